Source: an optimization exercise on an open RTL-to-GDS flow (aim: small area). Production flows keep margins and buffers that such runs may drop.
RTL that was checked went through simulation tests only; none was proved equivalent to the original.
Order is by start time. A run may have started before the one above it ended, and the first run may already hold edits.
Some runs may be left out. An edit can pass the tests and still lose a function that they never use.
No functional check of the RTL was part of run 1.
Power figures rest on the tool's default switching activity, not on a simulated workload.

File: flow/constraint.sdc
create_clock -name core_clock -period 12.0 [get_ports {clk}]
set_input_delay 2.4000 -clock core_clock [delete_from_list [all_inputs] [get_ports {clk}]]
set_output_delay 2.4000 -clock core_clock [all_outputs]
set_load 0.01 [all_outputs]
File: flow/design.v
module qpu_exec(
  input  clk,
  input  rst_n,
  input  i_valid,
  input  [31:0] i_ir,
  input  [31:0] i_pc,
  input  i_prdt_taken,
  input  [31:0] i_rs1,
  input  [31:0] i_rs2,
  input  [15:0] i_time,
  input  [11:0] i_qmr,
  input  [131:0] i_edata,
  input  [13:0] i_oprand,
  input  [47:0] i_tqgl_pre,
  input  [47:0] i_tqgl_cur,
  input  cmt_ready,
  input  cwbck_ready,
  input  qcwbck_ready,
  input  twbck_ready,
  input  ewbck_ready,
  output [5:0] o_rs1idx,
  output [5:0] o_rs2idx,
  output o_rs1en,
  output o_rs2en,
  output o_rs1x0,
  output o_rs2x0,
  output o_tqg,
  output o_bxx,
  output [31:0] o_bjp_imm,
  output o_ready,
  output cmt_valid,
  output [31:0] cmt_pc,
  output [31:0] cmt_imm,
  output cmt_bjp,
  output cmt_bjp_prdt,
  output cmt_bjp_rslv,
  output cwbck_valid,
  output [31:0] cwbck_data,
  output [5:0] cwbck_rdidx,
  output qcwbck_valid,
  output [31:0] qcwbck_data,
  output [5:0] qcwbck_rdidx,
  output twbck_valid,
  output [15:0] twbck_data,
  output ewbck_valid,
  output [131:0] ewbck_data,
  output [13:0] ewbck_oprand,
  output [47:0] ewbck_tqgl
  );
  wire [31:0] ir = i_ir;
  wire [4:0]  n_opc    = ir[4:0];
  wire [2:0]  n_f3     = ir[31:29];
  wire        n_q      = ir[0];
  wire        n_branch = (n_opc == 5'b11000);
  wire        n_opimm  = (n_opc == 5'b00010);
  wire        n_op     = (n_opc == 5'b01010);
  wire        n_qwait  = (n_opc == 5'b10010);
  wire        n_fmr    = (n_opc == 5'b11010);
  wire        n_smis   = (n_opc == 5'b00110);
  wire        n_meas   = &ir[9:1];            
  wire        n_pinz   = |n_f3;               
  wire n_arith = n_op | n_opimm;
  wire n_xor   = n_arith & (n_f3 == 3'd1);
  wire n_or    = n_arith & (n_f3 == 3'd2);
  wire n_and   = n_arith & (n_f3 == 3'd3);
  wire n_sub   = (n_op & (n_f3 == 3'd4)) | n_branch;
  wire [31:0] n_i_imm = {{18{ir[28]}}, ir[28:15]};
  wire [31:0] n_m_imm = {{10{ir[31]}}, ir[31:24], ir[14:10], ir[23:15]};
  wire [31:0] n_w_imm = {{5{ir[31]}}, ir[31:29], ir[9:5], ir[28:24], ir[14:10], ir[23:15]};
  wire [31:0] op1 = n_smis            ? 32'd0 :
                    (n_qwait | n_q)   ? {16'd0, i_time} :
                    n_fmr             ? {20'd0, i_qmr} :
                                        i_rs1;
  wire [31:0] op2 = n_opimm ? n_i_imm :
                    n_smis  ? n_m_imm :
                    n_qwait ? n_w_imm :
                    n_q     ? {29'd0, n_f3} :
                              i_rs2;
  wire [32:0] sum = {op1[31], op1} + ({33{n_sub}} ^ {op2[31], op2}) + {32'd0, n_sub};
  wire [31:0] res = n_xor ? (op1 ^ op2) :
                    n_or  ? (op1 | op2) :
                    n_and ? (op1 & op2) :
                            sum[31:0];
  wire n_eq  = (sum[31:0] == 32'd0);
  wire n_lt  = sum[32];
  wire n_cmp = n_f3[1] ? (n_lt ^ n_f3[0]) : (n_eq ^ n_f3[0]);
  wire [11:0]  n_oprand;
  wire [107:0] n_edata;
  genvar gi;
  generate
    for (gi = 0; gi < 12; gi = gi + 1) begin : g_qubit
      assign n_edata[gi*9 +: 9] = ({9{i_rs1[gi]}} & ir[9:1])
                                | ({9{i_rs2[gi]}} & ir[23:15])
                                | (i_edata[gi*9 +: 9] & {9{~n_pinz}});
      assign n_oprand[gi] = i_rs1[gi] | (~n_meas & (i_rs2[gi] | (i_oprand[gi] & ~n_pinz)));
    end
  endgenerate
  wire [47:0] n_tqgl = i_tqgl_cur | (i_tqgl_pre & {48{~n_pinz}});
  reg         r_valid;
  reg  [31:0] r_ir;
  reg  [31:0] r_pc;
  reg         r_prdt_taken;
  reg         r_cmt_ready;
  reg         r_cwbck_ready;
  reg         r_qcwbck_ready;
  reg         r_twbck_ready;
  reg         r_ewbck_ready;
  always @(posedge clk or negedge rst_n) begin
    if (rst_n == 1'b0) begin
      r_valid        <= 1'b0;
      r_ir           <= 32'd0;
      r_pc           <= 32'd0;
      r_prdt_taken   <= 1'b0;
      r_cmt_ready    <= 1'b0;
      r_cwbck_ready  <= 1'b0;
      r_qcwbck_ready <= 1'b0;
      r_twbck_ready  <= 1'b0;
      r_ewbck_ready  <= 1'b0;
    end
    else begin
      r_valid        <= i_valid;
      r_ir           <= i_ir;
      r_pc           <= i_pc;
      r_prdt_taken   <= i_prdt_taken;
      r_cmt_ready    <= cmt_ready;
      r_cwbck_ready  <= cwbck_ready;
      r_qcwbck_ready <= qcwbck_ready;
      r_twbck_ready  <= twbck_ready;
      r_ewbck_ready  <= ewbck_ready;
    end
  end
  reg  [31:0]  r_res_n;
  reg  [107:0] r_edata_n;
  reg  [11:0]  r_oprand_n;
  reg  [31:0]  r_tqgl_n;
  always @(posedge clk) begin
    r_res_n[31:16] <= ~(n_q ? n_tqgl[15:0] : res[31:16]);
    r_res_n[15:1]  <= ~res[15:1];
    r_res_n[0]     <= ~(n_branch ? n_cmp : res[0]);
    r_edata_n      <= ~n_edata;
    r_oprand_n     <= ~n_oprand;
    r_tqgl_n       <= ~n_tqgl[47:16];
  end
  wire [4:0] opc     = r_ir[4:0];
  wire [2:0] f3      = r_ir[31:29];
  wire q             = r_ir[0];
  wire load          = (opc == 5'b00000);
  wire store         = (opc == 5'b01000);
  wire branch        = (opc == 5'b11000);
  wire opimm         = (opc == 5'b00010);
  wire op            = (opc == 5'b01010);
  wire qwait         = (opc == 5'b10010);
  wire fmr           = (opc == 5'b11010);
  wire smis          = (opc == 5'b00110);
  wire rs1_x0 = (r_ir[14:10] == 5'd0);
  wire rs2_x0 = (r_ir[28:24] == 5'd0);
  wire rd_x0  = (r_ir[9:5]   == 5'd0);
  wire meas   = q & (&r_ir[9:1]);
  wire q_single = (r_ir[23:15] == 9'd0);
  wire ntp    = qwait | (q & (|f3));
  wire sel_bjp = branch;
  wire sel_qiu = q;
  wire sel_any = ~(load | store);
  assign o_rs1idx = {fmr | q, r_ir[14:10]};
  assign o_rs2idx = {q, r_ir[28:24]};
  assign o_rs1en  = ~rs1_x0 & ~qwait & ~smis;
  assign o_rs2en  = ~rs2_x0 & (branch | store | op | fmr | (q & ~q_single));
  assign o_rs1x0  = rs1_x0 & ~q;
  assign o_rs2x0  = rs2_x0;
  assign o_tqg    = q & (&r_ir[9:5]) & ~(&r_ir[4:1]);
  assign o_bxx    = branch;
  assign o_bjp_imm = {1'b0, {17{r_ir[9]}}, r_ir[9:5], r_ir[23:15]};
  wire [31:0] i_imm = {{18{r_ir[28]}}, r_ir[28:15]};
  wire [31:0] s_imm = {{15{r_ir[31]}}, r_ir[31:29], r_ir[9:5], r_ir[23:15]};
  wire [31:0] b_imm = {1'b0, {17{r_ir[9]}}, r_ir[9:5], r_ir[23:15]};
  wire [31:0] m_imm = {{10{r_ir[31]}}, r_ir[31:24], r_ir[14:10], r_ir[23:15]};
  wire [31:0] w_imm = {{5{r_ir[31]}}, r_ir[31:29], r_ir[9:5], r_ir[28:24], r_ir[14:10], r_ir[23:15]};
  wire [31:0] q_imm = {29'd0, f3};
  assign cmt_imm = ({32{opimm}} & i_imm)
                 | ({32{store}} & s_imm)
                 | ({32{branch}} & b_imm)
                 | ({32{smis}}  & m_imm)
                 | ({32{qwait}} & w_imm)
                 | ({32{q}}     & q_imm);
  assign cmt_pc = r_pc;
  wire alu_def = fmr | (op & (f3 <= 3'd4)) | (opimm & (f3 <= 3'd3));
  assign cwbck_data  = ~(r_res_n | {32{~alu_def}});
  assign qcwbck_data = {{10{r_ir[31] & smis}}, ~(r_res_n[21:0] | {22{~smis}})};
  assign twbck_data  = ~(r_res_n[15:0] | {16{~ntp}});
  wire qi_n = ~(q & ~meas);
  assign ewbck_data   = {{2{~(r_oprand_n | {12{~meas}})}}, ~(r_edata_n | {108{qi_n}})};
  assign ewbck_oprand = {meas, meas, ~(r_oprand_n | {12{qi_n}})};
  assign ewbck_tqgl   = ~({r_tqgl_n, r_res_n[31:16]} | {48{~q}});
  assign cwbck_rdidx  = {smis, r_ir[9:5]};
  assign qcwbck_rdidx = {smis, r_ir[9:5]};
  assign cmt_bjp      = branch;
  assign cmt_bjp_prdt = branch & r_prdt_taken;
  assign cmt_bjp_rslv = branch & ~f3[2] & ~r_res_n[0];
  wire rdwen = ~rd_x0 & ~branch & ~store & ~qwait & ~q;
  wire need_cwbck  = rdwen & ~smis;
  wire need_qcwbck = rdwen & smis;
  wire need_ewbck  = q | ntp;
  wire o_valid = r_valid & sel_any;
  assign o_ready = sel_any & r_cmt_ready
                 & (  need_cwbck  ? r_cwbck_ready
                    : need_qcwbck ? r_qcwbck_ready
                    : ntp         ? r_twbck_ready
                    : need_ewbck  ? r_ewbck_ready
                    : 1'b1);
  assign cwbck_valid  = need_cwbck  & o_valid & r_cmt_ready;
  assign qcwbck_valid = need_qcwbck & o_valid & r_cmt_ready;
  assign twbck_valid  = ntp         & o_valid & r_cmt_ready;
  assign ewbck_valid  = need_ewbck  & o_valid & r_cmt_ready;
  assign cmt_valid = o_valid
                   & (  need_cwbck ? r_cwbck_ready
                      : ntp        ? r_twbck_ready
                      : need_ewbck ? r_ewbck_ready
                      : 1'b1);
endmodule
File: flow/config.mk
export PLATFORM = sky130hd
export DESIGN_NAME = qpu_exec
export DESIGN_NICKNAME = qpu_exec
export VERILOG_FILES = /design/flow/design.v
export SDC_FILE = /design/flow/constraint.sdc
export NUM_CORES = 4
export LEC_CHECK = 0
export CAP_MARGIN = 20
export CORE_MARGIN = 2
export CORE_UTILIZATION = 30
export SLEW_MARGIN = 20
File: flow/run.sh
#!/bin/bash
# synth_recipe.tcl (not shown) runs the flow's synth.tcl, then flattens the netlist and writes it again
# the make line also repeats each setting of config.mk as NAME=value (left out here)
make -C /OpenROAD-flow-scripts/flow DESIGN_CONFIG=/design/flow/config.mk WORK_HOME=/design/flow/orfs CLKGATE_MAP_FILE= SYNTH_SCRIPT=/design/flow/synth_recipe.tcl finish
==> results of run 1 <==
## worst paths after layout
check,from,endpoint,slack [ps]
max,i_ir[2],r_res_n[0],3470
min,rst_n,r_ir[24],1620
max in group asynchronous,rst_n,r_ir[0],9220
min in group core_clock,i_pc[19],r_pc[19],2260
## power breakdown
group	internal [mW]	switching (mW)	total, mW
clock network	0.543	0.395	0.939
registers	0.934	0.0685	1.00
logic	0.410	0.438	0.848
## cell usage after synthesis (all sizes together), types with 7 or more instances
cell | count | share of area
nor2 | 319 | 0.079
dfxtp | 184 | 0.24
clkbuf | 134 | 0.033
a21oi | 130 | 0.043
nand2 | 116 | 0.029
a222oi | 114 | 0.075
ha | 93 | 0.077
inv | 82 | 0.020
buf | 76 | 0.035
dfrtp | 71 | 0.12
o21ai | 64 | 0.021
nor2b | 59 | 0.024
xnor2 | 44 | 0.025
and2 | 30 | 0.012
o211ai | 27 | 0.013
nor3 | 26 | 0.0089
a21o | 23 | 0.011
a211oi | 16 | 0.0086
nand3 | 14 | 0.0046
a22o | 13 | 0.0075
and3 | 13 | 0.0054
mux2i | 13 | 0.0086
nand2b | 13 | 0.0054
nor4 | 13 | 0.0068
xor2 | 13 | 0.0075
a31oi | 12 | 0.0060
o211a | 12 | 0.0079
o31ai | 9 | 0.0045
or4 | 7 | 0.0037
## layout make-up
cell class                      count  area, µm²
Fill cell                        4858      25800
Multi-Input combinational cell   1285       8390
Timing Repair Buffer              825       8140
Sequential cell                   255       5460
Clock buffer                       44        906
Tap cell                          672        841
Inverter                           82        308
Clock inverter                     12       97.6
Antenna cell                       15       37.5
## cells by family after synthesis
group | after synthesis | share of synthesized area
and+or+nand+nor | 648 | 0.199
other | 1 | 0.000248
muxes | 15 | 0.0101
DFF | 255 | 0.361
AOI/OAI and AO/OA | 469 | 0.229
adders and majority gates | 95 | 0.0788
buffers and inverters | 292 | 0.0889
xor gates and xnor gates | 57 | 0.0330
## routing by layer
| metal | routed length (µm) | part of all wire | global-route usage | up-vias |
|---|---|---|---|---|
| li1 | - | - | - | 7772 |
| met1 | 34000 | 0.37 | 0.384 | 8543 |
| met2 | 45500 | 0.49 | 0.585 | 1015 |
| met3 | 8310 | 0.090 | 0.0838 | 185 |
| met4 | 4650 | 0.050 | 0.167 | 8 |
| met5 | 51 | 0.00055 | 0 | - |
## through the flow
step,utilization,instances,hold slack [ps]
floorplan,-,1832,2100
global placement,0.463,3119,2210
detailed placement,0.463,3119,2210
CTS,0.483,3175,1580
global route,0.484,3187,1600
finish,0.484,3190,1620
## state kept, by name, indices dropped and copies added, names as in the netlist
name,cells
r_edata_n,108
r_ir,32
r_pc,32
r_res_n,32
r_tqgl_n,32
r_oprand_n,12
r_cmt_ready,1
r_cwbck_ready,1
r_ewbck_ready,1
r_prdt_taken,1
r_qcwbck_ready,1
r_twbck_ready,1
r_valid,1
==> tab_implementation.tex, run 1 <==
\begin{tabular}{lr}
\hline
Metric & Value \\
\hline
\multicolumn{2}{l}{\textbf{Status}} \\
Status & finished clean \\
\multicolumn{2}{l}{\textbf{Yosys}} \\
Warning count from the yosys run & 1 \\
Flops \& latches, synth & 255 \\
Mean instance size in the synthesized netlist & 8.26 µm² \\
Async S/R FF share, synth & 0.278 \\
Synth Instances & 1832 \\
Synth Net Count & between 2k and 2.5k \\
Sequential element share of the synthesized area & 0.361 \\
Post-synthesis cell area & 0.0151 mm² \\
Post-synth EDFFs & 0 \\
Dominant synthesized flop cell & dfxtp\_1 \\
Distinct cell type count of the synthesized netlist & 92 \\
\multicolumn{2}{l}{\textbf{Global route}} \\
Maximum number of pins on one net before global-route repair & 86 \\
Wire length of the first global-routing pass & approximately 130000 µm \\
Number of antenna violations at the first check in global routing & 20 \\
Number of global-route vias before repair & about 17k \\
Aggregate global-route resource usage & 0.337 \\
Total grt overflow & 0 \\
\multicolumn{2}{l}{\textbf{Power}} \\
Ratio of total power to cell area & 115 mW/mm² \\
Sum of internal, switching and leakage power & 2.79 mW \\
Peak supply drop & roughly 0.00011 V \\
Static Leakage & roughly 9.8 nW \\
\multicolumn{2}{l}{\textbf{Critical path}} \\
Required @ worst endpoint & about 13000 ps \\
Max stage delay cell, worst path & a31oi\_4 \\
Setup crit start kind & input port \\
Max FO, Critical Path & 24 \\
Crit path top cell by count & xnor2\_1 \\
Biggest cell delay along the critical path & $\sim$660 ps \\
Levels on crit path & 20 \\
Critical path class & in2reg \\
Critical path's top delay family & compound AO/OA/AOI/OAI gates \\
Chain of cells forming the critical path & clkdlybuf4s50\_1 > buf\_4 > xor2\_1 > a31oi\_4 > a22oi\_1 > o21ai\_0 > xnor2\_1 > ha\_1 > a21o\_1 > a31o\_2 > a221oi\_1 > a21bo\_2 > a21oi\_1 > o31ai\_1 > xnor2\_1 > o211ai\_1 > nor4\_1 > nand4\_1 > o311a\_1 > nor3\_1 \\
CP Data Arrival Time & 9030 ps \\
CP Buf/Inv Count & 2 \\
Type of destination of the critical path & flip-flop \\
\multicolumn{2}{l}{\textbf{Finish}} \\
Commonest non-fill, non-tap cells in the layout & 783 x clkdlybuf4s50\_1, 319 x nor2\_1, 184 x dfxtp\_1 \\
Most common library cell in the layout ignoring fill and taps & clkdlybuf4s50\_1 \\
Final-stage net count & a little under 3k \\
Synth-to-layout area growth & 59.7\% \\
Fraction of final layout cells sized beyond drive strength 1 & 0.0503 \\
Fin area & 0.0242 mm² \\
\multicolumn{2}{l}{\textbf{STA}} \\
Total negative slack & 0 ps \\
Achievable clock frequency & roughly 120 MHz \\
Count of endpoints failing setup in the final report & 0 \\
Final hold vios & 0 \\
Total count of max-transition violations in the final report & 0 \\
Tcrit/Tclk final & 0.711 \\
Relative slew slack & 0.215 \\
Worst-case setup margin in the final layout & about 3500 ps \\
Fin crit period & 8530 ps \\
Tightest Pin Transition & roughly 1200 ps \\
Unrepaired setup endpoints after global routing & no \\
\multicolumn{2}{l}{\textbf{Die}} \\
I/O pin cnt & between 800 and 900 \\
DIE HEIGHT & 229 µm \\
Cell row count & 82 \\
Core Region & around 0.05 mm² \\
Starting Density & 0.303 \\
Die Area & $\sim$0.052 mm² \\
Die Wd & 229 µm \\
\multicolumn{2}{l}{\textbf{Clock tree}} \\
Clock tree sinks & between 200 and 300 \\
\# resized after CTS & 0 \\
CTS hold repair buffers & 0 \\
CTS Buf Count & 31 \\
Clock transition time at the flip-flop clock pins of the worst setup and hold paths & roughly 70 ps \\
Root cell of the clock tree & clkbuf\_16 \\
Clock Path Buffers & 3 \\
CTS H-tree lvls & 1 \\
Setup repair bufs after CTS & 0 \\
TritonCTS clock tree & yes \\
\multicolumn{2}{l}{\textbf{Route}} \\
Mean number of vias per cell & 5.49 \\
Via total after detailed routing & about 18k \\
Iteration-0 DRC count of the detailed router & 2162 \\
First-pass DRT Iterations & 8 \\
Routed wire length & approximately 90000 µm \\
Wirelength per Cell & 29.0 µm \\
Antenna Violating Nets Remaining & 0 \\
Drt drc & 0 \\
\multicolumn{2}{l}{\textbf{Placement}} \\
Cell Area, Placed & 0.0231 mm² \\
Detailed placer's ending HPWL & roughly 70000 µm \\
Routability-driven placement congestion ratio & 0.971 \\
Count of port buffers added during placement & around 790 \\
Pre-CTS setup slack & approximately 3000 ps \\
\multicolumn{2}{l}{\textbf{Run}} \\
Max-cap check violation count & 0 \\
\multicolumn{2}{l}{\textbf{Hold path}} \\
Worst hold path class & in2async \\
\hline
\end{tabular}
==> inputs of run 2 (changes only) <==
--- a/flow/design.v
+++ b/flow/design.v
@@ -77,11 +77,22 @@
                     n_q     ? {29'd0, n_f3} :
                               i_rs2;
-  wire [32:0] sum = {op1[31], op1} + ({33{n_sub}} ^ {op2[31], op2}) + {32'd0, n_sub};
-  wire [31:0] res = n_xor ? (op1 ^ op2) :
-                    n_or  ? (op1 | op2) :
-                    n_and ? (op1 & op2) :
-                            sum[31:0];
-  wire n_eq  = (sum[31:0] == 32'd0);
-  wire n_lt  = sum[32];
+  wire [31:0] add_b = op2 ^ {32{n_sub}};
+  wire [31:0] add_p = op1 ^ add_b;
+  wire [31:0] add_g = op1 & add_b;
+  wire [32:0] add_c;
+  assign add_c[0] = n_sub;
+  genvar gc;
+  generate
+    for (gc = 0; gc < 32; gc = gc + 1) begin : g_carry
+      assign add_c[gc+1] = add_g[gc] | (add_p[gc] & add_c[gc]);
+    end
+  endgenerate
+  wire [31:0] sum = add_p ^ add_c[31:0];
+  wire [31:0] res = n_xor ? add_p :
+                    n_or  ? (add_p | add_g) :
+                    n_and ? add_g :
+                            sum;
+  wire n_eq  = &add_p;
+  wire n_lt  = add_p[31] ^ add_c[32];
   wire n_cmp = n_f3[1] ? (n_lt ^ n_f3[0]) : (n_eq ^ n_f3[0]);
   wire [11:0]  n_oprand;
==> run 2 against run 1 <==
Net effect:
- the flow now stops in 3_2_place_iop
- area after synthesis shrank 6.3%
- synthesized cell count shrank 14%
==> tab_implementation.tex, run 2 <==
\begin{tabular}{lr}
\hline
Metric & Value \\
\hline
\multicolumn{2}{l}{\textbf{Status}} \\
Status & stopped before the end \\
Stage at which the run stopped & 3\_2\_place\_iop \\
Run-stopping error & [ERROR PPL-0024] Number of IO pins (816) exceeds maximum number of available positions (796). Increase the die perimeter from 885.94um to 1109.76um. \\
\multicolumn{2}{l}{\textbf{Die}} \\
Starting Density & 0.304 (+0.00117) \\
DIE HEIGHT & 221 µm (-3.1\%) \\
Die Wd & 221 µm (-3.1\%) \\
Cell row count & 79 (-3.7\%) \\
\multicolumn{2}{l}{\textbf{Yosys}} \\
Largest family of logic cells by synthesized area & compound AO/OA/AOI/OAI gates \\
Synthesized-area fraction occupied by adder cells & 0.100 (+0.0213) \\
Most common cell in the synthesized netlist & nor2\_1 \\
Async S/R FF share, synth & 0.278 (unchanged) \\
Dominant synthesized flop cell & dfxtp\_1 \\
Distinct cell type count of the synthesized netlist & 64 (-30\%) \\
Post-synth EDFFs & 0 (unchanged) \\
Compound-cell area share of the yosys netlist & 0.191 (-0.0387) \\
Post-synthesis cell area & 0.0142 mm² (-6.3\%) \\
Synth Instances & 1576 (-14\%) \\
Mean instance size in the synthesized netlist & 9.00 µm² (+9.0\%) \\
Simple-gate share of the synthesized area & 0.169 (-0.0301) \\
Sequential element share of the synthesized area & 0.385 (+0.0241) \\
Multiplexer area fraction after synthesis & 0.0282 (+0.0181) \\
Warning count from the yosys run & 1 (unchanged) \\
Largest cells by area after synthesis & dfxtp\_1 26\%, dfrtp\_1 13\%, a222oi\_1 8.0\% \\
Fraction of synthesized cell area in xor and xnor cells & 0.0401 (+0.00714) \\
Synth Net Count & 2078 (-11\%) \\
Flops \& latches, synth & 255 (unchanged) \\
Top post-synthesis cells by count & 288 x nor2\_1, 184 x dfxtp\_1, 121 x clkbuf\_1 \\
Dominant cell type by area after synthesis & dfxtp\_1 \\
Portion of synthesized cell area occupied by the leading cell type & 0.260 (+0.0163) \\
\hline
\end{tabular}
==> run 2: logic make-up after synthesis <==
logic type,after synthesis
fa+ha+maj,95
simple gates,510
other cells,1
flops,255
compound gates,347
buf+inv,263
xor+xnor,65
mux,40
==> inputs of run 3 (changes only) <==
--- a/flow/design.v
+++ b/flow/design.v
@@ -80,12 +80,23 @@
   wire [31:0] add_p = op1 ^ add_b;
   wire [31:0] add_g = op1 & add_b;
-  wire [32:0] add_c;
-  assign add_c[0] = n_sub;
-  genvar gc;
-  generate
-    for (gc = 0; gc < 32; gc = gc + 1) begin : g_carry
-      assign add_c[gc+1] = add_g[gc] | (add_p[gc] & add_c[gc]);
-    end
-  endgenerate
+  reg  [31:0] pf_g;
+  reg  [31:0] pf_p;
+  integer d, k;
+  always @(*) begin
+    pf_g = add_g;
+    pf_p = add_p;
+    pf_g[0] = add_g[0] | (add_p[0] & n_sub);
+    for (d = 1; d < 32; d = d * 2)
+      for (k = 2 * d - 1; k < 32; k = k + 2 * d) begin
+        pf_g[k] = pf_g[k] | (pf_p[k] & pf_g[k-d]);
+        pf_p[k] = pf_p[k] & pf_p[k-d];
+      end
+    for (d = 8; d >= 1; d = d / 2)
+      for (k = 3 * d - 1; k < 32; k = k + 2 * d) begin
+        pf_g[k] = pf_g[k] | (pf_p[k] & pf_g[k-d]);
+        pf_p[k] = pf_p[k] & pf_p[k-d];
+      end
+  end
+  wire [32:0] add_c = {pf_g, n_sub};
   wire [31:0] sum = add_p ^ add_c[31:0];
   wire [31:0] res = n_xor ? add_p :
--- a/flow/config.mk
+++ b/flow/config.mk
@@ -7,5 +7,5 @@
 export LEC_CHECK = 0
 export CAP_MARGIN = 20
-export CORE_MARGIN = 2
-export CORE_UTILIZATION = 30
+export CORE_AREA = 5 5 285 285
+export DIE_AREA = 0 0 290 290
 export SLEW_MARGIN = 20
==> run 3 against run 2 <==
Net effect:
- now clean on timing, DRC and antenna
- synthesized cell count up 4.8%
- area after synthesis up 0.44%
==> tab_implementation.tex, run 3 <==
\begin{tabular}{lr}
\hline
Metric & Value \\
\hline
\multicolumn{2}{l}{\textbf{Die}} \\
I/O pin cnt & between 800 and 900 \\
Die Area & 0.0841 mm² \\
Die Wd & 290 µm (+31\%) \\
DIE HEIGHT & 290 µm (+31\%) \\
Starting Density & 0.184 (-0.120) \\
Cell row count & 102 (+29\%) \\
Core Region & 0.0776 mm² \\
\multicolumn{2}{l}{\textbf{Yosys}} \\
Top post-synthesis cells by count & 293 x nor2\_1, 184 x dfxtp\_1, 118 x clkbuf\_1 \\
Most common cell in the synthesized netlist & nor2\_1 \\
Synth Instances & 1651 (+4.8\%) \\
Async S/R FF share, synth & 0.278 (unchanged) \\
Synth Net Count & 2138 (+2.9\%) \\
Largest cells by area after synthesis & dfxtp\_1 26\%, dfrtp\_1 12\%, a222oi\_1 7.9\% \\
Flops \& latches, synth & 255 (unchanged) \\
Sequential element share of the synthesized area & 0.383 (-0.00169) \\
Mean instance size in the synthesized netlist & 8.63 µm² (-4.1\%) \\
Distinct cell type count of the synthesized netlist & 68 (+6.3\%) \\
Portion of synthesized cell area occupied by the leading cell type & 0.258 (-0.00114) \\
Warning count from the yosys run & 1 (unchanged) \\
Post-synthesis cell area & 0.0143 mm² (+0.44\%) \\
Post-synth EDFFs & 0 (unchanged) \\
Dominant synthesized flop cell & dfxtp\_1 \\
Dominant cell type by area after synthesis & dfxtp\_1 \\
\multicolumn{2}{l}{\textbf{Finish}} \\
Synth-to-layout area growth & 67.1\% \\
Final-stage net count & 2797 \\
Commonest non-fill, non-tap cells in the layout & 784 x clkdlybuf4s50\_1, 293 x nor2\_1, 184 x dfxtp\_1 \\
Register ranked first by flip-flop count & r\_edata\_n \\
\# fillers & between 8k and 9k \\
Max reg flops & 108 \\
Fraction of final layout cells sized beyond drive strength 1 & 0.0488 \\
Most common library cell in the layout ignoring fill and taps & clkdlybuf4s50\_1 \\
\multicolumn{2}{l}{\textbf{STA}} \\
Final hold vios & 0 \\
Tightest Pin Transition & 1240 ps \\
Tcrit/Tclk final & 0.665 \\
Unrepaired setup endpoints after global routing & no \\
Final Hold Slack & 1780 ps \\
Total count of max-transition violations in the final report & 0 \\
Total negative slack & 0 ps \\
Achievable clock frequency & $\sim$130 MHz \\
Relative slew slack & 0.170 \\
Fin crit period & between 7000 and 8000 ps \\
Count of endpoints failing setup in the final report & 0 \\
\multicolumn{2}{l}{\textbf{Critical path}} \\
Type of destination of the critical path & flip-flop \\
Setup crit start kind & input port \\
CP Data Arrival Time & $\sim$8500 ps \\
Required @ worst endpoint & 12470 ps \\
Critical path class & in2reg \\
Max FO, Critical Path & 22 \\
\multicolumn{2}{l}{\textbf{Global route}} \\
Number of global-route vias before repair & about 16k \\
Maximum number of pins on one net before global-route repair & around 80 \\
Number of antenna violations at the first check in global routing & 21 \\
Aggregate global-route resource usage & 0.195 \\
Wire length of the first global-routing pass & 121000 µm \\
Total grt overflow & 0 \\
\multicolumn{2}{l}{\textbf{Route}} \\
Iteration-0 DRC count of the detailed router & between 1.5k and 2k \\
Wirelength per Cell & 26.0 µm \\
Routed wire length & between 80000 and 90000 µm \\
Drt drc & 0 \\
Via total after detailed routing & around 16k \\
First-pass DRT Iterations & 11 \\
Mean number of vias per cell & 4.71 \\
Antenna Violating Nets Remaining & 0 \\
\multicolumn{2}{l}{\textbf{Clock tree}} \\
Clock transition time at the flip-flop clock pins of the worst setup and hold paths & 60 ps \\
Clock tree sinks & 255 \\
TritonCTS clock tree & yes \\
CTS Buf Count & 31 \\
Root cell of the clock tree & clkbuf\_16 \\
CTS H-tree lvls & 1 \\
CTS hold repair buffers & 0 \\
\# resized after CTS & 0 \\
Setup repair bufs after CTS & 0 \\
Clock Path Buffers & 3 \\
\multicolumn{2}{l}{\textbf{Power}} \\
Peak supply drop & just over 0.0001 V \\
Ratio of total power to cell area & roughly 110 mW/mm² \\
Static Leakage & 9.51 nW \\
\multicolumn{2}{l}{\textbf{Hold path}} \\
Worst hold path class & in2async \\
\multicolumn{2}{l}{\textbf{Status}} \\
Status & finished clean \\
\multicolumn{2}{l}{\textbf{Run}} \\
Max-cap check violation count & 0 \\
\multicolumn{2}{l}{\textbf{Placement}} \\
Detailed placer's ending HPWL & 68500 µm \\
Count of port buffers added during placement & $\sim$790 \\
Routability-driven placement congestion ratio & between 0.8 and 0.9 \\
\hline
\end{tabular}
==> run 3: cell types whose count changed after synthesis, sizes merged, moves of 15 or more <==
cell and change:
a21oi +43, a2bb2oi -22, fa -15, nand2 +17, o21ai +24, xnor2 -40
xor2 +31
==> run 3: cell families (layout without fill, tap and decap cells) <==
group	after synthesis	after routing	share of synthesized area
xor gates and xnor gates	56	56	0.0344
muxes	37	37	0.0264
and+or+nand+nor	552	552	0.180
AOI/OAI and AO/OA	398	398	0.205
other	1	11	0.000263
DFF	255	255	0.383
buffers and inverters	272	955	0.0924
adders and majority gates	80	80	0.0787
==> run 3: final timing paths <==
kind / start / endpoint / slack [ps] / cells past startpoint
min in group core_clock: i_pc[8] / r_pc[8] / 2240 / 1
max in group asynchronous: rst_n / r_ir[0] / 9610 / 2
hold / removal: rst_n / r_pc[23] / 1780 / 1
setup / recovery: i_ir[1] / r_res_n[30] / 4020 / 20
==> run 3: area by class of cell <==
type / instances / area, µm² / area share
Inverter: 71 / 267 / 0.0112
Clock buffer: 45 / 878 / 0.0369
Clock inverter: 12 / 143 / 0.00599
Multi-Input combinational cell: 1124 / 7540 / 0.317
Timing Repair Buffer: 827 / 8200 / 0.344
Tap cell: 1040 / 1300 / 0.0547
Sequential cell: 255 / 5460 / 0.229
Antenna cell: 10 / 25.0 / 0.00105
==> run 3: power by group <==
part           leakage, nW  internal (mW)  total, mW  switching, mW
combinational         6.63          0.384      0.759          0.375
sequential            2.38          0.933      0.990         0.0564
clock                0.501          0.569      0.967          0.398
total                 9.51           1.89       2.72          0.829
==> run 3: metrics by stage <==
step                utilization  worst slack, ps  std cells  cell area [µm²]  power, mW
finish                    0.307             4020       3384            23800       2.72
CTS                       0.306             4110       3372            23700       2.76
detailed placement        0.293             3470       3315            22700       1.77
floorplan                     -             5160       1651            14300       1.32
global route              0.307             3530       3375            23800       2.85
global placement          0.293             3540       3315            22700       1.76
==> run 3: metal layers <==
layer	vias to the layer above	track usage	wire length (µm)
li1	7122	-	-
met1	7732	0.234	34200
met2	938	0.340	42800
met3	128	0.0609	8410
met4	16	0.0512	2360
met5	-	0	101
==> run 3: worst max-delay path, cell delays in order <==
cell,delay (ps)
clkdlybuf4s50_1,460
buf_4,360
nand2b_1,170
nor3_2,560
or2_2,510
nor2_1,90
a21oi_1,310
mux2i_1,300
fa_1,280
nand3b_1,150
a21oi_1,90
a2111oi_2,800
o21ai_0,220
nor2_1,360
inv_1,150
a21oi_1,230
fa_1,420
o211ai_1,170
o21ai_0,140
mux2_2,280
==> inputs of run 4 (changes only) <==
==> flow/flow/run.sh (new file) <==
#!/bin/bash
set -euo pipefail
export BUFFER_PORTS_ARGS="-buffer_cell sky130_fd_sc_hd__buf_1"
bash standard.sh > standard.log 2>&1
==> flow/standard.sh (new file) <==
#!/bin/bash
# synth_recipe.tcl (not shown) runs the flow's synth.tcl, then flattens the netlist and writes it again
# the make line also repeats each setting of config.mk as NAME=value (left out here)
make -C /OpenROAD-flow-scripts/flow DESIGN_CONFIG=/design/flow/config.mk WORK_HOME=/design/flow/orfs CLKGATE_MAP_FILE= SYNTH_SCRIPT=/design/flow/synth_recipe.tcl "${@:-finish}"
--- a/flow/config.mk
+++ b/flow/config.mk
@@ -8,4 +8,6 @@
 export CAP_MARGIN = 20
 export CORE_AREA = 5 5 285 285
+export CTS_BUF_LIST = sky130_fd_sc_hd__clkbuf_4
+export CTS_CLUSTER_SIZE = 20
 export DIE_AREA = 0 0 290 290
 export SLEW_MARGIN = 20
removed: flow/run.sh
==> run 4 against run 3 <==
Net effect:
- utilization down 6.2 points
- design area down 20%
- critical path depth down 1
- hold slack worse by 77 ps
- synthesized cell count unchanged
- power down 8.1%
- routed wire length down 2.9%
- sequential share of layout area up 5.8 points
- worst setup slack better by 190 ps
- final cell count up 2.7%
- maximum frequency up 2.4%
- combinational power down 23%
- critical path type unchanged
- critical endpoint unchanged
- highest routed layer unchanged
==> tab_implementation.tex, run 4 <==
\begin{tabular}{lr}
\hline
Metric & Value \\
\hline
\multicolumn{2}{l}{\textbf{Finish}} \\
Synth-to-layout area growth & 33.2\% \\
Final-stage net count & 2853 (+2.0\%) \\
Number of non-filler instances in the completed layout & 3476 (+2.7\%) \\
Area taken by flip-flops and latches & 0.00546 mm² (unchanged) \\
Register ranked first by flip-flop count & r\_edata\_n \\
\# fillers & 8765 (+5.2\%) \\
Most common library cell in the layout ignoring fill and taps & buf\_1 \\
Area used by multi-input combinational logic & 0.00754 mm² (unchanged) \\
Fraction of final layout cells sized beyond drive strength 1 & 0.0878 (+0.0389) \\
Max reg flops & 108 (unchanged) \\
Commonest non-fill, non-tap cells in the layout & 777 x buf\_1, 293 x nor2\_1, 184 x dfxtp\_1 \\
\multicolumn{2}{l}{\textbf{Route}} \\
First-pass DRT Iterations & 9 (-2) \\
Drt drc & 0 (unchanged) \\
Antenna Violating Nets Remaining & 0 (unchanged) \\
Via total after detailed routing & 16.5k (+3.5\%) \\
Wirelength per Cell & 24.5 µm (-5.4\%) \\
Iteration-0 DRC count of the detailed router & 1671 (+3.6\%) \\
Routed wire length & 85300 µm (-2.9\%) \\
Mean number of vias per cell & 4.75 (+0.77\%) \\
\multicolumn{2}{l}{\textbf{STA}} \\
Unrepaired setup endpoints after global routing & no \\
Relative slew slack & 0.267 (+0.0966) \\
Tightest Pin Transition & 1100 ps (-141 ps) \\
Total count of max-transition violations in the final report & 0 (unchanged) \\
Final hold vios & 0 (unchanged) \\
Fin crit period & 7800 ps (-189 ps) \\
Count of endpoints failing setup in the final report & 0 (unchanged) \\
Achievable clock frequency & 128 MHz (+2.4\%) \\
Tcrit/Tclk final & 0.650 (-0.0157) \\
Total negative slack & 0 ps (unchanged) \\
\multicolumn{2}{l}{\textbf{Power}} \\
Clock network power share & 0.369 (+0.013) \\
Internal power & 1.63 mW (-14\%) \\
Ratio of total power to cell area & 132 mW/mm² (+15\%) \\
Peak supply drop & 0.0000651 V (-37\%) \\
Combinational fraction of design power & 0.234 (-0.046) \\
Static Leakage & 7.66 nW (-19\%) \\
Sequential share of power & 0.397 (+0.033) \\
Switching component of the power & 0.871 mW (+5.0\%) \\
Switching portion of total power & 0.349 (+0.0434) \\
\multicolumn{2}{l}{\textbf{Die}} \\
Starting Density & 0.184 (unchanged) \\
Die Area & 0.0841 mm² (unchanged) \\
Die Wd & 290 µm (unchanged) \\
Core Region & 0.0776 mm² (unchanged) \\
I/O pin cnt & 816 (unchanged) \\
DIE HEIGHT & 290 µm (unchanged) \\
Cell row count & 102 (unchanged) \\
\multicolumn{2}{l}{\textbf{Critical path}} \\
Critical path class & in2reg \\
Setup crit start kind & input port \\
Critical path's top delay family & compound AO/OA/AOI/OAI gates \\
Max stage delay cell, worst path & a2111oi\_2 \\
Required @ worst endpoint & 12680 ps (+210 ps) \\
Type of destination of the critical path & flip-flop \\
Max FO, Critical Path & 22 (unchanged) \\
Levels on crit path & 19 (-5.0\%) \\
CP Data Arrival Time & 8470 ps (about the same) \\
CP Buf/Inv Count & 2 (-1) \\
Biggest cell delay along the critical path & 850 ps (+50 ps) \\
Chain of cells forming the critical path & clkbuf\_2 > nand2b\_1 > nor3\_2 > or2\_2 > nor2\_1 > a21oi\_1 > mux2i\_1 > fa\_1 > nand3b\_1 > a21oi\_1 > a2111oi\_2 > o21ai\_0 > nor2\_1 > inv\_1 > a21oi\_1 > fa\_1 > o211ai\_1 > o21ai\_0 > mux2\_2 \\
Crit path top cell by count & a21oi\_1 \\
\multicolumn{2}{l}{\textbf{Yosys}} \\
Sequential element share of the synthesized area & 0.383 (unchanged) \\
Most common cell in the synthesized netlist & nor2\_1 \\
Top post-synthesis cells by count & 293 x nor2\_1, 184 x dfxtp\_1, 118 x clkbuf\_1 \\
Portion of synthesized cell area occupied by the leading cell type & 0.258 (unchanged) \\
Synthesized-area fraction occupied by adder cells & 0.0787 (unchanged) \\
Dominant synthesized flop cell & dfxtp\_1 \\
Flops \& latches, synth & 255 (unchanged) \\
Largest family of logic cells by synthesized area & compound AO/OA/AOI/OAI gates \\
Compound-cell area share of the yosys netlist & 0.205 (unchanged) \\
Synth Instances & 1651 (unchanged) \\
Mean instance size in the synthesized netlist & 8.63 µm² (unchanged) \\
Warning count from the yosys run & 1 (unchanged) \\
Post-synth EDFFs & 0 (unchanged) \\
Multiplexer area fraction after synthesis & 0.0264 (unchanged) \\
Post-synthesis cell area & 0.0143 mm² (unchanged) \\
Largest cells by area after synthesis & dfxtp\_1 26\%, dfrtp\_1 12\%, a222oi\_1 7.9\% \\
Synth Net Count & 2138 (unchanged) \\
Async S/R FF share, synth & 0.278 (unchanged) \\
Fraction of synthesized cell area in xor and xnor cells & 0.0344 (unchanged) \\
Simple-gate share of the synthesized area & 0.180 (unchanged) \\
Dominant cell type by area after synthesis & dfxtp\_1 \\
Distinct cell type count of the synthesized netlist & 68 (unchanged) \\
\multicolumn{2}{l}{\textbf{Hold path}} \\
Hold path depth & 1 \\
Worst hold path class & in2reg \\
\multicolumn{2}{l}{\textbf{Run}} \\
Max-cap check violation count & 0 (unchanged) \\
\multicolumn{2}{l}{\textbf{Clock tree}} \\
CTS hold repair buffers & 0 (unchanged) \\
Clock transition time at the flip-flop clock pins of the worst setup and hold paths & 70 ps (about the same) \\
Setup repair bufs after CTS & 0 (unchanged) \\
Root cell of the clock tree & clkbuf\_4 \\
\# resized after CTS & 0 (unchanged) \\
TritonCTS clock tree & yes \\
Clock Path Buffers & 3 (unchanged) \\
CTS Buf Count & 80 (+160\%) \\
CTS H-tree lvls & 3 (+2) \\
Clock tree sinks & 255 (unchanged) \\
\multicolumn{2}{l}{\textbf{Global route}} \\
Wire length of the first global-routing pass & 118000 µm (-2.8\%) \\
Number of global-route vias before repair & 16.2k (+2.9\%) \\
Maximum number of pins on one net before global-route repair & 91 (+15\%) \\
Number of antenna violations at the first check in global routing & 21 (unchanged) \\
Aggregate global-route resource usage & 0.191 (-0.00410) \\
Total grt overflow & 0 (unchanged) \\
\multicolumn{2}{l}{\textbf{Placement}} \\
Detailed placer's ending HPWL & 66600 µm (-2.8\%) \\
Number of instances in the placed design & 3323 (+0.24\%) \\
Count of port buffers added during placement & 788 (unchanged) \\
Routability-driven placement congestion ratio & 0.872 (+2.3\%) \\
\multicolumn{2}{l}{\textbf{Status}} \\
Status & finished clean \\
\hline
\end{tabular}
[run 4: cell counts after synthesis]
No cell type changed its count.
[run 4: path summary, 6_finish.rpt]
path / from / to / slack [ps]
max: i_ir[1] / r_res_n[30] / 4200
min: i_pc[27] / r_pc[27] / 1710
max in group asynchronous: rst_n / r_ir[0] / 9440
min in group asynchronous: rst_n / r_cmt_ready / 1890
[run 4: power by group through the flow]
| stage | registers (mW) | clock network [mW] | logic, mW |
|---|---|---|---|
| final | 0.990 | 0.922 | 0.585 |
| after global routing | 0.998 | 1.01 | 0.642 |
| after CTS | 0.991 | 0.967 | 0.586 |
| after detailed placement | 1.01 | 0 | 0.583 |
| after global placement | 1.01 | 0 | 0.577 |
| after floorplan | 0.986 | 0 | 0.336 |
[run 4: logic make-up after synthesis]
logic type,after synthesis
adders and majority gates,80
muxes,37
buffers and inverters,272
DFF,255
other,1
xor gates and xnor gates,56
and+or+nand+nor,552
AOI/OAI and AO/OA,398
[run 4: per-layer routing]
| layer | share of wire | track usage | vias to the layer above |
|---|---|---|---|
| li1 | - | - | 7287 |
| met2 | 0.48 | 0.327 | 1118 |
| met1 | 0.38 | 0.225 | 7867 |
| met5 | 0.0011 | 0 | - |
| met3 | 0.10 | 0.0619 | 210 |
| met4 | 0.040 | 0.0671 | 14 |
[run 4: final cells by class]
type | count | share of cell area
repair buffers | 834 | 0.176
multi-input cells | 1124 | 0.397
inverters | 71 | 0.0140
flip-flops and latches | 255 | 0.288
clock inverters | 24 | 0.00824
diodes | 9 | 0.00119
well taps | 1040 | 0.0686
clock buffers | 119 | 0.0471
[run 4: stage by stage]
stage / worst slack, ps / hold slack [ps] / total power [mW] / instance area, µm² / utilization
floorplan: 5160 / 2100 / 1.32 / 14300 / -
global placement: 3560 / 2500 / 1.58 / 17900 / 0.230
detailed placement: 3530 / 2500 / 1.59 / 17900 / 0.230
CTS: 4430 / 1550 / 2.54 / 18900 / 0.244
global route: 3860 / 1570 / 2.65 / 19000 / 0.244
finish: 4200 / 1710 / 2.50 / 19000 / 0.245
==> inputs of run 5 (changes only) <==
--- a/flow/design.v
+++ b/flow/design.v
@@ -68,42 +68,65 @@
   wire [31:0] n_m_imm = {{10{ir[31]}}, ir[31:24], ir[14:10], ir[23:15]};
   wire [31:0] n_w_imm = {{5{ir[31]}}, ir[31:29], ir[9:5], ir[28:24], ir[14:10], ir[23:15]};
-  wire [31:0] op1 = n_smis            ? 32'd0 :
-                    (n_qwait | n_q)   ? {16'd0, i_time} :
-                    n_fmr             ? {20'd0, i_qmr} :
-                                        i_rs1;
-  wire [31:0] op2 = n_opimm ? n_i_imm :
-                    n_smis  ? n_m_imm :
-                    n_qwait ? n_w_imm :
-                    n_q     ? {29'd0, n_f3} :
-                              i_rs2;
+  wire n_imm   = n_opimm | n_smis | n_qwait;
+  wire n_mw    = n_smis | n_qwait;
+  wire n_time  = n_qwait | n_q;
+  wire s_rs1   = ~(n_smis | n_time | n_fmr);
+  wire s_rs1h  = ~(n_smis | n_fmr);
+  wire s_rs2   = ~(n_imm | n_q);
+  wire [31:0] op1;
+  assign op1[11:0]  = (i_rs1[11:0] & {12{s_rs1}}) | (i_time[11:0] & {12{n_time}}) | (i_qmr & {12{n_fmr}});
+  assign op1[15:12] = (i_rs1[15:12] & {4{s_rs1}}) | (i_time[15:12] & {4{n_time}});
+  assign op1[21:16] = i_rs1[21:16] & {6{s_rs1h}};
+  assign op1[31:22] = i_rs1[31:22] & {10{~n_fmr}};
+  wire [31:0] op2;
+  assign op2[2:0]   = (i_rs2[2:0] & {3{s_rs2}}) | (ir[17:15] & {3{n_imm}}) | (ir[31:29] & {3{n_q}});
+  assign op2[8:3]   = (i_rs2[8:3] & {6{s_rs2}}) | (ir[23:18] & {6{n_imm}});
+  assign op2[13:9]  = (i_rs2[13:9] & {5{s_rs2}}) | (ir[28:24] & {5{n_opimm}}) | (ir[14:10] & {5{n_mw}});
+  assign op2[15:14] = (i_rs2[15:14] & {2{s_rs2}}) | ({2{ir[28] & n_opimm}}) | (ir[25:24] & {2{n_mw}});
+  assign op2[21:16] = (i_rs2[21:16] & {6{s_rs2}}) | ({6{ir[28] & n_opimm}}) | (ir[31:26] & {6{n_mw}});
+  assign op2[31:22] = (i_rs2[31:22] & {10{s_rs2}}) | ({10{ir[28] & n_opimm}});
+  localparam BS = 4;
+  localparam NB = 32 / BS;
+  wire        n_chain = ~(n_xor | n_or | n_and);
+  wire        n_cout  = n_or | n_and;
   wire [31:0] add_b = op2 ^ {32{n_sub}};
-  wire [31:0] add_p = op1 ^ add_b;
-  wire [31:0] add_g = op1 & add_b;
-  reg  [31:0] pf_g;
-  reg  [31:0] pf_p;
-  integer d, k;
-  always @(*) begin
-    pf_g = add_g;
-    pf_p = add_p;
-    pf_g[0] = add_g[0] | (add_p[0] & n_sub);
-    for (d = 1; d < 32; d = d * 2)
-      for (k = 2 * d - 1; k < 32; k = k + 2 * d) begin
-        pf_g[k] = pf_g[k] | (pf_p[k] & pf_g[k-d]);
-        pf_p[k] = pf_p[k] & pf_p[k-d];
+  wire [31:0] add_ci;
+  wire [31:0] add_s0;
+  wire [31:0] add_co;
+  wire [31:0] add_inc;                 
+  wire [NB:0] blk_c;                   
+  assign blk_c[0] = n_sub;
+  genvar gc;
+  generate
+    for (gc = 0; gc < 32; gc = gc + 1) begin : g_slice
+      if (gc == 0) begin : g_lsb
+        assign add_ci[gc] = n_chain ? n_sub : n_or;
+      end else if (gc % BS == 0) begin : g_first
+        assign add_ci[gc] = ~n_chain & n_or;
+      end else begin : g_next
+        assign add_ci[gc] = n_chain ? add_co[gc-1] : n_or;
       end
-    for (d = 8; d >= 1; d = d / 2)
-      for (k = 3 * d - 1; k < 32; k = k + 2 * d) begin
-        pf_g[k] = pf_g[k] | (pf_p[k] & pf_g[k-d]);
-        pf_p[k] = pf_p[k] & pf_p[k-d];
+      assign add_s0[gc] = op1[gc] ^ add_b[gc] ^ add_ci[gc];
+      assign add_co[gc] = (op1[gc] & add_b[gc]) | (op1[gc] & add_ci[gc]) | (add_b[gc] & add_ci[gc]);
+      if (gc < BS) begin : g_blk0
+        assign add_inc[gc] = 1'b0;
+      end else if (gc % BS == 0) begin : g_incfirst
+        assign add_inc[gc] = blk_c[gc/BS] & n_chain;
+      end else begin : g_incnext
+        assign add_inc[gc] = add_inc[gc-1] & add_s0[gc-1];
       end
-  end
-  wire [32:0] add_c = {pf_g, n_sub};
-  wire [31:0] sum = add_p ^ add_c[31:0];
-  wire [31:0] res = n_xor ? add_p :
-                    n_or  ? (add_p | add_g) :
-                    n_and ? add_g :
-                            sum;
-  wire n_eq  = &add_p;
-  wire n_lt  = add_p[31] ^ add_c[32];
+    end
+    for (gc = 0; gc < NB; gc = gc + 1) begin : g_blk
+      if (gc == 0) begin : g_b0
+        assign blk_c[gc+1] = add_co[BS-1];
+      end else begin : g_bn
+        assign blk_c[gc+1] = add_co[gc*BS+BS-1] | (blk_c[gc] & (&add_s0[gc*BS +: BS]));
+      end
+    end
+  endgenerate
+  wire [31:0] add_s = add_s0 ^ add_inc;
+  wire [31:0] res = n_cout ? add_co : add_s;
+  wire n_eq  = ~|add_s;
+  wire n_lt  = op1[31] ^ add_b[31] ^ blk_c[NB];
   wire n_cmp = n_f3[1] ? (n_lt ^ n_f3[0]) : (n_eq ^ n_f3[0]);
   wire [11:0]  n_oprand;
==> flow/flow/run.sh (replaced) <==
#!/bin/bash
# The standard layout (standard.sh), with two changes made through the
# ORFS variables it reads from the environment:
#  - port buffers use the smallest buffer cell (buf_1) instead of the one
#    buffer_ports picks by itself;
#  - clock tree: larger sink clusters on clkbuf_16 and no dummy loads.
set -euo pipefail
export BUFFER_PORTS_ARGS="-buffer_cell sky130_fd_sc_hd__buf_1"
export CTS_ARGS="-sink_clustering_enable -repair_clock_nets -dont_use_dummy_load -sink_clustering_size 22 -sink_clustering_max_diameter 150 -buf_list sky130_fd_sc_hd__clkbuf_16"
bash standard.sh > standard.log 2>&1
--- a/flow/config.mk
+++ b/flow/config.mk
@@ -8,6 +8,4 @@
 export CAP_MARGIN = 20
 export CORE_AREA = 5 5 285 285
-export CTS_BUF_LIST = sky130_fd_sc_hd__clkbuf_4
-export CTS_CLUSTER_SIZE = 20
 export DIE_AREA = 0 0 290 290
 export SLEW_MARGIN = 20
==> run 5 against run 4 <==
Net effect:
- still clean
- global-route usage fell by 2.0 points
- worst setup slack got worse by 1800 ps
- hold slack improved by 24 ps
- design area fell by 11%
- first-iteration DRC count rose by 3.0%
- utilization fell by 2.8 points
- die area did not move
- power fell by 17%
- combinational power fell by 3%
- via count fell by 14%
- critical path type unchanged
- largest cell class unchanged
- largest power group unchanged
- highest routed layer unchanged
==> tab_implementation.tex, run 5 <==
\begin{tabular}{lr}
\hline
Metric & Value \\
\hline
\multicolumn{2}{l}{\textbf{Yosys}} \\
Flops \& latches, synth & 255 (unchanged) \\
Portion of synthesized cell area occupied by the leading cell type & 0.290 (+0.0312) \\
Sequential element share of the synthesized area & 0.429 (+0.0463) \\
Post-synth EDFFs & 0 (unchanged) \\
Dominant synthesized flop cell & dfxtp\_1 \\
Largest cells by area after synthesis & dfxtp\_1 29\%, dfrtp\_1 14\%, a222oi\_1 9.1\% \\
Warning count from the yosys run & 1 (unchanged) \\
Synth Instances & 1433 (-13\%) \\
Async S/R FF share, synth & 0.278 (unchanged) \\
Top post-synthesis cells by count & 290 x nor2\_1, 184 x dfxtp\_1, 117 x clkbuf\_1 \\
Mean instance size in the synthesized netlist & 8.87 µm² (+2.8\%) \\
Dominant cell type by area after synthesis & dfxtp\_1 \\
Most common cell in the synthesized netlist & nor2\_1 \\
Synth Net Count & 1894 (-11\%) \\
Distinct cell type count of the synthesized netlist & 68 (unchanged) \\
Post-synthesis cell area & 0.0127 mm² (-11\%) \\
\multicolumn{2}{l}{\textbf{Critical path}} \\
CP Data Arrival Time & 10040 ps (+1570 ps) \\
Required @ worst endpoint & 12440 ps (-240 ps) \\
Critical path class & in2reg \\
Critical Path Source & i\_ir[3] \\
Setup crit start kind & input port \\
Max FO, Critical Path & 32 (+45\%) \\
Type of destination of the critical path & flip-flop \\
\multicolumn{2}{l}{\textbf{Clock tree}} \\
Root cell of the clock tree & clkbuf\_16 \\
Clock tree sinks & 255 (unchanged) \\
Setup repair bufs after CTS & 0 (unchanged) \\
\# resized after CTS & 0 (unchanged) \\
CTS H-tree lvls & 1 (-2) \\
Clock transition time at the flip-flop clock pins of the worst setup and hold paths & 100 ps (+30 ps) \\
CTS Buf Count & 15 (-81\%) \\
TritonCTS clock tree & yes \\
CTS hold repair buffers & 0 (unchanged) \\
Clock Path Buffers & 3 (unchanged) \\
\multicolumn{2}{l}{\textbf{Route}} \\
First-pass DRT Iterations & 10 (+1) \\
Antenna Violating Nets Remaining & 0 (unchanged) \\
Via total after detailed routing & 14.2k (-14\%) \\
Drt drc & 0 (unchanged) \\
Iteration-0 DRC count of the detailed router & 1721 (+3.0\%) \\
Routed wire length & 77300 µm (-9.4\%) \\
Wirelength per Cell & 24.6 µm (+0.40\%) \\
Mean number of vias per cell & 4.53 (-4.5\%) \\
\multicolumn{2}{l}{\textbf{Die}} \\
Die Area & 0.0841 mm² (unchanged) \\
I/O pin cnt & 816 (unchanged) \\
DIE HEIGHT & 290 µm (unchanged) \\
Die Wd & 290 µm (unchanged) \\
Core Region & 0.0776 mm² (unchanged) \\
Cell row count & 102 (unchanged) \\
Starting Density & 0.164 (-0.0198) \\
\multicolumn{2}{l}{\textbf{Finish}} \\
Fraction of final layout cells sized beyond drive strength 1 & 0.0450 (-0.0428) \\
Final-stage net count & 2554 (-10\%) \\
Core occupancy in the finished layout & 0.217 (-0.0276) \\
Commonest non-fill, non-tap cells in the layout & 777 x buf\_1, 289 x nor2\_1, 184 x dfxtp\_1 \\
Synth-to-layout area growth & 32.4\% \\
Register ranked first by flip-flop count & r\_edata\_n \\
Max reg flops & 108 (unchanged) \\
Fin area & 0.0168 mm² (-11\%) \\
Number of non-filler instances in the completed layout & 3136 (-9.8\%) \\
Most common library cell in the layout ignoring fill and taps & buf\_1 \\
\multicolumn{2}{l}{\textbf{Global route}} \\
Aggregate global-route resource usage & 0.171 (-0.0202) \\
Total grt overflow & 0 (unchanged) \\
Number of antenna violations at the first check in global routing & 14 (-33\%) \\
Wire length of the first global-routing pass & 106000 µm (-10\%) \\
Maximum number of pins on one net before global-route repair & 154 (+69\%) \\
Number of global-route vias before repair & 14.1k (-13\%) \\
\multicolumn{2}{l}{\textbf{Power}} \\
Switching portion of total power & 0.346 (-0.00228) \\
Sum of internal, switching and leakage power & 2.08 mW (-17\%) \\
Ratio of total power to cell area & 124 mW/mm² (-6.1\%) \\
Peak supply drop & 0.000114 V (+74\%) \\
Static Leakage & 6.40 nW (-16\%) \\
Clock network power share & 0.254 (-0.115) \\
Internal power & 1.36 mW (-16\%) \\
Sequential share of power & 0.474 (+0.077) \\
Switching component of the power & 0.721 mW (-17\%) \\
Combinational fraction of design power & 0.272 (+0.038) \\
\multicolumn{2}{l}{\textbf{Placement}} \\
Detailed placer's ending HPWL & 61200 µm (-8.2\%) \\
Count of port buffers added during placement & 788 (unchanged) \\
Routability-driven placement congestion ratio & 0.934 (+7.1\%) \\
Cell Area, Placed & 0.0164 mm² (-8.0\%) \\
Number of instances in the placed design & 3116 (-6.2\%) \\
\multicolumn{2}{l}{\textbf{STA}} \\
Achievable clock frequency & 104 MHz (-19\%) \\
Tightest Pin Transition & 1190 ps (+89.1 ps) \\
Unrepaired setup endpoints after global routing & no \\
Total count of max-transition violations in the final report & 0 (unchanged) \\
Final hold vios & 0 (unchanged) \\
Total negative slack & 0 ps (unchanged) \\
Count of endpoints failing setup in the final report & 0 (unchanged) \\
Fin crit period & 9600 ps (+1810 ps) \\
Tcrit/Tclk final & 0.800 (+0.151) \\
Relative slew slack & 0.207 (-0.0594) \\
\multicolumn{2}{l}{\textbf{Hold path}} \\
Worst hold path class & in2async \\
\multicolumn{2}{l}{\textbf{Status}} \\
Status & finished clean \\
\multicolumn{2}{l}{\textbf{Run}} \\
Max-cap check violation count & 0 (unchanged) \\
\hline
\end{tabular}
[run 5: cell count changes in the layout (fill, tap and decap cells not counted), moves of 14 or more]
cell / delta
xor2_1: -14
o21ai_1: +21
inv_1: -52
nand2_1: +28
clkbuf_4: -119
mux2i_1: -27
fa_1: +16
o21ai_0: -39
ha_1: -42
clkbuf_16: +15
[run 5: critical path, cell delays in order]
cell and delay, ps:
clkbuf_2 450, inv_2 240, a31o_2 630, a22oi_1 260, o21ai_0 280, fa_1 320, o21ai_0 140, fa_1 460
nand2_1 70, nand2_1 80, fa_1 450, nand2_1 70, nand2_1 80, fa_1 530, nor4_1 480, a21oi_1 240
nand4bb_1 340, a31oi_1 250, ha_1 180, ha_1 140, ha_1 250, or4_1 390, or4b_1 560, nor4b_2 300
a21o_2 150, o21ai_2 60, a21o_1 170
[run 5: cells by family (layout without fill, tap and decap cells)]
family,count (synthesis),count (layout),synth area share
muxes,5,5,0.00394
xor gates and xnor gates,40,40,0.0276
and+or+nand+nor,547,547,0.199
adders and majority gates,54,54,0.0720
AOI/OAI and AO/OA,320,320,0.186
buffers and inverters,211,869,0.0815
other,1,6,0.000295
DFF,255,255,0.429
[run 5: cell type report]
type	count	area, µm²
tap	1040	1300
timing repair buffer	833	3320
sequential	255	5460
antenna	5	12.5
fill	8764	60800
multi-input combinational	967	6280
inverter	21	78.8
clock buffer	15	375
[run 5: how the worst max path moves through the flow]
stage                            end  slack [ps]  depth (start not counted)
final                     r_res_n[0]        2400                         27
after global routing      r_res_n[0]        1870                         29
after CTS                 r_res_n[0]        2370                         29
after detailed placement  r_res_n[0]        1750                         29
after global placement    r_res_n[0]        1780                         29
after floorplan           r_res_n[0]        3050                         28
[run 5: stage by stage]
step	setup slack, ps	hold WS (ps)
detailed placement	1750	2290
global route	1870	1720
CTS	2370	1680
finish	2400	1730
global placement	1780	2290
floorplan	3050	2100
[run 5: layer usage]
layer	up-vias	track usage	wire, µm
li1	6305	-	-
met1	6869	0.219	31300
met2	895	0.277	35200
met3	124	0.0493	7970
met4	14	0.0563	2750
met5	-	0	92
[run 5: power groups by stage]
| stage | Combinational [mW] | Sequential, mW | Clock [mW] |
|---|---|---|---|
| final | 0.567 | 0.986 | 0.528 |
| after CTS | 0.570 | 0.986 | 0.557 |
| after floorplan | 0.306 | 0.989 | 0 |
| after global placement | 0.565 | 1.00 | 0 |
| after global routing | 0.618 | 0.994 | 0.576 |
| after detailed placement | 0.567 | 1.00 | 0 |
==> inputs of run 6 (changes only) <==
--- a/flow/design.v
+++ b/flow/design.v
@@ -143,5 +143,7 @@
   wire [47:0] n_tqgl = i_tqgl_cur | (i_tqgl_pre & {48{~n_pinz}});
   reg         r_valid;
-  reg  [31:0] r_ir;
+  reg  [31:1] r_ir_hi;
+  reg         r_ir0_n;                 
+  wire [31:0] r_ir = {r_ir_hi, ~r_ir0_n};
   reg  [31:0] r_pc;
   reg         r_prdt_taken;
@@ -154,5 +156,6 @@
     if (rst_n == 1'b0) begin
       r_valid        <= 1'b0;
-      r_ir           <= 32'd0;
+      r_ir_hi        <= 31'd0;
+      r_ir0_n        <= 1'b1;
       r_pc           <= 32'd0;
       r_prdt_taken   <= 1'b0;
@@ -165,5 +168,6 @@
     else begin
       r_valid        <= i_valid;
-      r_ir           <= i_ir;
+      r_ir_hi        <= i_ir[31:1];
+      r_ir0_n        <= ~i_ir[0];
       r_pc           <= i_pc;
       r_prdt_taken   <= i_prdt_taken;
@@ -236,5 +240,5 @@
   assign ewbck_data   = {{2{~(r_oprand_n | {12{~meas}})}}, ~(r_edata_n | {108{qi_n}})};
   assign ewbck_oprand = {meas, meas, ~(r_oprand_n | {12{qi_n}})};
-  assign ewbck_tqgl   = ~({r_tqgl_n, r_res_n[31:16]} | {48{~q}});
+  assign ewbck_tqgl   = ~({r_tqgl_n, r_res_n[31:16]} | {48{r_ir0_n}});
   assign cwbck_rdidx  = {smis, r_ir[9:5]};
   assign qcwbck_rdidx = {smis, r_ir[9:5]};
==> run 6 against run 5 <==
Net effect:
- routed wire length rose by 0.67%
- critical endpoint unchanged
- global-route usage fell by 0.061 points
- still clean
- design area shrank 0.70%
- non-clock buffer count up 3
- critical path type unchanged
==> tab_implementation.tex, run 6 <==
\begin{tabular}{lr}
\hline
Metric & Value \\
\hline
\multicolumn{2}{l}{\textbf{Status}} \\
Status & finished clean \\
\multicolumn{2}{l}{\textbf{Yosys}} \\
Synth Instances & 1444 (+0.77\%) \\
Dominant cell type by area after synthesis & dfxtp\_1 \\
Async S/R FF share, synth & 0.278 (unchanged) \\
Post-synthesis cell area & 0.0126 mm² (-1.2\%) \\
Mean instance size in the synthesized netlist & 8.70 µm² (-1.9\%) \\
Flops \& latches, synth & 255 (unchanged) \\
Most common cell in the synthesized netlist & nor2\_1 \\
Top post-synthesis cells by count & 357 x nor2\_1, 184 x dfxtp\_1, 122 x a21oi\_1 \\
Warning count from the yosys run & 1 (unchanged) \\
Synth Net Count & 1905 (+0.58\%) \\
Largest cells by area after synthesis & dfxtp\_1 29\%, dfrtp\_1 14\%, nor2\_1 11\% \\
Dominant synthesized flop cell & dfxtp\_1 \\
Distinct cell type count of the synthesized netlist & 62 (-8.8\%) \\
Portion of synthesized cell area occupied by the leading cell type & 0.293 (+0.00337) \\
Post-synth EDFFs & 0 (unchanged) \\
Sequential element share of the synthesized area & 0.435 (+0.00510) \\
\multicolumn{2}{l}{\textbf{Power}} \\
Peak supply drop & 0.000104 V (-8.1\%) \\
Sequential share of power & 0.473 (about the same) \\
Switching portion of total power & 0.345 (-0.00159) \\
Ratio of total power to cell area & 125 mW/mm² (+1.2\%) \\
Internal power & 1.37 mW (+0.70\%) \\
Clock network power share & 0.261 (+0.007) \\
Combinational fraction of design power & 0.266 (-0.006) \\
Static Leakage & 6.36 nW (-0.60\%) \\
Switching component of the power & 0.721 mW (about the same) \\
\multicolumn{2}{l}{\textbf{Clock tree}} \\
Clock Path Buffers & 3 (unchanged) \\
\# resized after CTS & 0 (unchanged) \\
Root cell of the clock tree & clkbuf\_16 \\
Clock tree sinks & 255 (unchanged) \\
CTS H-tree lvls & 1 (unchanged) \\
CTS Buf Count & 16 (+1) \\
Setup repair bufs after CTS & 0 (unchanged) \\
TritonCTS clock tree & yes \\
CTS hold repair buffers & 0 (unchanged) \\
Clock transition time at the flip-flop clock pins of the worst setup and hold paths & 90 ps (about the same) \\
\multicolumn{2}{l}{\textbf{Die}} \\
DIE HEIGHT & 290 µm (unchanged) \\
Die Area & 0.0841 mm² (unchanged) \\
Cell row count & 102 (unchanged) \\
Die Wd & 290 µm (unchanged) \\
Starting Density & 0.162 (-0.00189) \\
I/O pin cnt & 816 (unchanged) \\
Core Region & 0.0776 mm² (unchanged) \\
\multicolumn{2}{l}{\textbf{Finish}} \\
Commonest non-fill, non-tap cells in the layout & 777 x buf\_1, 355 x nor2\_1, 184 x dfxtp\_1 \\
\# fillers & 8793 (+0.33\%) \\
Core occupancy in the finished layout & 0.215 (-0.00152) \\
Area taken by flip-flops and latches & 0.00546 mm² (unchanged) \\
Max reg flops & 108 (unchanged) \\
Area used by multi-input combinational logic & 0.00612 mm² (-2.6\%) \\
Most common library cell in the layout ignoring fill and taps & buf\_1 \\
Register ranked first by flip-flop count & r\_edata\_n \\
Number of non-filler instances in the completed layout & 3150 (+0.45\%) \\
Synth-to-layout area growth & 33.0\% \\
Fraction of final layout cells sized beyond drive strength 1 & 0.0456 (+0.000608) \\
Final-stage net count & 2570 (+0.63\%) \\
\multicolumn{2}{l}{\textbf{STA}} \\
Tcrit/Tclk final & 0.817 (+0.0168) \\
Unrepaired setup endpoints after global routing & no \\
Final Hold Slack & 1760 ps (+33.7 ps) \\
Fin crit period & 9800 ps (+202 ps) \\
Final hold vios & 0 (unchanged) \\
Total count of max-transition violations in the final report & 0 (unchanged) \\
Count of endpoints failing setup in the final report & 0 (unchanged) \\
Total negative slack & 0 ps (unchanged) \\
Tightest Pin Transition & 1050 ps (-136 ps) \\
Achievable clock frequency & 102 MHz (-2.1\%) \\
Relative slew slack & 0.298 (+0.0908) \\
\multicolumn{2}{l}{\textbf{Route}} \\
Iteration-0 DRC count of the detailed router & 1723 (+0.12\%) \\
First-pass DRT Iterations & 9 (-1) \\
Antenna Violating Nets Remaining & 0 (unchanged) \\
Via total after detailed routing & 14.3k (+0.90\%) \\
Wirelength per Cell & 24.7 µm (+0.22\%) \\
Routed wire length & 77800 µm (+0.67\%) \\
Drt drc & 0 (unchanged) \\
Mean number of vias per cell & 4.55 (+0.45\%) \\
\multicolumn{2}{l}{\textbf{Global route}} \\
Aggregate global-route resource usage & 0.170 (-0.000607) \\
Number of global-route vias before repair & 13.9k (-1.1\%) \\
Maximum number of pins on one net before global-route repair & 81 (-47\%) \\
Number of antenna violations at the first check in global routing & 11 (-3) \\
Total grt overflow & 0 (unchanged) \\
Wire length of the first global-routing pass & 105000 µm (-0.44\%) \\
\multicolumn{2}{l}{\textbf{Critical path}} \\
Setup crit start kind & input port \\
Required @ worst endpoint & 12420 ps (-20 ps) \\
Biggest cell delay along the critical path & 660 ps (+30 ps) \\
Critical path class & in2reg \\
Crit path top cell by count & fa\_1 \\
Max FO, Critical Path & 32 (unchanged) \\
CP Data Arrival Time & 10220 ps (+180 ps) \\
Max stage delay cell, worst path & a21oi\_2 \\
Type of destination of the critical path & flip-flop \\
\multicolumn{2}{l}{\textbf{Placement}} \\
Routability-driven placement congestion ratio & 0.960 (+2.8\%) \\
Count of port buffers added during placement & 788 (unchanged) \\
Detailed placer's ending HPWL & 61700 µm (+0.82\%) \\
Number of instances in the placed design & 3131 (+0.48\%) \\
\multicolumn{2}{l}{\textbf{Run}} \\
Max-cap check violation count & 0 (unchanged) \\
\multicolumn{2}{l}{\textbf{Hold path}} \\
Worst hold path class & in2async \\
\hline
\end{tabular}
[run 6: cell count changes after synthesis, sizes merged, moves of 3 or more]
cell	delta
nor2b	-49
clkbuf	-4
inv	+5
nand3b	-3
a211oi	+3
buf	+3
o21ai	-11
nor2	+67
a21oi	+10
or3	+3
a21o	-6
[run 6: path summary, 6_finish.rpt]
check                      slack, ps      from     endpoint
setup / recovery                2200   i_ir[0]   r_res_n[0]
hold / removal                  1760     rst_n     r_pc[15]
max in group asynchronous       9190     rst_n  r_ir_hi[19]
min in group core_clock         1970  i_pc[30]     r_pc[30]
[run 6: cells by family after synthesis]
kind of cell | synth area share
compound gates | 0.185
xor+xnor | 0.0279
flops | 0.435
fa+ha+maj | 0.0729
other cells | 0.000298
simple gates | 0.193
mux | 0.00319
buf+inv | 0.0830
[run 6: cell type report]
cell class	count	share of cell area
multi-input cells	974	0.366
flip-flops and latches	255	0.327
repair buffers	836	0.199
well taps	1040	0.0778
clock buffers	16	0.0239
inverters	26	0.00584
diodes	3	0.000449
[run 6: power by group through the flow]
stage                     registers, mW  logic (mW)  clock network, mW
final                             0.988       0.557              0.546
after global routing              0.995       0.606              0.597
after CTS                         0.987       0.561              0.577
after detailed placement           1.01       0.558                  0
after global placement             1.00       0.552                  0
after floorplan                   0.989       0.301                  0
[run 6: per-stage QoR]
step,area (µm²),setup slack (ps),power [mW]
global route,16700,1910,2.20
CTS,16700,2360,2.12
finish,16700,2200,2.09
detailed placement,16300,1780,1.56
global placement,16300,1910,1.56
floorplan,12600,3440,1.29
[run 6: layer usage]
layer / vias to the layer above / track usage / routed length [µm]
li1: 6338 / - / -
met1: 6959 / 0.223 / 32600
met2: 913 / 0.277 / 35300
met3: 115 / 0.0397 / 7010
met4: 10 / 0.0568 / 2870
met5: - / 0 / 70
[run 6: critical path: cells and delay by family]
family                   cells  cell delay [ps]
AO/OA/AOI/OAI               10             2350
XOR/XNOR                     1              230
adder cells (fa/ha/maj)      7             2190
buffers and inverters        4              950
AND/OR/NAND/NOR              7             2030
==> inputs of run 7 (changes only) <==
--- a/flow/design.v
+++ b/flow/design.v
@@ -72,23 +72,26 @@
   wire n_time  = n_qwait | n_q;
   wire s_rs1   = ~(n_smis | n_time | n_fmr);
-  wire s_rs1h  = ~(n_smis | n_fmr);
-  wire s_rs2   = ~(n_imm | n_q);
+  wire s_rs1h  = ~(n_smis | n_fmr | n_q);
+  wire s_rs1u  = ~(n_fmr | n_q);
+  wire s_rs2   = ~(n_imm | n_q) & ~n_sub;    
+  wire s_rs2n  = n_sub;                       
+  wire [47:0] n_tqgl = i_tqgl_cur | (i_tqgl_pre & {48{~n_pinz}});
   wire [31:0] op1;
   assign op1[11:0]  = (i_rs1[11:0] & {12{s_rs1}}) | (i_time[11:0] & {12{n_time}}) | (i_qmr & {12{n_fmr}});
   assign op1[15:12] = (i_rs1[15:12] & {4{s_rs1}}) | (i_time[15:12] & {4{n_time}});
-  assign op1[21:16] = i_rs1[21:16] & {6{s_rs1h}};
-  assign op1[31:22] = i_rs1[31:22] & {10{~n_fmr}};
+  assign op1[21:16] = (i_rs1[21:16] & {6{s_rs1h}}) | (n_tqgl[5:0] & {6{n_q}});
+  assign op1[31:22] = (i_rs1[31:22] & {10{s_rs1u}}) | (n_tqgl[15:6] & {10{n_q}});
   wire [31:0] op2;
-  assign op2[2:0]   = (i_rs2[2:0] & {3{s_rs2}}) | (ir[17:15] & {3{n_imm}}) | (ir[31:29] & {3{n_q}});
-  assign op2[8:3]   = (i_rs2[8:3] & {6{s_rs2}}) | (ir[23:18] & {6{n_imm}});
-  assign op2[13:9]  = (i_rs2[13:9] & {5{s_rs2}}) | (ir[28:24] & {5{n_opimm}}) | (ir[14:10] & {5{n_mw}});
-  assign op2[15:14] = (i_rs2[15:14] & {2{s_rs2}}) | ({2{ir[28] & n_opimm}}) | (ir[25:24] & {2{n_mw}});
-  assign op2[21:16] = (i_rs2[21:16] & {6{s_rs2}}) | ({6{ir[28] & n_opimm}}) | (ir[31:26] & {6{n_mw}});
-  assign op2[31:22] = (i_rs2[31:22] & {10{s_rs2}}) | ({10{ir[28] & n_opimm}});
+  assign op2[2:0]   = (i_rs2[2:0] & {3{s_rs2}}) | (~i_rs2[2:0] & {3{s_rs2n}}) | (ir[17:15] & {3{n_imm}}) | (ir[31:29] & {3{n_q}});
+  assign op2[8:3]   = (i_rs2[8:3] & {6{s_rs2}}) | (~i_rs2[8:3] & {6{s_rs2n}}) | (ir[23:18] & {6{n_imm}});
+  assign op2[13:9]  = (i_rs2[13:9] & {5{s_rs2}}) | (~i_rs2[13:9] & {5{s_rs2n}}) | (ir[28:24] & {5{n_opimm}}) | (ir[14:10] & {5{n_mw}});
+  assign op2[15:14] = (i_rs2[15:14] & {2{s_rs2}}) | (~i_rs2[15:14] & {2{s_rs2n}}) | ({2{ir[28] & n_opimm}}) | (ir[25:24] & {2{n_mw}});
+  assign op2[21:16] = (i_rs2[21:16] & {6{s_rs2}}) | (~i_rs2[21:16] & {6{s_rs2n}}) | ({6{ir[28] & n_opimm}}) | (ir[31:26] & {6{n_mw}});
+  assign op2[31:22] = (i_rs2[31:22] & {10{s_rs2}}) | (~i_rs2[31:22] & {10{s_rs2n}}) | ({10{ir[28] & n_opimm}});
   localparam BS = 4;
   localparam NB = 32 / BS;
   wire        n_chain = ~(n_xor | n_or | n_and);
   wire        n_cout  = n_or | n_and;
-  wire [31:0] add_b = op2 ^ {32{n_sub}};
+  wire [31:0] add_b = op2;             
   wire [31:0] add_ci;
   wire [31:0] add_s0;
@@ -112,5 +115,5 @@
         assign add_inc[gc] = 1'b0;
       end else if (gc % BS == 0) begin : g_incfirst
-        assign add_inc[gc] = blk_c[gc/BS] & n_chain;
+        assign add_inc[gc] = blk_c[gc/BS] & n_chain & ~(n_q & (gc >= 16));
       end else begin : g_incnext
         assign add_inc[gc] = add_inc[gc-1] & add_s0[gc-1];
@@ -141,5 +144,4 @@
     end
   endgenerate
-  wire [47:0] n_tqgl = i_tqgl_cur | (i_tqgl_pre & {48{~n_pinz}});
   reg         r_valid;
   reg  [31:1] r_ir_hi;
@@ -184,5 +186,5 @@
   reg  [31:0]  r_tqgl_n;
   always @(posedge clk) begin
-    r_res_n[31:16] <= ~(n_q ? n_tqgl[15:0] : res[31:16]);
+    r_res_n[31:16] <= ~res[31:16];
     r_res_n[15:1]  <= ~res[15:1];
     r_res_n[0]     <= ~(n_branch ? n_cmp : res[0]);
==> run 7 against run 6 <==
Net effect:
- sequential cell count did not move
- synthesized cell count fell by 6.4%
- power rose by 0.59%
- via count fell by 1.7%
- sequential power barely moved
- non-clock buffer count rose by 7
- area after synthesis fell by 1.1%
- critical path depth did not move
- clock power barely moved
- count of clock-buffer cells in the layout fell by 1
- worst setup slack improved by 260 ps
- critical endpoint unchanged
- largest power group unchanged
==> tab_implementation.tex, run 7 <==
\begin{tabular}{lr}
\hline
Metric & Value \\
\hline
\multicolumn{2}{l}{\textbf{Yosys}} \\
Synth Net Count & 1813 (-4.8\%) \\
Distinct cell type count of the synthesized netlist & 64 (+3.2\%) \\
Post-synthesis cell area & 0.0124 mm² (-1.1\%) \\
Most common cell in the synthesized netlist & nor2\_1 \\
Largest cells by area after synthesis & dfxtp\_1 30\%, dfrtp\_1 14\%, a222oi\_1 10\% \\
Synth Instances & 1352 (-6.4\%) \\
Portion of synthesized cell area occupied by the leading cell type & 0.296 (+0.00330) \\
Sequential element share of the synthesized area & 0.439 (+0.00490) \\
Post-synth EDFFs & 0 (unchanged) \\
Async S/R FF share, synth & 0.278 (unchanged) \\
Top post-synthesis cells by count & 317 x nor2\_1, 184 x dfxtp\_1, 124 x a222oi\_1 \\
Mean instance size in the synthesized netlist & 9.19 µm² (+5.6\%) \\
Dominant cell type by area after synthesis & dfxtp\_1 \\
Warning count from the yosys run & 1 (unchanged) \\
Dominant synthesized flop cell & dfxtp\_1 \\
Flops \& latches, synth & 255 (unchanged) \\
\multicolumn{2}{l}{\textbf{Clock tree}} \\
Root cell of the clock tree & clkbuf\_16 \\
Setup repair bufs after CTS & 0 (unchanged) \\
TritonCTS clock tree & yes \\
\# resized after CTS & 0 (unchanged) \\
CTS Buf Count & 15 (-1) \\
Clock tree sinks & 255 (unchanged) \\
Clock Path Buffers & 3 (unchanged) \\
CTS H-tree lvls & 1 (unchanged) \\
CTS hold repair buffers & 0 (unchanged) \\
Clock transition time at the flip-flop clock pins of the worst setup and hold paths & 100 ps (about the same) \\
\multicolumn{2}{l}{\textbf{Power}} \\
Static Leakage & 6.39 nW (+0.51\%) \\
Ratio of total power to cell area & 127 mW/mm² (+1.6\%) \\
Internal power & 1.36 mW (-0.89\%) \\
Switching portion of total power & 0.354 (+0.00961) \\
Sequential share of power & 0.484 (+0.011) \\
Sum of internal, switching and leakage power & 2.10 mW (+0.59\%) \\
Peak supply drop & 0.000130 V (+25\%) \\
Clock network power share & 0.258 (-0.003) \\
Combinational fraction of design power & 0.258 (-0.008) \\
Switching component of the power & 0.745 mW (+3.4\%) \\
\multicolumn{2}{l}{\textbf{STA}} \\
Fin crit period & 9550 ps (-257 ps) \\
Achievable clock frequency & 105 MHz (+2.7\%) \\
Count of endpoints failing setup in the final report & 0 (unchanged) \\
Total negative slack & 0 ps (unchanged) \\
Relative slew slack & 0.239 (-0.0587) \\
Final hold vios & 0 (unchanged) \\
Unrepaired setup endpoints after global routing & no \\
Total count of max-transition violations in the final report & 0 (unchanged) \\
Tcrit/Tclk final & 0.796 (-0.0214) \\
Tightest Pin Transition & 1140 ps (+88.1 ps) \\
\multicolumn{2}{l}{\textbf{Critical path}} \\
Setup crit start kind & input port \\
Max FO, Critical Path & 20 (-38\%) \\
Critical path class & in2reg \\
Max stage delay cell, worst path & a222oi\_1 \\
Biggest cell delay along the critical path & 750 ps (+90 ps) \\
Required @ worst endpoint & 12430 ps (about the same) \\
CP Data Arrival Time & 9970 ps (-250 ps) \\
Type of destination of the critical path & flip-flop \\
CP Buf/Inv Count & 5 (+1) \\
Critical path's top delay family & adder cells \\
\multicolumn{2}{l}{\textbf{Finish}} \\
Max reg flops & 108 (unchanged) \\
Fraction of final layout cells sized beyond drive strength 1 & 0.0488 (+0.00325) \\
Register ranked first by flip-flop count & r\_edata\_n \\
Area taken by flip-flops and latches & 0.00546 mm² (unchanged) \\
Area used by multi-input combinational logic & 0.00592 mm² (-3.3\%) \\
Commonest non-fill, non-tap cells in the layout & 780 x buf\_1, 316 x nor2\_1, 184 x dfxtp\_1 \\
Number of non-filler instances in the completed layout & 3075 (-2.4\%) \\
Most common library cell in the layout ignoring fill and taps & buf\_1 \\
\# fillers & 8838 (+0.51\%) \\
Final-stage net count & 2491 (-3.1\%) \\
Synth-to-layout area growth & 33.2\% \\
\multicolumn{2}{l}{\textbf{Die}} \\
DIE HEIGHT & 290 µm (unchanged) \\
Die Wd & 290 µm (unchanged) \\
Cell row count & 102 (unchanged) \\
Starting Density & 0.160 (-0.00181) \\
Die Area & 0.0841 mm² (unchanged) \\
Core Region & 0.0776 mm² (unchanged) \\
I/O pin cnt & 816 (unchanged) \\
\multicolumn{2}{l}{\textbf{Placement}} \\
Number of instances in the placed design & 3053 (-2.5\%) \\
Count of port buffers added during placement & 788 (unchanged) \\
Routability-driven placement congestion ratio & 0.908 (-5.4\%) \\
Detailed placer's ending HPWL & 63400 µm (+2.8\%) \\
\multicolumn{2}{l}{\textbf{Global route}} \\
Aggregate global-route resource usage & 0.176 (+0.00608) \\
Total grt overflow & 0 (unchanged) \\
Number of global-route vias before repair & 13.9k (+0.10\%) \\
Wire length of the first global-routing pass & 108000 µm (+3.0\%) \\
Number of antenna violations at the first check in global routing & 16 (+5) \\
Maximum number of pins on one net before global-route repair & 89 (+9.9\%) \\
\multicolumn{2}{l}{\textbf{Route}} \\
Mean number of vias per cell & 4.58 (+0.73\%) \\
Drt drc & 0 (unchanged) \\
Via total after detailed routing & 14.1k (-1.7\%) \\
Wirelength per Cell & 25.9 µm (+4.8\%) \\
Routed wire length & 79600 µm (+2.3\%) \\
Iteration-0 DRC count of the detailed router & 1653 (-4.1\%) \\
First-pass DRT Iterations & 8 (-1) \\
Antenna Violating Nets Remaining & 0 (unchanged) \\
\multicolumn{2}{l}{\textbf{Status}} \\
Status & finished clean \\
\multicolumn{2}{l}{\textbf{Hold path}} \\
Worst hold path class & in2async \\
\multicolumn{2}{l}{\textbf{Run}} \\
Max-cap check violation count & 0 (unchanged) \\
\hline
\end{tabular}
[run 7: cell types whose count changed in the layout (fill, tap and decap cells not counted), sizes merged, moves of 10 or more]
cell and change:
a21oi -44, nand2 -41, nor2 -40, o211ai +20, o21a +20, a221oi -17
mux2i +17, xor2 -17, xnor2 -15, buf +10
[run 7: cells by family (layout without fill, tap and decap cells)]
group	after synthesis	count (layout)	synth area share
and+or+nand+nor	468	468	0.167
other	1	8	0.000302
xor gates and xnor gates	8	8	0.00564
AOI/OAI and AO/OA	334	334	0.209
muxes	23	23	0.0187
adders and majority gates	54	54	0.0737
buffers and inverters	209	885	0.0872
DFF	255	255	0.439
[run 7: through the flow]
stage               utilization  instance area (µm²)  hold WS [ps]  worst slack, ps
floorplan                     -                12400          2100             3330
global placement          0.208                16200          2360             2010
detailed placement        0.208                16200          2360             2020
CTS                       0.213                16500          1760             2570
global route              0.213                16500          1780             2030
finish                    0.213                16600          1790             2450
[run 7: power by group through the flow]
stage          clock network (mW)  logic [mW]  registers (mW)
5_1_grt                     0.591       0.590            1.02
3_3_place_gp                    0       0.540            1.04
2_1_floorplan                   0       0.289           0.995
3_5_place_dp                    0       0.542            1.04
4_1_cts                     0.566       0.545            1.02
6_report                    0.543       0.543            1.02
[run 7: path summary, 6_finish.rpt]
path | slack (ps) | to | cells past startpoint | startpoint
setup / recovery | 2450 | r_res_n[0] | 29 | i_ir[4]
hold / removal | 1790 | r_pc[19] | 1 | rst_n
max in group asynchronous | 9110 | r_ir_hi[4] | 2 | rst_n
min in group core_clock | 1950 | r_pc[23] | 1 | i_pc[23]
[run 7: layer usage]
layer	wire length, µm	vias to the layer above	global-route usage
li1	-	6167	-
met1	31200	6818	0.218
met2	37800	970	0.302
met3	7450	129	0.0408
met4	3060	12	0.0606
met5	65	-	0
[run 7: layout make-up]
cell class / count / share of cell area
inverters: 27 / 0.00612
multi-input cells: 888 / 0.357
flip-flops and latches: 255 / 0.330
well taps: 1040 / 0.0786
repair buffers: 843 / 0.204
clock buffers: 15 / 0.0227
diodes: 7 / 0.00106

port drivers added, routing unchanged:
The flow's constraints put no driver on any port. The routed layouts listed below were extracted and timed again, unchanged, in two steps.
Step 1 sets driving cells, clkbuf_16 on the clock port and buf_2 on the other inputs (assumed; they add their load-dependent delay and slew).
Step 2 moves the port delays by t, midway between the first and last clock arrival at a register: inputs arrive t later, outputs are due t later. That takes back most of the time a late clock gives input paths.
Slacks: no drivers / after step 1 / after step 2; pairs: no drivers / after step 1.
run	t, ns	setup slack, ns	worst hold slack (ns)	worst setup path after step 2
run 1	0.634	3.468 / 3.473 / 2.839	1.617 / 1.659 / 2.293	input to register
run 3	0.643	4.016 / 4.031 / 3.388	1.782 / 1.749 / 2.392	input to register
run 4	0.825	4.204 / 4.234 / 3.410	1.705 / 1.687 / 2.511	input to register
run 5	0.568	2.398 / 2.419 / 1.852	1.730 / 1.705 / 2.273	input to register
run 6	0.582	2.196 / 2.215 / 1.634	1.763 / 1.743 / 2.324	input to register
run 7	0.579	2.453 / 2.475 / 1.896	1.788 / 1.759 / 2.338	input to register
After both steps setup and hold are still met in every run listed. The setup slack of run 4, which loses most, moves by +0.030 ns with the drivers and by -0.794 ns with both steps.
